This is an optimization exercise on Yosys and OpenROAD, whose aim is small area, not a production implementation.
In this exercise RTL edits were held to simulation tests only and were not proved equivalent to the original.
Order is by start time. A run may have started before the one above it ended, and the first run may already hold edits.
Some runs may be left out. An edit can pass the tests and still lose a function that they never use.
The clock port is modelled as an ideal driver; clocking choices that lean on that would not hold on a real chip.
Power is estimated from default activity; no workload was simulated.

## run.sh

```bash
#!/bin/bash
# synth_recipe.tcl (not shown) runs the flow's synth.tcl, then flattens the netlist and writes it again
# the make line also repeats each setting of config.mk as NAME=value (left out here)
make -C /OpenROAD-flow-scripts/flow DESIGN_CONFIG=/design/flow/config.mk WORK_HOME=/design/flow/orfs CLKGATE_MAP_FILE= SYNTH_SCRIPT=/design/flow/synth_recipe.tcl finish
```

## config.mk

```make
export PLATFORM = sky130hd
export DESIGN_NAME = videogen
export DESIGN_NICKNAME = videogen
export VERILOG_FILES = /design/flow/design.v
export SDC_FILE = /design/flow/constraint.sdc
export NUM_CORES = 4
export LEC_CHECK = 0
export CAP_MARGIN = 20
export CORE_MARGIN = 2
export CORE_UTILIZATION = 40
export SLEW_MARGIN = 20
```

## constraint.sdc

```tcl
create_clock -name core_clock -period 8.5 [get_ports {clk}]
set_input_delay 1.7000 -clock core_clock [delete_from_list [all_inputs] [get_ports {clk}]]
set_output_delay 1.7000 -clock core_clock [all_outputs]
set_load 0.01 [all_outputs]
```

## design.v

```verilog
module format_vg
    (
        input [7:0] FORMAT,
        output reg INTERLACED,
        output reg [11:0] V_TOTAL_0,
        output reg [11:0] V_FP_0,
        output reg [11:0] V_BP_0,
        output reg [11:0] V_SYNC_0,
        output reg [11:0] V_TOTAL_1,
        output reg [11:0] V_FP_1,
        output reg [11:0] V_BP_1,
        output reg [11:0] V_SYNC_1,
        output reg [11:0] H_TOTAL,
        output reg [11:0] H_FP,
        output reg [11:0] H_BP,
        output reg [11:0] H_SYNC,
        output reg [11:0] HV_OFFSET_0,
        output reg [11:0] HV_OFFSET_1,
        output reg [19:0] PATTERN_RAMP_STEP
    );
    localparam F_CEA_1_640x480p    = 8'd1,
               F_CEA_4_1280x720p   = 8'd4,
               F_CEA_5_1920x1080i  = 8'd5,
               F_CEA_16_1920x1080p = 8'd16,
               F_VESA_1280x800p    = 8'd128;
    always @(*) begin
        case (FORMAT)
            F_CEA_1_640x480p: begin
                INTERLACED = 1'b0;
                V_TOTAL_0 = 12'd525;
                V_FP_0 = 12'd10;
                V_BP_0 = 12'd33;
                V_SYNC_0 = 12'd2;
                V_TOTAL_1 = 12'd0;
                V_FP_1 = 12'd0;
                V_BP_1 = 12'd0;
                V_SYNC_1 = 12'd0;
                H_TOTAL = 12'd800;
                H_FP = 12'd16;
                H_BP = 12'd48;
                H_SYNC = 12'd96;
                HV_OFFSET_0 = 12'd0;
                HV_OFFSET_1 = 12'd0;
                PATTERN_RAMP_STEP = 20'h0666;  
            end
            F_CEA_4_1280x720p: begin
                INTERLACED = 1'b0;
                V_TOTAL_0 = 12'd750;
                V_FP_0 = 12'd5;
                V_BP_0 = 12'd20;
                V_SYNC_0 = 12'd5;
                V_TOTAL_1 = 12'd0;
                V_FP_1 = 12'd0;
                V_BP_1 = 12'd0;
                V_SYNC_1 = 12'd0;
                H_TOTAL = 12'd1650;
                H_FP = 12'd110;
                H_BP = 12'd220;
                H_SYNC = 12'd40;
                HV_OFFSET_0 = 12'd0;
                HV_OFFSET_1 = 12'd0;
                PATTERN_RAMP_STEP = 20'h0333;  
            end
            F_CEA_5_1920x1080i: begin
                INTERLACED = 1'b1;
                V_TOTAL_0 = 12'd562;
                V_FP_0 = 12'd2;
                V_BP_0 = 12'd15;
                V_SYNC_0 = 12'd5;
                V_TOTAL_1 = 12'd563;
                V_FP_1 = 12'd2;
                V_BP_1 = 12'd16;
                V_SYNC_1 = 12'd5;
                H_TOTAL = 12'd2200;
                H_FP = 12'd88;
                H_BP = 12'd148;
                H_SYNC = 12'd44;
                HV_OFFSET_0 = 12'd0;
                HV_OFFSET_1 = 12'd1100;
                PATTERN_RAMP_STEP = 20'h0222;  
            end
            F_CEA_16_1920x1080p: begin
                INTERLACED = 1'b0;
                V_TOTAL_0 = 12'd1125;
                V_FP_0 = 12'd4;
                V_BP_0 = 12'd36;
                V_SYNC_0 = 12'd5;
                V_TOTAL_1 = 12'd0;
                V_FP_1 = 12'd0;
                V_BP_1 = 12'd0;
                V_SYNC_1 = 12'd0;
                H_TOTAL = 12'd2200;
                H_FP = 12'd88;
                H_BP = 12'd148;
                H_SYNC = 12'd44;
                HV_OFFSET_0 = 12'd0;
                HV_OFFSET_1 = 12'd0;
                PATTERN_RAMP_STEP = 20'h0222;  
            end
            F_VESA_1280x800p: begin
                INTERLACED = 1'b0;
                V_TOTAL_0 = 12'd828;
                V_FP_0 = 12'd1;
                V_BP_0 = 12'd24;
                V_SYNC_0 = 12'd3;
                V_TOTAL_1 = 12'd0;
                V_FP_1 = 12'd0;
                V_BP_1 = 12'd0;
                V_SYNC_1 = 12'd0;
                H_TOTAL = 12'd1680;
                H_FP = 12'd64;
                H_BP = 12'd200;
                H_SYNC = 12'd136;
                HV_OFFSET_0 = 12'd0;
                HV_OFFSET_1 = 12'd0;
                PATTERN_RAMP_STEP = 20'h0333;  
            end
            default: begin
                INTERLACED = 1'b0;
                V_TOTAL_0 = 12'd0;
                V_FP_0 = 12'd0;
                V_BP_0 = 12'd0;
                V_SYNC_0 = 12'd0;
                V_TOTAL_1 = 12'd0;
                V_FP_1 = 12'd0;
                V_BP_1 = 12'd0;
                V_SYNC_1 = 12'd0;
                H_TOTAL = 12'd0;
                H_FP = 12'd0;
                H_BP = 12'd0;
                H_SYNC = 12'd0;
                HV_OFFSET_0 = 12'd0;
                HV_OFFSET_1 = 12'd0;
                PATTERN_RAMP_STEP = 20'h0;
            end
        endcase
    end
endmodule
module sync_vg
    #(
        parameter X_BITS=12,
        Y_BITS=12
    )(
        input wire clk,
        input wire reset,
        input wire interlaced,
        input wire [Y_BITS-1:0] v_total_0,
        input wire [Y_BITS-1:0] v_fp_0,
        input wire [Y_BITS-1:0] v_bp_0,
        input wire [Y_BITS-1:0] v_sync_0,
        input wire [Y_BITS-1:0] v_total_1,
        input wire [Y_BITS-1:0] v_fp_1,
        input wire [Y_BITS-1:0] v_bp_1,
        input wire [Y_BITS-1:0] v_sync_1,
        input wire [X_BITS-1:0] h_total,
        input wire [X_BITS-1:0] h_fp,
        input wire [X_BITS-1:0] h_bp,
        input wire [X_BITS-1:0] h_sync,
        input wire [X_BITS-1:0] hv_offset_0,
        input wire [X_BITS-1:0] hv_offset_1,
        output reg vs_out,
        output reg hs_out,
        output reg de_out,
        output reg [Y_BITS:0] v_count_out,
        output reg [X_BITS-1:0] h_count_out,
        output reg [X_BITS-1:0] x_out,
        output reg [Y_BITS:0] y_out,
        output reg field_out
    );
    reg [X_BITS-1:0] h_count;
    reg [Y_BITS-1:0] v_count;
    reg field;
    reg [Y_BITS-1:0] v_total;
    reg [Y_BITS-1:0] v_fp;
    reg [Y_BITS-1:0] v_bp;
    reg [Y_BITS-1:0] v_sync;
    reg [X_BITS-1:0] hv_offset;
    always @(posedge clk) begin
        if (~reset) begin
            h_count <= 0;
        end
        else begin
            if (h_count < h_total - 1'b1)
                h_count <= h_count + 1'b1;
            else
                h_count <= 0;
        end
    end
    always @(posedge clk) begin
        if (~reset) begin
            v_count <= 0;
        end
        else begin
            if (h_count == h_total - 1'b1) begin
                if (v_count == v_total - 1'b1)
                    v_count <= 0;
                else
                    v_count <= v_count + 1'b1;
            end
        end
    end
    always @(posedge clk) begin
        if (~reset) begin
            field <= 0;
            v_total <= v_total_0;
            v_fp <= interlaced ? v_fp_1 : v_fp_0;  
            v_bp <= v_bp_0;
            v_sync <= v_sync_0;
            hv_offset <= hv_offset_0;
        end
        else begin
            if ((interlaced) && ((v_count == v_total - 1) && (h_count == h_total - 1))) begin
                field <= field + interlaced;
                v_total <= field ? v_total_0 : v_total_1;
                v_fp <= field ? v_fp_1 : v_fp_0;  
                v_bp <= field ? v_bp_0 : v_bp_1;
                v_sync <= field ? v_sync_0 : v_sync_1;
                hv_offset <= field ? hv_offset_0 : hv_offset_1;
            end
        end
    end
    always @(posedge clk) begin
        if (~reset) begin
            {vs_out, hs_out, de_out, field_out} <= 4'b0;
        end
        else begin
            hs_out <= ((h_count < h_sync));
            de_out <= (((v_count >= v_sync + v_bp) && (v_count <= v_total - v_fp - 1)) && ((h_count >= h_sync + h_bp) && (h_count <= h_total - h_fp - 1)));
            if ((v_count == 0) && (h_count == hv_offset))
                vs_out <= 1'b1;
            else if ((v_count == v_sync) && (h_count == hv_offset))
                vs_out <= 1'b0;
            h_count_out <= h_count;
            if (field)
                v_count_out <= v_count + v_total_0;
            else
                v_count_out <= v_count;
            x_out <= h_count - (h_sync + h_bp);
            if (interlaced)
                y_out <= { (v_count - (v_sync + v_bp)) , field };
            else
                y_out <= { 1'b0, (v_count - (v_sync + v_bp)) };
            field_out <= field;
        end
    end
endmodule        
module pattern_vg
    #(
        parameter B=8,  
        X_BITS=13,
        Y_BITS=13,
        FRACTIONAL_BITS = 12
    )
    (
        input reset, clk_in,
        input wire [X_BITS-1:0] x,
        input wire [Y_BITS-1:0] y,
        input wire vn_in, hn_in, dn_in,
        input wire [B-1:0] r_in, g_in, b_in,
        output reg vn_out, hn_out, den_out,
        output reg [B-1:0] r_out, g_out, b_out,
        input wire [X_BITS-1:0] total_active_pix,
        input wire [Y_BITS-1:0] total_active_lines,
        input wire [7:0] pattern,
        input wire [B+FRACTIONAL_BITS-1:0] ramp_step
    );
    reg [B+FRACTIONAL_BITS-1:0] ramp_values;  
    always @ (posedge clk_in) begin
        if (~reset) begin
            ramp_values <= 0;
            vn_out <= 1'b0;
            hn_out <= 1'b0;
            den_out <= 1'b0;
        end
        else begin
            vn_out <= vn_in;
            hn_out <= hn_in;
            den_out <= dn_in;
            if (pattern == 8'b0) begin  
                r_out <= r_in;
                g_out <= g_in;
                b_out <= b_in;
            end
            else if (pattern == 8'b1) begin  
                if (dn_in && ((y == 12'b0) || (x == 12'b0) || (x == total_active_pix - 1) || (y == total_active_lines - 1))) begin
                    r_out <= 8'hFF;
                    g_out <= 8'hFF;
                    b_out <= 8'hFF;
                end
                else begin
                    r_out <= r_in;
                    g_out <= g_in;
                    b_out <= b_in;
                end
            end
            else if (pattern == 8'd2) begin  
                if ((dn_in) && x[0] == 1'b1) begin
                    r_out <= 8'hFF;
                    g_out <= 8'hFF;
                    b_out <= 8'hFF;
                end
                else begin
                    r_out <= 8'b0;
                    g_out <= 8'b0;
                    b_out <= 8'b0;
                end
            end
            else if (pattern == 8'd3) begin  
                if ((dn_in) && y[0] == 1'b1) begin
                    r_out <= 8'hFF;
                    g_out <= 8'hFF;
                    b_out <= 8'hFF;
                end
                else begin
                    r_out <= 8'b0;
                    g_out <= 8'b0;
                    b_out <= 8'b0;
                end
            end
            else if (pattern == 8'd4) begin  
                r_out <= ramp_values[B+FRACTIONAL_BITS-1:FRACTIONAL_BITS];
                g_out <= ramp_values[B+FRACTIONAL_BITS-1:FRACTIONAL_BITS];
                b_out <= ramp_values[B+FRACTIONAL_BITS-1:FRACTIONAL_BITS];
                if ((x == total_active_pix - 1) && (dn_in))
                    ramp_values <= 0;
                else if ((x == 0) && (dn_in))
                    ramp_values <= ramp_step;
                else if (dn_in)
                    ramp_values <= ramp_values + ramp_step;
            end
            else if (pattern == 8'd5) begin  
                r_out <= ramp_values[B+FRACTIONAL_BITS-1:FRACTIONAL_BITS];
                g_out <= 8'b0;
                b_out <= 8'b0;
                if ((x == total_active_pix - 1) && (dn_in))
                    ramp_values <= 0;
                else if ((x == 0) && (dn_in))
                    ramp_values <= ramp_step;
                else if (dn_in)
                    ramp_values <= ramp_values + ramp_step;
            end
            else if (pattern == 8'd6) begin  
                r_out <= 8'b0;
                g_out <= ramp_values[B+FRACTIONAL_BITS-1:FRACTIONAL_BITS];
                b_out <= 8'b0;
                if ((x == total_active_pix - 1) && (dn_in))
                    ramp_values <= 0;
                else if ((x == 0) && (dn_in))
                    ramp_values <= ramp_step;
                else if (dn_in)
                    ramp_values <= ramp_values + ramp_step;
            end
            else if (pattern == 8'd7) begin  
                r_out <= 8'b0;
                g_out <= 8'b0;
                b_out <= ramp_values[B+FRACTIONAL_BITS-1:FRACTIONAL_BITS];
                if ((x == total_active_pix - 1) && (dn_in))
                    ramp_values <= 0;
                else if ((x == 0) && (dn_in))
                    ramp_values <= ramp_step;
                else if (dn_in)
                    ramp_values <= ramp_values + ramp_step;
            end
        end
    end
endmodule
module videogen (
    input  wire       clk,
    input  wire       reset_n,
    input  wire [7:0] format,
    input  wire [7:0] pattern,
    input  wire [7:0] r_in,
    input  wire [7:0] g_in,
    input  wire [7:0] b_in,
    output wire       vs,
    output wire       hs,
    output wire       de,
    output wire [7:0] r,
    output wire [7:0] g,
    output wire [7:0] b
);
    wire        interlaced;
    wire [11:0] v_total_0, v_fp_0, v_bp_0, v_sync_0;
    wire [11:0] v_total_1, v_fp_1, v_bp_1, v_sync_1;
    wire [11:0] h_total, h_fp, h_bp, h_sync;
    wire [11:0] hv_offset_0, hv_offset_1;
    wire [19:0] ramp_step;
    format_vg u_format (
        .FORMAT(format),
        .INTERLACED(interlaced),
        .V_TOTAL_0(v_total_0), .V_FP_0(v_fp_0), .V_BP_0(v_bp_0), .V_SYNC_0(v_sync_0),
        .V_TOTAL_1(v_total_1), .V_FP_1(v_fp_1), .V_BP_1(v_bp_1), .V_SYNC_1(v_sync_1),
        .H_TOTAL(h_total), .H_FP(h_fp), .H_BP(h_bp), .H_SYNC(h_sync),
        .HV_OFFSET_0(hv_offset_0), .HV_OFFSET_1(hv_offset_1),
        .PATTERN_RAMP_STEP(ramp_step)
    );
    wire        s_vs, s_hs, s_de, s_field;
    wire [12:0] s_v_count;
    wire [11:0] s_h_count;
    wire [11:0] s_x;
    wire [12:0] s_y;
    sync_vg #(.X_BITS(12), .Y_BITS(12)) u_sync (
        .clk(clk), .reset(reset_n), .interlaced(interlaced),
        .v_total_0(v_total_0), .v_fp_0(v_fp_0), .v_bp_0(v_bp_0), .v_sync_0(v_sync_0),
        .v_total_1(v_total_1), .v_fp_1(v_fp_1), .v_bp_1(v_bp_1), .v_sync_1(v_sync_1),
        .h_total(h_total), .h_fp(h_fp), .h_bp(h_bp), .h_sync(h_sync),
        .hv_offset_0(hv_offset_0), .hv_offset_1(hv_offset_1),
        .vs_out(s_vs), .hs_out(s_hs), .de_out(s_de),
        .v_count_out(s_v_count), .h_count_out(s_h_count),
        .x_out(s_x), .y_out(s_y), .field_out(s_field)
    );
    wire [11:0] active_pix   = h_total - h_fp - h_bp - h_sync;
    wire [12:0] active_lines = {1'b0, v_total_0 - v_fp_0 - v_bp_0 - v_sync_0}
                             + {1'b0, v_total_1 - v_fp_1 - v_bp_1 - v_sync_1};
    pattern_vg #(.B(8), .X_BITS(12), .Y_BITS(13), .FRACTIONAL_BITS(12)) u_pattern (
        .reset(reset_n), .clk_in(clk),
        .x(s_x), .y(s_y),
        .vn_in(s_vs), .hn_in(s_hs), .dn_in(s_de),
        .r_in(r_in), .g_in(g_in), .b_in(b_in),
        .vn_out(vs), .hn_out(hs), .den_out(de),
        .r_out(r), .g_out(g), .b_out(b),
        .total_active_pix(active_pix),
        .total_active_lines(active_lines),
        .pattern(pattern),
        .ramp_step(ramp_step)
    );
endmodule
```

==> flow_metrics.tcl, run 1 <==
set metrics [dict create \
    num_rows 63 \
    die_h_um 176.7 \
    synth_cell_types 77 \
    multi_input_area_um2 8139 \
    seq_area_frac_synth 0.2709 \
    drc 0 \
    antenna_found_initial 0 \
    cts_tree "done" \
    synth_seq_cells 125 \
    r2r_setup_slack_ns 3.90 \
    r2r_start "u_sync.v_total[0]" \
    synth.most_common_cell "ha_1" \
    grt_first_pass_wirelength_um 50830 \
    irDropWorstVdd_v 0.0001282 \
    syn_area_um2 11930 \
    r2r-end "u_sync.de_out" \
    n_fill_cell 2834 \
    track_usage 0.2050 \
    finalCriticalPeriod_ns 8.066 \
    max_cap_viol_count 0 \
    rr_worst_depth 18 \
    tns_ns 0 \
    synth-edff-count 73 \
    vias 10330 \
    required_ns 8.76 \
    fin_nets 1668 \
    core-area_um2 29480 \
    power_density_nw_per_um2 128.3 \
    die_w_um 176.7 \
    cts_buffers 17 \
    io_pins 69 \
    ctsHtreeMaxLevel 4 \
    grt_overflow_total 0 \
    globalplace.congestion 0.9059 \
    hold_class "register to register" \
    die_area_um2 31230 \
    cpPeakStageDelay_ns 0.58 \
    hpwl_um 24590 \
    worstMarginPinSlew_ns 1.031 \
    io_buffer_count 68 \
    cts.clk_slew.worst_paths_ns 0.06 \
    setup_violations 0 \
    synth.largest_area_cell "edfxtp_1" \
    synth.top_cell.area_share 0.1837 \
    first_pass_iters 5 \
    cp_max_fo 10 \
    finalHoldViolCount 0 \
    synth_area_leaders "edfxtp_1, ha_1, dfxtp_1" \
    syn_avg_cell_area_um2 8.654 \
    ant_nets 0 \
    p_leak_nw 5.900 \
    drt-initial-drc-count 647 \
    synthToLayoutAreaGrowth_pct 16.70 \
    clk_path_buf_depth 2 \
    yosys_warnings 3 \
    initial_core_util 0.4048 \
    grt_max_degree 49 \
    clk_latency_ns 0.43 \
    cp-end-kind "register" \
    crit_slowest_cell "or4_4" \
    clock_sinks 125 \
    crit_end "u_pattern.b_out[4]" \
    avgRoutedWirePerCell_um 17.08 \
    postSynthCellCount 1379 \
    clockRootBuffer "clkbuf_16" \
    fin_crit_sh 0.9490 \
    yosys_most_used_dff "edfxtp_1" \
    pre_cts_ws_ns -0.1587 \
    drive_gt1_frac 0.09115 \
    vias_per_cell 5.522 \
    status "finished clean" \
    cp.arrival_ns 8.33 \
    setup_ws_ns 0.4336 \
    fin_worst_skew_ns 0.01303 \
    path_class "input port to register" \
    synth_fp_nets 1579 \
    max_slew_margin 0.3112 \
    ff_latch_area_um2 3233 \
    yosys-top-cells-count "ha_1, nor2_1, a21oi_1, nand2_1, inv_1" \
    cp-startpoint "format[3]" \
    finalPower_mw 1.786 \
    grt_pass1_vias 9821 \
    drv_slew 0 \
    fmax_mhz 124.0 \
    antenna_cells 0 \
    startpoint_type "input port" \
    drt_wl_total_um 31960 \
    async_flop_share 0 \
]
-- power breakdown --
group	internal [mW]	total, mW	leakage, nW	switching [mW]
sequential	0.656	0.673	1.18	0.0171
clock	0.416	0.716	0.285	0.300
combinational	0.190	0.397	4.44	0.207
total	1.26	1.79	5.90	0.524
-- worst max-delay path: cells and delay by family --
kind | cells | cell delay, ns
and+or+nand+nor | 9 | 2.35
adders and majority gates | 5 | 1.87
AOI/OAI and AO/OA | 9 | 1.35
buffers and inverters | 5 | 0.92
muxes | 1 | 0.15
-- worst min path at each step --
stage / from / to / slack [ns] / depth (start not counted)
2_1_floorplan: u_sync.hs_out / u_pattern.hn_out / 0.41 / 1
3_3_place_gp: u_pattern.ramp_values[4] / u_pattern.ramp_values[4] / 0.44 / 2
3_5_place_dp: u_pattern.ramp_values[2] / u_pattern.ramp_values[2] / 0.45 / 2
4_1_cts: u_pattern.ramp_values[2] / u_pattern.ramp_values[2] / 0.46 / 2
5_1_grt: u_sync.hs_out / u_pattern.hn_out / 0.48 / 1
6_report: u_sync.hs_out / u_pattern.hn_out / 0.46 / 1
-- metrics by stage --
stage	utilization	instances	hold WS, ns	cell area [um2]
2_1_floorplan	-	1379	0.4119	11930
3_3_place_gp	0.4514	1838	0.4408	13310
3_5_place_dp	0.4519	1839	0.4489	13320
4_1_cts	0.4712	1871	0.4623	13890
5_1_grt	0.4724	1871	0.4772	13930
6_report	0.4724	1871	0.4575	13930
-- kinds of logic (layout without fill, tap and decap cells) --
family,after synthesis,count (layout),share of synthesized area
fa+ha+maj,158,158,0.1808
compound gates,312,312,0.1838
mux,8,8,0.006920
simple gates,457,457,0.1881
flops,125,125,0.2709
xor+xnor,162,162,0.1189
buf+inv,157,259,0.05064
-- per-layer routing --
layer  vias up  track usage  part of all wire
met5         -            0                 0
met4         0      0.06026             0.018
met3        43      0.02642             0.048
met2       278       0.3486              0.48
met1      4905       0.2718              0.46
li1       5106            -                 -
-- registers in the layout, summed over array words and instances, names as in the netlist, 3 cells and up --
register,count
u_pattern.r_out,8
u_sync.v_sync,3
u_sync.x_out,12
u_sync.v_bp,6
u_sync.y_out,13
u_sync.v_fp,4
u_pattern.b_out,8
u_sync.h_count,12
u_pattern.ramp_values,20
u_pattern.g_out,8
u_sync.v_count,12
u_sync.v_total,11
-- timing repair --
item | in CTS | in global routing
buffers inserted | 0 | 0
endpoints found under the setup margin | 0 | 24
resized for setup | 0 | 8
hold buffers | 0 | 0
-- cell type report --
type	instances	area share
multi-input cells	1097	0.5844
flip-flops and latches	125	0.2321
repair buffers	121	0.07879
well taps	390	0.03504
clock buffers	18	0.03153
inverters	106	0.02866
clock inverters	14	0.009433
-- placed cells by master, fill, tap and decap left out, drive strengths merged, types with 9 or more instances in the layout --
cell type      instances
clkdlybuf4s50         67
a2bb2oi               24
edfxtp                73
inv                  114
nor3                  21
nand2                107
nor2b                 24
xnor2                 98
nand4                 31
nand3                 39
nor4                  20
dfxtp                 52
and2                  14
ha                   134
nand2b                14
a41oi                 26
fa                    24
buf                   54
xor2                  64
and3                  14
nor2                 132
a21boi                 9
a31oi                 10
or3                   11
o21ai                 53
a211oi                 9
clkbuf                18
a21o                  19
o21a                   9
o31ai                  9
a21oi                106
==> run 2, diff against run 1 <==
==> design.v (replaced) <==
module format_vg (
    input  wire [7:0] FORMAT,
    output wire       F1,     
    output wire       F4,     
    output wire       F5,     
    output wire       F16,    
    output wire       F128    
);
    assign F1   =  FORMAT[0] & ~FORMAT[2];
    assign F4   = ~FORMAT[0] &  FORMAT[2];
    assign F5   =  FORMAT[0] &  FORMAT[2];
    assign F128 = ~FORMAT[0] & ~FORMAT[2] &  FORMAT[7];
    assign F16  = ~FORMAT[0] & ~FORMAT[2] & ~FORMAT[7];
endmodule
module sync_vg (
    input  wire        clk,
    input  wire        reset_n,
    input  wire        F1, F4, F5, F16, F128,
    output wire        hs1,       
    output wire        vs1,       
    output wire        de1,       
    output wire        x_first,   
    output wire        x_last,    
    output wire        x_odd,     
    output wire        y_first,   
    output wire        y_last,    
    output wire        y_odd      
);
    reg [11:0] h;
    reg [10:0] l;
    wire h_wrap = F1   ? ((h & 12'd799)  == 12'd799)  :
                  F4   ? ((h & 12'd1649) == 12'd1649) :
                  F128 ? ((h & 12'd1679) == 12'd1679) :
                         ((h & 12'd2199) == 12'd2199);
    wire l_wrap = F1   ? ((l & 11'd524)  == 11'd524)  :
                  F4   ? ((l & 11'd749)  == 11'd749)  :
                  F128 ? ((l & 11'd827)  == 11'd827)  :
                         ((l & 11'd1124) == 11'd1124);
    always @(posedge clk) begin
        if (~reset_n) begin
            h <= 12'd0;
            l <= 11'd0;
        end else if (h_wrap) begin
            h <= 12'd0;
            l <= l_wrap ? 11'd0 : l + 11'd1;
        end else begin
            h <= h + 12'd1;
        end
    end
    assign hs1 = (h != 12'd0) &&
                 (F1   ? (h <= 12'd96)  :
                  F4   ? (h <= 12'd40)  :
                  F128 ? (h <= 12'd136) : (h <= 12'd44));
    wire l0 = (l == 11'd0);
    wire h0 = (h == 12'd0);
    wire [2:0] vsl = F1 ? 3'd2 : F128 ? 3'd3 : 3'd5;
    wire vs_f0 = ((l < {8'd0, vsl}) && !(l0 && h0)) || ((l == {8'd0, vsl}) && h0);
    wire vs_f1 = ((l == 11'd562) && (h >= 12'd1101)) ||
                 ((l >= 11'd563) && (l <= 11'd566)) ||
                 ((l == 11'd567) && (h < 12'd1101));
    assign vs1 = vs_f0 || (F5 && vs_f1);
    wire h_act = F1   ? ((h >= 12'd145) && (h <= 12'd784))  :
                 F4   ? ((h >= 12'd261) && (h <= 12'd1540)) :
                 F128 ? ((h >= 12'd337) && (h <= 12'd1616)) :
                        ((h >= 12'd193) && (h <= 12'd2112));
    wire v_act = F1   ? ((l >= 11'd35) && (l <= 11'd514))  :
                 F4   ? ((l >= 11'd25) && (l <= 11'd744))  :
                 F5   ? (((l >= 11'd20) && (l <= 11'd559)) ||
                         ((l >= 11'd583) && (l <= 11'd1122))) :
                 F16  ? ((l >= 11'd41) && (l <= 11'd1120)) :
                        ((l >= 11'd27) && (l <= 11'd826));
    assign de1 = h_act && v_act;
    assign x_first = F1   ? (h == 12'd145) :
                     F4   ? (h == 12'd261) :
                     F128 ? (h == 12'd337) : (h == 12'd193);
    assign x_last  = F1   ? (h == 12'd784)  :
                     F4   ? (h == 12'd1540) :
                     F128 ? (h == 12'd1616) : (h == 12'd2112);
    assign x_odd = ~h[0];
    assign y_first = F1  ? (l == 11'd35) :
                     F4  ? (l == 11'd25) :
                     F5  ? (l == 11'd20) :
                     F16 ? (l == 11'd41) : (l == 11'd27);
    assign y_last  = F1  ? (l == 11'd514)  :
                     F4  ? (l == 11'd744)  :
                     F5  ? (l == 11'd1122) :
                     F16 ? (l == 11'd1120) : (l == 11'd826);
    assign y_odd = F5 ? (l >= 11'd576) : ~l[0];
endmodule
module pattern_vg (
    input  wire       clk,
    input  wire       reset_n,
    input  wire       F1, F4, F5, F16, F128,
    input  wire       hs1, vs1, de1,
    input  wire       x_first, x_last, x_odd,
    input  wire       y_first, y_last, y_odd,
    input  wire [7:0] pattern,
    input  wire [7:0] r_in, g_in, b_in,
    output reg        vs, hs, de,
    output reg  [7:0] r, g, b
);
    reg  [19:0] ramp;
    wire [19:0] step = F1 ? 20'h00666 : (F4 | F128) ? 20'h00333 : 20'h00222;
    always @(posedge clk) begin
        if (~reset_n) begin
            vs <= 1'b0;
            hs <= 1'b0;
            de <= 1'b0;
        end else begin
            vs <= vs1;
            hs <= hs1;
            de <= de1;
        end
    end
    wire border = x_first | x_last | y_first | y_last;
    always @(posedge clk) begin
        if (~reset_n)
            ramp <= 20'd0;
        else if ((pattern[7:2] == 6'd1) && de1)
            ramp <= x_last ? 20'd0 : ((x_first ? 20'd0 : ramp) + step);
    end
    always @(posedge clk) begin
        if (reset_n && (pattern[7:3] == 5'd0)) begin
            case (pattern[2:0])
                3'd0: {r, g, b} <= {r_in, g_in, b_in};
                3'd1: {r, g, b} <= (de1 && border) ? 24'hFFFFFF : {r_in, g_in, b_in};
                3'd2: {r, g, b} <= {24{de1 & x_odd}};
                3'd3: {r, g, b} <= {24{de1 & y_odd}};
                3'd4: {r, g, b} <= {ramp[19:12], ramp[19:12], ramp[19:12]};
                3'd5: {r, g, b} <= {ramp[19:12], 16'd0};
                3'd6: {r, g, b} <= {8'd0, ramp[19:12], 8'd0};
                default: {r, g, b} <= {16'd0, ramp[19:12]};
            endcase
        end
    end
endmodule
module videogen (
    input  wire       clk,
    input  wire       reset_n,
    input  wire [7:0] format,
    input  wire [7:0] pattern,
    input  wire [7:0] r_in,
    input  wire [7:0] g_in,
    input  wire [7:0] b_in,
    output wire       vs,
    output wire       hs,
    output wire       de,
    output wire [7:0] r,
    output wire [7:0] g,
    output wire [7:0] b
);
    wire f1, f4, f5, f16, f128;
    format_vg u_format (
        .FORMAT(format),
        .F1(f1), .F4(f4), .F5(f5), .F16(f16), .F128(f128)
    );
    wire hs1, vs1, de1, x_first, x_last, x_odd, y_first, y_last, y_odd;
    sync_vg u_sync (
        .clk(clk), .reset_n(reset_n),
        .F1(f1), .F4(f4), .F5(f5), .F16(f16), .F128(f128),
        .hs1(hs1), .vs1(vs1), .de1(de1),
        .x_first(x_first), .x_last(x_last), .x_odd(x_odd),
        .y_first(y_first), .y_last(y_last), .y_odd(y_odd)
    );
    pattern_vg u_pattern (
        .clk(clk), .reset_n(reset_n),
        .F1(f1), .F4(f4), .F5(f5), .F16(f16), .F128(f128),
        .hs1(hs1), .vs1(vs1), .de1(de1),
        .x_first(x_first), .x_last(x_last), .x_odd(x_odd),
        .y_first(y_first), .y_last(y_last), .y_odd(y_odd),
        .pattern(pattern), .r_in(r_in), .g_in(g_in), .b_in(b_in),
        .vs(vs), .hs(hs), .de(de), .r(r), .g(g), .b(b)
    );
endmodule
==> flow_metrics.tcl, run 2 <==
set metrics [dict create \
    synth-edff-count 24 \
    hold_class "register to register" \
    startpoint_type "input port" \
    synth_cell_types 82 \
    clock_sinks 70 \
    drc 0 \
    tns_ns 0 \
    core-area_um2 13830 \
    required_ns 8.74 \
    grt_max_degree 30 \
    yosys_most_used_dff "dfxtp_1" \
    finalHoldViolCount 0 \
    rsz0062_at_grt "no" \
    fmax_mhz 163.4 \
    postSynthCellCount 706 \
    track_usage 0.2407 \
    avgRoutedWirePerCell_um 19.81 \
    yosys-top-cells-count "nor2_1, nand2_1, dfxtp_1" \
    syn_area_um2 5625 \
    holdBufCountCts 0 \
    drive_gt1_frac 0.05335 \
    syn_avg_cell_area_um2 7.968 \
    io_buffer_count 63 \
    die_w_um 122.6 \
    drv_slew 0 \
    die_area_um2 15030 \
    num_rows 43 \
    grt_pass1_vias 5515 \
    initial_core_util 0.4068 \
    first_pass_iters 7 \
    cp.arrival_ns 6.36 \
    final_cell_mix "clkdlybuf4s50_1, nor2_1, nand2_1, dfxtp_1, o21ai_0" \
    yosys_warnings 2 \
    synth.most_common_cell "nor2_1" \
    vias 5825 \
    p_leak_nw 2.343 \
    fin_nets 786 \
    top_register "u_pattern.ramp" \
    max_cap_viol_count 0 \
    seq_area_frac_synth 0.2918 \
    synth.top_cell.area_share 0.1637 \
    synth_seq_cells 70 \
    cts_tree "done" \
    clk_latency_ns 0.35 \
    worstMarginPinSlew_ns 0.9829 \
    finalPower_mw 0.8118 \
    vias_per_cell 6.394 \
    antenna_cells 0 \
    synthToLayoutAreaGrowth_pct 16.39 \
    cts_resized 0 \
    grt_first_pass_wirelength_um 28470 \
    setup_ws_ns 2.380 \
    layout_commonest_cell "clkdlybuf4s50_1" \
    clockRootBuffer "clkbuf_16" \
    synth.largest_area_cell "dfxtp_1" \
    globalplace.congestion 0.9643 \
    largest_reg_flops 20 \
    fin_crit_sh 0.7199 \
    cp_max_fo 19 \
    cts.clk_slew.worst_paths_ns 0.06 \
    cts_buffers 9 \
    cp-end-kind "register" \
    status "finished clean" \
    hpwl_um 12350 \
    max_slew_margin 0.3446 \
    antenna_found_initial 0 \
    synth_area_leaders "dfxtp_1, edfxtp_1, ha_1" \
    grt_overflow_total 0 \
    drt_wl_total_um 18040 \
    die_h_um 122.6 \
    setup_violations 0 \
    path_class "input port to register" \
    cts_setup_buffers 0 \
    synth_fp_nets 766 \
    ctsHtreeMaxLevel 3 \
    ant_nets 0 \
    irDropWorstVdd_v 0.00006900 \
    pre_cts_ws_ns 2.185 \
    fin_worst_skew_ns 0.005970 \
    hold_ws_ns 0.4617 \
    power_density_nw_per_um2 124.0 \
    drt-initial-drc-count 663 \
    reg.largest.list "u_pattern.ramp: 20 flops, u_sync.h: 12 flops, u_sync.l: 11 flops" \
    async_flop_share 0 \
    io_pins 69 \
    clk_path_buf_depth 2 \
    finalCriticalPeriod_ns 6.120 \
]
## run 2: cell count changes in the layout (fill, tap and decap cells not counted), moves of 12 or more
cell / delta
ha_1: -115
xnor2_1: -90
inv_1: -79
nor2_1: -75
a21oi_1: -68
nand2_1: -57
edfxtp_1: -49
buf_4: -47
xor2_1: -46
fa_1: -23
a2bb2oi_1: -14
nor2b_1: -12
nor3b_1: +12
## run 2: final timing paths
| check | startpoint | slack, ns | depth (start not counted) | to |
|---|---|---|---|---|
| max | format[2] | 2.38 | 16 | u_pattern.ramp[14] |
| min | u_pattern.ramp[2] | 0.46 | 2 | u_pattern.ramp[2] |
| max reg2reg | u_sync.h[0] | 3.96 | 13 | u_pattern.ramp[19] |
| min reg2reg | u_pattern.ramp[2] | 0.46 | 2 | u_pattern.ramp[2] |
## run 2: area by class of cell
type                            instances  area (um2)
Fill cell                            1323        7279
Sequential cell                        70        1642
Clock buffer                            9       225.2
Multi-Input combinational cell        555        3664
Clock inverter                          7       48.80
Tap cell                              180       225.2
Timing Repair Buffer                   66       653.1
Inverter                               24       90.09
## run 2: cell families (layout without fill, tap and decap cells)
group,after synthesis,count (layout),synth area share
multiplexers,8,8,0.01424
AND/OR/NAND/NOR,298,298,0.3003
XOR/XNOR,25,25,0.03892
buffers and inverters,81,106,0.05961
adder cells (fa/ha/maj),18,18,0.04004
flip-flops,70,70,0.2918
AO/OA/AOI/OAI,206,206,0.2551
## run 2: worst max-delay path, cell delays in order
cell	delay [ns]
clkdlybuf4s50_1	0.89
nand2b_1	0.39
inv_2	0.21
a41oi_1	0.34
a31o_1	0.68
and2_1	0.22
ha_1	0.18
inv_1	0.06
ha_1	0.18
nor2b_1	0.18
o211ai_1	0.18
a21boi_0	0.29
o2111a_1	0.35
nand2_1	0.11
a221oi_1	0.30
o21ai_1	0.08
## run 2: through the flow
stage | utilization | std cells | instance area [um2]
after global routing | 0.4735 | 911 | 6548
after CTS | 0.4731 | 911 | 6541
after global placement | 0.4533 | 895 | 6267
final | 0.4735 | 911 | 6548
after detailed placement | 0.4533 | 895 | 6267
after floorplan | - | 706 | 5625
## run 2: report_power, final
part / internal, mW / switching, mW / total, mW
sequential: 0.349 / 0.00614 / 0.356
clock: 0.198 / 0.164 / 0.362
combinational: 0.0410 / 0.0537 / 0.0946
total: 0.588 / 0.223 / 0.812
## run 2: routing by layer
metal  global-route usage  vias to the layer above  part of all wire
li1                     -                     2738                 -
met1               0.3209                     2761              0.44
met2               0.3910                      278              0.47
met3              0.03253                       48             0.066
met4               0.1006                        0             0.026
met5                    0                        -                 0
==> run 3, diff against run 2 <==
==> design.v (replaced) <==
module format_vg (
    input  wire [7:0] FORMAT,
    output wire       F1,     
    output wire       F4,     
    output wire       F5,     
    output wire       F16,    
    output wire       F128    
);
    assign F1   =  FORMAT[0] & ~FORMAT[2];
    assign F4   = ~FORMAT[0] &  FORMAT[2];
    assign F5   =  FORMAT[0] &  FORMAT[2];
    assign F128 = ~FORMAT[0] & ~FORMAT[2] &  FORMAT[7];
    assign F16  = ~FORMAT[0] & ~FORMAT[2] & ~FORMAT[7];
endmodule
module sync_vg (
    input  wire        clk,
    input  wire        reset_n,
    input  wire        F1, F4, F5, F16, F128,
    output wire        hs1,       
    output wire        vs1,       
    output wire        de0,       
    output wire        x_odd,     
    output wire        y_first,   
    output wire        y_last,    
    output wire        y_odd      
);
    reg [11:0] h;
    reg [10:0] l;
    function automatic ge12(input [11:0] a, input [11:0] k);    
        integer i;
        begin
            ge12 = 1'b1;
            for (i = 0; i < 12; i = i + 1)
                ge12 = k[i] ? (a[i] & ge12) : (a[i] | ge12);
        end
    endfunction
    function automatic ge11(input [10:0] a, input [10:0] k);    
        integer i;
        begin
            ge11 = 1'b1;
            for (i = 0; i < 11; i = i + 1)
                ge11 = k[i] ? (a[i] & ge11) : (a[i] | ge11);
        end
    endfunction
    function automatic [11:0] inc12(input [11:0] a);
        integer i;
        reg c;
        begin
            c = 1'b1;
            for (i = 0; i < 12; i = i + 1) begin
                inc12[i] = a[i] ^ c;
                c = c & a[i];
            end
        end
    endfunction
    function automatic [10:0] inc11(input [10:0] a);
        integer i;
        reg c;
        begin
            c = 1'b1;
            for (i = 0; i < 11; i = i + 1) begin
                inc11[i] = a[i] ^ c;
                c = c & a[i];
            end
        end
    endfunction
    wire h_wrap = F1   ? ((h & 12'd799)  == 12'd799)  :
                  F4   ? ((h & 12'd1649) == 12'd1649) :
                  F128 ? ((h & 12'd1679) == 12'd1679) :
                         ((h & 12'd2199) == 12'd2199);
    wire l_wrap = F1   ? ((l & 11'd524)  == 11'd524)  :
                  F4   ? ((l & 11'd749)  == 11'd749)  :
                  F128 ? ((l & 11'd827)  == 11'd827)  :
                         ((l & 11'd1124) == 11'd1124);
    always @(posedge clk) begin
        if (~reset_n) begin
            h <= 12'd0;
            l <= 11'd0;
        end else if (h_wrap) begin
            h <= 12'd0;
            l <= l_wrap ? 11'd0 : inc11(l);
        end else begin
            h <= inc12(h);
        end
    end
    assign hs1 = (h != 12'd0) &&
                 (F1   ? (!ge12(h, 12'd97))  :
                  F4   ? (!ge12(h, 12'd41))  :
                  F128 ? (!ge12(h, 12'd137)) : (!ge12(h, 12'd45)));
    wire l0 = (l == 11'd0);
    wire h0 = (h == 12'd0);
    wire [2:0] vsl = F1 ? 3'd2 : F128 ? 3'd3 : 3'd5;
    wire vs_f0 = (!ge11(l, {8'd0, vsl}) && !(l0 && h0)) || ((l == {8'd0, vsl}) && h0);
    wire vs_f1 = ((l == 11'd562) && (ge12(h, 12'd1101))) ||
                 ((ge11(l, 11'd563)) && (!ge11(l, 11'd567))) ||
                 ((l == 11'd567) && (!ge12(h, 12'd1101)));
    assign vs1 = vs_f0 || (F5 && vs_f1);
    wire h_act = F1   ? ((ge12(h, 12'd144)) && (!ge12(h, 12'd784)))  :
                 F4   ? ((ge12(h, 12'd260)) && (!ge12(h, 12'd1540))) :
                 F128 ? ((ge12(h, 12'd336)) && (!ge12(h, 12'd1616))) :
                        ((ge12(h, 12'd192)) && (!ge12(h, 12'd2112)));
    wire v_act = F1   ? ((ge11(l, 11'd35)) && (!ge11(l, 11'd515)))  :
                 F4   ? ((ge11(l, 11'd25)) && (!ge11(l, 11'd745)))  :
                 F5   ? (((ge11(l, 11'd20)) && (!ge11(l, 11'd560))) ||
                         ((ge11(l, 11'd583)) && (!ge11(l, 11'd1123)))) :
                 F16  ? ((ge11(l, 11'd41)) && (!ge11(l, 11'd1121))) :
                        ((ge11(l, 11'd27)) && (!ge11(l, 11'd827)));
    assign de0 = h_act && v_act;
    assign x_odd = ~h[0];
    assign y_first = F1  ? (l == 11'd35) :
                     F4  ? (l == 11'd25) :
                     F5  ? (l == 11'd20) :
                     F16 ? (l == 11'd41) : (l == 11'd27);
    assign y_last  = F1  ? (l == 11'd514)  :
                     F4  ? (l == 11'd744)  :
                     F5  ? (l == 11'd1122) :
                     F16 ? (l == 11'd1120) : (l == 11'd826);
    assign y_odd = F5 ? (ge11(l, 11'd576)) : ~l[0];
endmodule
module pattern_vg (
    input  wire       clk,
    input  wire       reset_n,
    input  wire       F1, F4, F5, F16, F128,
    input  wire       hs1, vs1, de0,
    input  wire       x_odd,
    input  wire       y_first, y_last, y_odd,
    input  wire [7:0] pattern,
    input  wire [7:0] r_in, g_in, b_in,
    output reg        vs, hs, de,
    output reg  [7:0] r, g, b
);
    reg  [19:0] ramp;
    reg         de1;    
    wire x_first = de1 & ~de;
    wire x_last  = de1 & ~de0;
    wire [19:0] step = F1 ? 20'h00666 : (F4 | F128) ? 20'h00333 : 20'h00222;
    always @(posedge clk) begin
        if (~reset_n) begin
            vs  <= 1'b0;
            hs  <= 1'b0;
            de1 <= 1'b0;
            de  <= 1'b0;
        end else begin
            vs  <= vs1;
            hs  <= hs1;
            de1 <= de0;
            de  <= de1;
        end
    end
    function automatic [19:0] add20(input [19:0] a, input [19:0] b);
        integer i;
        reg c;
        begin
            c = 1'b0;
            for (i = 0; i < 20; i = i + 1) begin
                add20[i] = a[i] ^ b[i] ^ c;
                c = (a[i] & b[i]) | (c & (a[i] ^ b[i]));
            end
        end
    endfunction
    wire border = x_first | x_last | y_first | y_last;
    always @(posedge clk) begin
        if (~reset_n)
            ramp <= 20'd0;
        else if ((pattern[7:2] == 6'd1) && de1)
            ramp <= x_last ? 20'd0 : add20(x_first ? 20'd0 : ramp, step);
    end
    always @(posedge clk) begin
        if (reset_n && (pattern[7:3] == 5'd0)) begin
            case (pattern[2:0])
                3'd0: {r, g, b} <= {r_in, g_in, b_in};
                3'd1: {r, g, b} <= (de1 && border) ? 24'hFFFFFF : {r_in, g_in, b_in};
                3'd2: {r, g, b} <= {24{de1 & x_odd}};
                3'd3: {r, g, b} <= {24{de1 & y_odd}};
                3'd4: {r, g, b} <= {ramp[19:12], ramp[19:12], ramp[19:12]};
                3'd5: {r, g, b} <= {ramp[19:12], 16'd0};
                3'd6: {r, g, b} <= {8'd0, ramp[19:12], 8'd0};
                default: {r, g, b} <= {16'd0, ramp[19:12]};
            endcase
        end
    end
endmodule
module videogen (
    input  wire       clk,
    input  wire       reset_n,
    input  wire [7:0] format,
    input  wire [7:0] pattern,
    input  wire [7:0] r_in,
    input  wire [7:0] g_in,
    input  wire [7:0] b_in,
    output wire       vs,
    output wire       hs,
    output wire       de,
    output wire [7:0] r,
    output wire [7:0] g,
    output wire [7:0] b
);
    wire f1, f4, f5, f16, f128;
    format_vg u_format (
        .FORMAT(format),
        .F1(f1), .F4(f4), .F5(f5), .F16(f16), .F128(f128)
    );
    wire hs1, vs1, de0, x_odd, y_first, y_last, y_odd;
    sync_vg u_sync (
        .clk(clk), .reset_n(reset_n),
        .F1(f1), .F4(f4), .F5(f5), .F16(f16), .F128(f128),
        .hs1(hs1), .vs1(vs1), .de0(de0),
        .x_odd(x_odd),
        .y_first(y_first), .y_last(y_last), .y_odd(y_odd)
    );
    pattern_vg u_pattern (
        .clk(clk), .reset_n(reset_n),
        .F1(f1), .F4(f4), .F5(f5), .F16(f16), .F128(f128),
        .hs1(hs1), .vs1(vs1), .de0(de0),
        .x_odd(x_odd),
        .y_first(y_first), .y_last(y_last), .y_odd(y_odd),
        .pattern(pattern), .r_in(r_in), .g_in(g_in), .b_in(b_in),
        .vs(vs), .hs(hs), .de(de), .r(r), .g(g), .b(b)
    );
endmodule
==> flow_metrics.tcl, run 3 <==
set metrics [dict create \
    holdBufCountCts 0 \
    ant_nets 0 \
    setup_ws_ns 1.391 \
    fin_crit_sh 0.8363 \
    core-area_um2 11560 \
    pre_cts_ws_ns 1.041 \
    async_flop_share 0 \
    cts_setup_buffers 0 \
    yosys_most_used_dff "dfxtp_1" \
    clockRootBuffer "clkbuf_16" \
    die_area_um2 12870 \
    initial_core_util 0.4143 \
    fmax_mhz 140.7 \
    synth_fp_nets 589 \
    synth_cell_types 77 \
    synth_area_leaders "dfxtp_1, edfxtp_1, ha_1" \
    path_common_cell "ha_1" \
    cp-end-kind "register" \
    antenna_cells 0 \
    globalplace.congestion 0.9535 \
    die_w_um 113.4 \
    die_h_um 113.4 \
    synth.largest_area_cell "dfxtp_1" \
    r2r_setup_slack_ns 2.55 \
    finalHoldViolCount 0 \
    startpoint_type "input port" \
    clk_path_buf_depth 2 \
    grt_pass1_vias 3794 \
    power_density_nw_per_um2 140.6 \
    synthToLayoutAreaGrowth_pct 19.01 \
    dpl-instance-area_um2 5418 \
    ctsHtreeMaxLevel 3 \
    setup_violations 0 \
    irDropWorstVdd_v 0.0001217 \
    cts_buffers 9 \
    rsz0062_at_grt "no" \
    largest_reg_flops 20 \
    hpwl_um 8751 \
    reg.largest.list "u_pattern.ramp: 20 flops, u_sync.h: 12 flops, u_sync.l: 11 flops" \
    drt_wl_total_um 12320 \
    final_cell_mix "clkdlybuf4s50_1, dfxtp_1, ha_1, nand2_1, edfxtp_1" \
    yosys-top-cells-count "dfxtp_1, ha_1, nand2_1" \
    seq_area_frac_synth 0.3468 \
    antenna_found_initial 0 \
    syn_avg_cell_area_um2 9.525 \
    cp_max_fo 15 \
    synth-edff-count 24 \
    tns_ns 0 \
    hold_class "register to register" \
    worstMarginPinSlew_ns 0.9703 \
    n_fill_cell 1114 \
    yosys_warnings 2 \
    drc 0 \
    max_cap_viol_count 0 \
    max_slew_margin 0.3511 \
    grt_overflow_total 0 \
    cts.clk_slew.worst_paths_ns 0.05 \
    drive_gt1_frac 0.06998 \
    fin_nets 624 \
    num_rows 39 \
    grt_max_degree 25 \
    io_pins 69 \
    layout_commonest_cell "clkdlybuf4s50_1" \
    p_leak_nw 2.319 \
    drv_slew 0 \
    synth.most_common_cell "dfxtp_1" \
    cts_tree "done" \
    finalCriticalPeriod_ns 7.109 \
    crit_slowest_cell "clkdlybuf4s50_1" \
    placed_cells 670 \
    required_ns 8.74 \
    drt-initial-drc-count 213 \
    cts_resized 0 \
    postSynthCellCount 503 \
    track_usage 0.1976 \
    status "finished clean" \
    synth_seq_cells 71 \
    cp.arrival_ns 7.35 \
    path_class "input port to register" \
    final_cells 686 \
    fin_worst_skew_ns 0.008689 \
    avgRoutedWirePerCell_um 17.96 \
    first_pass_iters 4 \
    clock_sinks 71 \
    io_buffer_count 63 \
    cpPeakStageDelay_ns 0.66 \
    vias 4039 \
    synth.top_cell.area_share 0.1964 \
    grt_first_pass_wirelength_um 20110 \
    syn_area_um2 4791 \
    top_register "u_pattern.ramp" \
    clk_latency_ns 0.35 \
    vias_per_cell 5.888 \
    design_area_um2 5702 \
]
## run 3: cell count changes after synthesis, moves of 12 or more
cell / before / now
nor3b_1: 14 / 2
nand2_1: 49 / 29
a22o_1: 1 / 22
nor2_1: 56 / 17
xor2_1: 18 / 2
ha_1: 18 / 39
o21ai_0: 39 / 18
a21oi_1: 36 / 13
nand4_1: 25 / 5
## run 3: metrics by stage
| stage | util | hold WS (ns) | power (mW) |
|---|---|---|---|
| floorplan | - | 0.4249 | 0.4048 |
| global placement | 0.4685 | 0.4370 | 0.4383 |
| detailed placement | 0.4685 | 0.4430 | 0.4393 |
| CTS | 0.4929 | 0.4564 | 0.8100 |
| global route | 0.4930 | 0.4847 | 0.8300 |
| finish | 0.4930 | 0.4513 | 0.8017 |
## run 3: per-layer routing
| metal | GRT usage | part of all wire |
|---|---|---|
| met3 | 0.04570 | 0.041 |
| met2 | 0.3054 | 0.47 |
| met5 | 0 | 0 |
| met4 | 0.07480 | 0.019 |
| met1 | 0.2703 | 0.47 |
## run 3: worst paths after layout
path / startpoint / end / cells after the start
max reg2reg: u_pattern.de / u_pattern.ramp[19] / 31
min reg2reg: u_pattern.ramp[1] / u_pattern.ramp[1] / 2
max: format[0] / u_pattern.ramp[19] / 32
min: u_pattern.ramp[1] / u_pattern.ramp[1] / 2
## run 3: where the power goes
part           switching [mW]  leakage (nW)  internal, mW
clock                   0.144         0.135         0.225
sequential            0.00264         0.557         0.354
combinational          0.0379          1.63        0.0380
total                   0.185          2.32         0.617
## run 3: cells by family after synthesis
logic type | after synthesis | share of synthesized area
mux | 12 | 0.02507
xor+xnor | 3 | 0.005485
simple gates | 170 | 0.2100
buf+inv | 63 | 0.06085
compound gates | 140 | 0.2290
flops | 71 | 0.3468
fa+ha+maj | 44 | 0.1227
## run 3: critical path, delay by kind of cell
| family | cells | cell delay [ns] |
|---|---|---|
| fa+ha+maj | 19 | 3.79 |
| buf+inv | 8 | 1.05 |
| compound gates | 4 | 0.71 |
| xor+xnor | 1 | 0.08 |
## run 3: layout make-up
type | instances | area [um2] | area share
Clock buffer | 11 | 232.7 | 0.04082
Clock inverter | 5 | 50.05 | 0.008778
Inverter | 19 | 71.32 | 0.01251
Multi-Input combinational cell | 369 | 2839 | 0.4979
Sequential cell | 71 | 1662 | 0.2914
Tap cell | 143 | 178.9 | 0.03138
Timing Repair Buffer | 68 | 668.1 | 0.1172
==> run 4, diff against run 3 <==
--- a/design.v
+++ b/design.v
@@ -99,23 +99,29 @@
                  F4   ? ((ge12(h, 12'd260)) && (!ge12(h, 12'd1540))) :
                  F128 ? ((ge12(h, 12'd336)) && (!ge12(h, 12'd1616))) :
                         ((ge12(h, 12'd192)) && (!ge12(h, 12'd2112)));
-    wire v_act = F1   ? ((ge11(l, 11'd35)) && (!ge11(l, 11'd515)))  :
-                 F4   ? ((ge11(l, 11'd25)) && (!ge11(l, 11'd745)))  :
-                 F5   ? (((ge11(l, 11'd20)) && (!ge11(l, 11'd560))) ||
-                         ((ge11(l, 11'd583)) && (!ge11(l, 11'd1123)))) :
-                 F16  ? ((ge11(l, 11'd41)) && (!ge11(l, 11'd1121))) :
-                        ((ge11(l, 11'd27)) && (!ge11(l, 11'd827)));
+    wire va_next = F1   ? (ge11(l, 11'd34) && !ge11(l, 11'd514))  :
+                   F4   ? (ge11(l, 11'd24) && !ge11(l, 11'd744))  :
+                   F5   ? ((ge11(l, 11'd19)  && !ge11(l, 11'd559)) ||
+                           (ge11(l, 11'd582) && !ge11(l, 11'd1122))) :
+                   F16  ? (ge11(l, 11'd40) && !ge11(l, 11'd1120)) :
+                          (ge11(l, 11'd26) && !ge11(l, 11'd826));
+    reg va, vp;
+    always @(posedge clk) begin
+        if (~reset_n) begin
+            va <= 1'b0;
+            vp <= 1'b0;
+        end else if (h_wrap) begin
+            va <= va_next;
+            vp <= va;
+        end
+    end
+    wire v_act = va;
+    wire fld1 = F5 & ge11(l, 11'd576);
     assign de0 = h_act && v_act;
     assign x_odd = ~h[0];
-    assign y_first = F1  ? (l == 11'd35) :
-                     F4  ? (l == 11'd25) :
-                     F5  ? (l == 11'd20) :
-                     F16 ? (l == 11'd41) : (l == 11'd27);
-    assign y_last  = F1  ? (l == 11'd514)  :
-                     F4  ? (l == 11'd744)  :
-                     F5  ? (l == 11'd1122) :
-                     F16 ? (l == 11'd1120) : (l == 11'd826);
-    assign y_odd = F5 ? (ge11(l, 11'd576)) : ~l[0];
+    assign y_first = va & ~vp & ~fld1;
+    assign y_last  = va & ~va_next & (fld1 | ~F5);
+    assign y_odd = F5 ? fld1 : ~l[0];
 endmodule
 module pattern_vg (
     input  wire       clk,
==> flow/run.sh (new file) <==
#!/bin/bash
# Own layout flow: the standard flow (standard.sh) with
#  - an area-oriented ABC script in synthesis (flow/synth.tcl, flow/area.abc),
#  - the smallest buffer for the port buffers that the standard flow inserts.
# make's full output goes to standard.log; each ORFS step logs under orfs/logs.
set -euo pipefail
here=$(pwd)
export AREA_ABC_SCRIPT="$here/flow/area.abc"
bash standard.sh \
  SYNTH_SCRIPT="$here/flow/synth.tcl" \
  "BUFFER_PORTS_ARGS=-buffer_cell sky130_fd_sc_hd__buf_1" \
  finish > "$here/standard.log" 2>&1
==> flow/area.abc (new file) <==
&get -n
&st
&syn3
&dch
&nf -R 1000 -p
&st
&syn3
&dch
&nf -R 1000 -p
&put
topo
stime -c
==> flow/synth.tcl (new file) <==
# The standard synthesis (synth_recipe.tcl, in the work folder), with one
# change: the final technology mapping uses an area-oriented ABC script
# (flow/area.abc) instead of ORFS's delay-oriented one. Flip-flops are mapped
# before ABC runs, so registers, their names and cell types are unchanged.
proc abc {args} {
  set i [lsearch -exact $args -script]
  if {$i >= 0} {
    lset args [expr {$i + 1}] $::env(AREA_ABC_SCRIPT)
  }
  yosys abc {*}$args
}
source [file join [file dirname [file normalize [info script]]] .. synth_recipe.tcl]
==> standard.sh (new file) <==
#!/bin/bash
# synth_recipe.tcl (not shown) runs the flow's synth.tcl, then flattens the netlist and writes it again
# the make line also repeats each setting of config.mk as NAME=value (left out here)
make -C /OpenROAD-flow-scripts/flow DESIGN_CONFIG=/design/flow/config.mk WORK_HOME=/design/flow/orfs CLKGATE_MAP_FILE= SYNTH_SCRIPT=/design/flow/synth_recipe.tcl "${@:-finish}"
--- a/config.mk
+++ b/config.mk
@@ -7,5 +7,6 @@
 export LEC_CHECK = 0
 export CAP_MARGIN = 20
 export CORE_MARGIN = 2
-export CORE_UTILIZATION = 40
+export CORE_UTILIZATION = 60
+export CTS_BUF_LIST = sky130_fd_sc_hd__clkbuf_4 sky130_fd_sc_hd__clkbuf_8
 export SLEW_MARGIN = 20
removed: run.sh
==> flow_metrics.tcl, run 4 <==
set metrics [dict create \
    fin_nets 622 \
    synth_area_leaders "dfxtp_1, edfxtp_1, ha_1" \
    first_pass_iters 5 \
    cp_max_fo 11 \
    antenna_found_initial 0 \
    die_w_um 87.67 \
    whs_endpoint "u_sync.vp" \
    pre_cts_ws_ns 1.148 \
    hpwl_um 6743 \
    r2r_setup_slack_ns 2.69 \
    cp.arrival_ns 7.24 \
    final_core_util 0.7107 \
    holdBufCountCts 0 \
    worstMarginPinSlew_ns 0.9413 \
    top_register "u_pattern.ramp" \
    layout_commonest_cell "buf_1" \
    async_flop_share 0 \
    finalCriticalPeriod_ns 7.009 \
    die_area_um2 7686 \
    synth_seq_cells 73 \
    r2r-end "u_pattern.ramp[19]" \
    drv_slew 0 \
    die_h_um 87.67 \
    globalplace.congestion 0.9304 \
    hold_ws_ns 0.4716 \
    max_cap_viol_count 0 \
    setup_ws_ns 1.491 \
    antenna_cells 0 \
    clk_latency_ns 0.34 \
    initial_core_util 0.6182 \
    synth.most_common_cell "nand2_1" \
    dpl-instance-area_um2 4579 \
    power_density_nw_per_um2 154.8 \
    rr_worst_depth 30 \
    status "finished clean" \
    p_leak_nw 1.942 \
    num_rows 30 \
    path_class "input port to register" \
    yosys_warnings 2 \
    irDropWorstVdd_v 0.0001159 \
    yosys_most_used_dff "dfxtp_1" \
    cts_tree "done" \
    track_usage 0.2505 \
    synth_fp_nets 545 \
    syn_avg_cell_area_um2 9.171 \
    vias_per_cell 5.814 \
    startpoint_type "input port" \
    synthToLayoutAreaGrowth_pct 14.95 \
    required_ns 8.73 \
    grt_first_pass_wirelength_um 15310 \
    cts_resized 0 \
    drt-initial-drc-count 224 \
    core-area_um2 6794 \
    finalHoldViolCount 0 \
    final_cell_mix "buf_1, nand2_1, dfxtp_1, ha_1, o21ai_0" \
    max_slew_margin 0.3702 \
    clk_path_buf_depth 2 \
    fin_crit_sh 0.8246 \
    ctsHtreeMaxLevel 3 \
    reg.largest.list "u_pattern.ramp: 20 flops, u_sync.h: 12 flops, u_sync.l: 11 flops" \
    hp-start "u_sync.vp" \
    rsz0062_at_grt "no" \
    clock_sinks 73 \
    io_pins 69 \
    drc 0 \
    grt_pass1_vias 3283 \
    grt_max_degree 41 \
    postSynthCellCount 458 \
    drive_gt1_frac 0.03704 \
    hold_class "register to register" \
    drt_wl_total_um 9322 \
    clockRootBuffer "clkbuf_8" \
    io_buffer_count 63 \
    setup_violations 0 \
    cts.clk_slew.worst_paths_ns 0.08 \
    syn_area_um2 4200 \
    seq_area_frac_synth 0.4051 \
    synth-edff-count 24 \
    synth.top_cell.area_share 0.2335 \
    r2r_start "u_pattern.de" \
    design_area_um2 4828 \
    largest_reg_flops 20 \
    fin_worst_skew_ns 0.009213 \
    cts_setup_buffers 0 \
    yosys-top-cells-count "nand2_1, dfxtp_1, ha_1" \
    tns_ns 0 \
    cts_buffers 9 \
    synth_cell_types 45 \
    grt_overflow_total 0 \
    avgRoutedWirePerCell_um 14.66 \
    hold_path_depth 2 \
    vias 3698 \
    cp-end-kind "register" \
    fmax_mhz 142.7 \
    ant_nets 0 \
    synth.largest_area_cell "dfxtp_1" \
]
-- run 4: routing by layer --
layer | global-route usage | share of wire | wire, um | up-vias
met3 | 0.05749 | 0.065 | 609 | 9
met1 | 0.3508 | 0.47 | 4360 | 1695
met4 | 0.08392 | 0.010 | 93 | 0
met2 | 0.3843 | 0.46 | 4257 | 141
li1 | - | - | - | 1853
met5 | 0 | 0 | 0 | -
-- run 4: where the power goes --
group | total [mW] | switching (mW) | internal, mW
combinational | 0.0478 | 0.0291 | 0.0187
sequential | 0.365 | 0.00178 | 0.363
clock | 0.335 | 0.135 | 0.200
-- run 4: cell families (layout without fill, tap and decap cells) --
| group | Yosys count | in the layout | synth area share |
|---|---|---|---|
| AO/OA/AOI/OAI | 108 | 108 | 0.1635 |
| buffers and inverters | 19 | 101 | 0.01698 |
| adder cells (fa/ha/maj) | 45 | 45 | 0.1430 |
| multiplexers | 10 | 10 | 0.02383 |
| AND/OR/NAND/NOR | 200 | 200 | 0.2413 |
| flip-flops | 73 | 73 | 0.4051 |
| XOR/XNOR | 3 | 3 | 0.006257 |
-- run 4: area by class of cell --
cell class	instances	area, um2
Clock inverter	6	115.1
Sequential cell	73	1702
Inverter	19	71.32
Tap cell	96	120.1
Fill cell	547	1966
Multi-Input combinational cell	366	2430
Timing Repair Buffer	66	259.0
Clock buffer	10	131.4
-- run 4: worst max-delay path: stages --
cell and delay, ns:
buf_1 0.30, nor2b_1 0.50, clkinv_1 0.41, fa_1 0.51
clkinv_1 0.06, ha_1 0.14, clkinv_1 0.08, fa_1 0.37
ha_1 0.19, clkinv_1 0.05, fa_1 0.16, ha_1 0.16
clkinv_1 0.07, fa_1 0.39, ha_1 0.22, fa_1 0.37
clkinv_1 0.06, ha_1 0.14, ha_1 0.14, ha_1 0.15
ha_1 0.15, ha_1 0.15, ha_1 0.15, ha_1 0.15
ha_1 0.17, nor3b_1 0.06, o21ai_0 0.13, a21boi_0 0.10
-- run 4: worst max path at each step --
stage,from,to,slack (ns),cells after the start
after floorplan,format[0],u_pattern.ramp[18],2.01,30
after global placement,format[0],u_pattern.ramp[19],1.30,28
after detailed placement,format[0],u_pattern.ramp[19],1.15,28
after CTS,format[0],u_pattern.ramp[19],1.47,28
after global routing,format[0],u_pattern.ramp[19],1.07,28
final,format[0],u_pattern.ramp[19],1.49,28
-- run 4: per-stage QoR --
stage | power, mW | cells
2_1_floorplan | 0.3995 | 458
3_3_place_gp | 0.4185 | 620
3_5_place_dp | 0.4200 | 620
4_1_cts | 0.7525 | 636
5_1_grt | 0.7734 | 636
6_report | 0.7473 | 636
==> run 5, diff against run 4 <==
==> flow/run.sh (replaced) <==
#!/bin/bash
# Own layout flow: the standard flow (standard.sh) with
#  - an area-oriented ABC script in synthesis (flow/synth.tcl, flow/area.abc),
#  - the smallest buffer for the port buffers that the standard flow inserts,
#  - clock tree synthesis without dummy loads, from small clock buffers.
# make's full output goes to standard.log; each ORFS step logs under orfs/logs.
set -euo pipefail
here=$(pwd)
export AREA_ABC_SCRIPT="$here/flow/area.abc"
CTS="-sink_clustering_enable -repair_clock_nets -dont_use_dummy_load"
BUFS="-buf_list {sky130_fd_sc_hd__clkbuf_4 sky130_fd_sc_hd__clkbuf_8}"
CTS="$CTS ${EXP_CTS:-$BUFS}"
bash standard.sh \
  SYNTH_SCRIPT="$here/flow/synth.tcl" \
  "BUFFER_PORTS_ARGS=-buffer_cell sky130_fd_sc_hd__buf_1" \
  "CTS_ARGS=$CTS" \
  finish > "$here/standard.log" 2>&1
==> flow/area.abc (replaced) <==
&get -n
&st
&syn4
&syn4
&dch
&nf -R 1000 -p
&st
&syn4
&syn4
&dch
&nf -R 1000 -p
&put
topo
stime -c
--- a/config.mk
+++ b/config.mk
@@ -7,6 +7,6 @@
 export LEC_CHECK = 0
 export CAP_MARGIN = 20
 export CORE_MARGIN = 2
-export CORE_UTILIZATION = 60
-export CTS_BUF_LIST = sky130_fd_sc_hd__clkbuf_4 sky130_fd_sc_hd__clkbuf_8
+export CORE_UTILIZATION = 50
+export GPL_TIMING_DRIVEN = 0
 export SLEW_MARGIN = 20
==> flow_metrics.tcl, run 5 <==
set metrics [dict create \
    status "finished clean" \
    synth-edff-count 24 \
    power_density_nw_per_um2 136.5 \
    cp.arrival_ns 7.12 \
    hold_class "register to register" \
    finalPower_mw 0.6183 \
    final_cell_mix "buf_1, dfxtp_1, ha_1, nand2_1" \
    seq_area_frac_synth 0.4267 \
    async_flop_share 0 \
    cp-startpoint "format[0]" \
    p_leak_nw 1.794 \
    yosys_warnings 2 \
    cp_top_family "adder cells" \
    clk_latency_ns 0.35 \
    irDropWorstVdd_v 0.00006356 \
    cp_max_fo 10 \
    clock_sinks 73 \
    fmax_mhz 146.3 \
    avgRoutedWirePerCell_um 15.69 \
    yosys.area_share.xor_xnor 0.002196 \
    top_register "u_pattern.ramp" \
    track_usage 0.2173 \
    cts_buffers 9 \
    largest_reg_flops 20 \
    synth_compound_area_frac 0.2096 \
    fin_worst_skew_ns 0.02240 \
    yosys_most_used_dff "dfxtp_1" \
    drt-initial-drc-count 107 \
    cts_setup_buffers 0 \
    grt_pass1_vias 3090 \
    die_area_um2 8706 \
    max_slew_margin 0.2523 \
    antenna_cells 0 \
    synthAdderAreaFrac 0.1506 \
    synth_area_leaders "dfxtp_1, edfxtp_1, ha_1" \
    muxShareOfSynthArea 0.002824 \
    yosys-top-cells-count "dfxtp_1, ha_1, nand2_1" \
    num_rows 32 \
    first_pass_iters 4 \
    antenna_found_initial 0 \
    required_ns 8.79 \
    drt_wl_total_um 8976 \
    r2r_start "u_pattern.de" \
    finalHoldViolCount 0 \
    layout_commonest_cell "buf_1" \
    crit_slowest_cell "fa_1" \
    synth.top_cell.area_share 0.2460 \
    synthToLayoutAreaGrowth_pct 13.59 \
    die_h_um 93.31 \
    cp.buffers_inverters 7 \
    grt_overflow_total 0 \
    synth.most_common_cell "dfxtp_1" \
    path_class "input port to register" \
    synth.largest_area_cell "dfxtp_1" \
    tns_ns 0 \
    die_w_um 93.31 \
    cts_resized 0 \
    postSynthCellCount 395 \
    final_core_util 0.5861 \
    startpoint_type "input port" \
    cts_tree "done" \
    synth_top_family_by_area "compound AO/OA/AOI/OAI gates" \
    grt_max_degree 24 \
    syn_area_um2 3988 \
    drc 0 \
    fin_nets 559 \
    synth_seq_cells 73 \
    ant_nets 0 \
    ctsHtreeMaxLevel 3 \
    max_cap_viol_count 0 \
    globalplace.congestion 0.8522 \
    cp-end-kind "register" \
    hp-start "u_pattern.ramp[5]" \
    cts.clk_slew.worst_paths_ns 0.08 \
    setup_violations 0 \
    grt_first_pass_wirelength_um 14980 \
    core-area_um2 7727 \
    io_pins 69 \
    reg.largest.list "u_pattern.ramp: 20 flops, u_sync.h: 12 flops, u_sync.l: 11 flops" \
    io_buffer_count 63 \
    cpPeakStageDelay_ns 0.54 \
    vias 3384 \
    fin_crit_sh 0.8043 \
    holdBufCountCts 0 \
    worstMarginPinSlew_ns 1.119 \
    finalCriticalPeriod_ns 6.837 \
    initial_core_util 0.5160 \
    path_common_cell "ha_1" \
    drive_gt1_frac 0.03191 \
    rsz0062_at_grt "no" \
    yosys.area_share.simple 0.1883 \
    synth_fp_nets 482 \
    clockRootBuffer "clkbuf_8" \
    clk_path_buf_depth 2 \
    hpwl_um 6455 \
    synth_cell_types 41 \
    drv_slew 0 \
    syn_avg_cell_area_um2 10.10 \
    vias_per_cell 5.916 \
]
==> run 5: kinds of logic (layout without fill, tap and decap cells) <==
logic type                 count (synthesis)  count (layout)
and+or+nand+nor                          144             144
AOI/OAI and AO/OA                        110             110
DFF                                       73              73
adders and majority gates                 45              45
buffers and inverters                     21              96
xor gates and xnor gates                   1               1
muxes                                      1               1
==> run 5: power breakdown <==
part           internal [mW]  switching, mW
registers              0.362        0.00179
clock network         0.0945          0.116
logic                 0.0173         0.0267
total                  0.474          0.144
==> run 5: path summary, 6_finish.rpt <==
kind	end	slack (ns)	cells past startpoint
hold reg to reg	u_pattern.ramp[5]	0.46	2
setup reg to reg	u_pattern.ramp[19]	2.71	30
hold / removal	u_pattern.ramp[5]	0.46	2
setup / recovery	u_pattern.ramp[19]	1.66	28
==> run 5: area by class of cell <==
type / instances / area, um2
fill: 689 / 3198
multi-input combinational: 301 / 2216
sequential: 73 / 1702
timing repair buffer: 66 / 281.5
tap: 102 / 127.6
clock buffer: 9 / 123.9
inverter: 21 / 78.83
==> run 5: layer usage <==
layer	part of all wire	GRT usage	vias to the layer above
li1	-	-	1680
met1	0.46	0.2878	1568
met2	0.47	0.3507	127
met3	0.067	0.05157	9
met4	0.0095	0.06985	0
met5	0	0	-
==> run 5: worst reg2reg max path, delay by kind of cell (launching register included) <==
family / cells / cell delay [ns]
simple gates: 2 / 0.82
fa+ha+maj: 19 / 3.85
compound gates: 3 / 0.38
buf+inv: 6 / 0.37
flops: 1 / 0.32
==> run 5: per-stage QoR <==
stage | cells | instance area, um2 | hold WS, ns | worst slack (ns)
2_1_floorplan | 395 | 3988 | 0.4249 | 2.068
3_3_place_gp | 560 | 4352 | 0.4344 | 1.295
3_5_place_dp | 563 | 4405 | 0.4423 | 1.264
4_1_cts | 572 | 4529 | 0.4607 | 1.613
5_1_grt | 572 | 4529 | 0.4995 | 1.309
6_report | 572 | 4529 | 0.4570 | 1.663
==> run 6, diff against run 5 <==
--- a/design.v
+++ b/design.v
@@ -16,8 +16,10 @@
     input  wire        clk,
     input  wire        reset_n,
     input  wire        F1, F4, F5, F16, F128,
-    output wire        hs1,       
-    output wire        vs1,       
+    output wire        hs_set,    
+    output wire        hs_clr,    
+    output wire        vs_set,    
+    output wire        vs_clr,    
     output wire        de0,       
     output wire        x_odd,     
     output wire        y_first,   
@@ -53,11 +55,11 @@
             end
         end
     endfunction
-    function automatic [10:0] inc11(input [10:0] a);
+    function automatic [10:0] inc11(input [10:0] a, input cin);    
         integer i;
         reg c;
         begin
-            c = 1'b1;
+            c = cin;
             for (i = 0; i < 11; i = i + 1) begin
                 inc11[i] = a[i] ^ c;
                 c = c & a[i];
@@ -73,28 +75,24 @@
                   F128 ? ((l & 11'd827)  == 11'd827)  :
                          ((l & 11'd1124) == 11'd1124);
     always @(posedge clk) begin
-        if (~reset_n) begin
+        if (~reset_n || h_wrap)
             h <= 12'd0;
-            l <= 11'd0;
-        end else if (h_wrap) begin
-            h <= 12'd0;
-            l <= l_wrap ? 11'd0 : inc11(l);
-        end else begin
+        else
             h <= inc12(h);
-        end
-    end
-    assign hs1 = (h != 12'd0) &&
-                 (F1   ? (!ge12(h, 12'd97))  :
-                  F4   ? (!ge12(h, 12'd41))  :
-                  F128 ? (!ge12(h, 12'd137)) : (!ge12(h, 12'd45)));
-    wire l0 = (l == 11'd0);
-    wire h0 = (h == 12'd0);
+    end
+    wire l_keep = reset_n & ~(h_wrap & l_wrap);
+    wire l_add  = reset_n & h_wrap & ~l_wrap;
+    always @(posedge clk)
+        l <= inc11(l & {11{l_keep}}, l_add);
+    assign hs_clr = F1   ? (h == 12'd97)  :
+                    F4   ? (h == 12'd41)  :
+                    F128 ? (h == 12'd137) : (h == 12'd45);
+    wire h1 = (h == 12'd1);
+    assign hs_set = h1;
+    wire h1101 = (h == 12'd1101);
     wire [2:0] vsl = F1 ? 3'd2 : F128 ? 3'd3 : 3'd5;
-    wire vs_f0 = (!ge11(l, {8'd0, vsl}) && !(l0 && h0)) || ((l == {8'd0, vsl}) && h0);
-    wire vs_f1 = ((l == 11'd562) && (ge12(h, 12'd1101))) ||
-                 ((ge11(l, 11'd563)) && (!ge11(l, 11'd567))) ||
-                 ((l == 11'd567) && (!ge12(h, 12'd1101)));
-    assign vs1 = vs_f0 || (F5 && vs_f1);
+    assign vs_set = (h1 && (l == 11'd0)) || (F5 && h1101 && (l == 11'd562));
+    assign vs_clr = (h1 && (l == {8'd0, vsl})) || (F5 && h1101 && (l == 11'd567));
     wire h_act = F1   ? ((ge12(h, 12'd144)) && (!ge12(h, 12'd784)))  :
                  F4   ? ((ge12(h, 12'd260)) && (!ge12(h, 12'd1540))) :
                  F128 ? ((ge12(h, 12'd336)) && (!ge12(h, 12'd1616))) :
@@ -127,7 +125,7 @@
     input  wire       clk,
     input  wire       reset_n,
     input  wire       F1, F4, F5, F16, F128,
-    input  wire       hs1, vs1, de0,
+    input  wire       hs_set, hs_clr, vs_set, vs_clr, de0,
     input  wire       x_odd,
     input  wire       y_first, y_last, y_odd,
     input  wire [7:0] pattern,
@@ -147,8 +145,8 @@
             de1 <= 1'b0;
             de  <= 1'b0;
         end else begin
-            vs  <= vs1;
-            hs  <= hs1;
+            vs  <= vs_set | (vs & ~vs_clr);
+            hs  <= hs_set | (hs & ~hs_clr);
             de1 <= de0;
             de  <= de1;
         end
@@ -165,25 +163,26 @@
         end
     endfunction
     wire border = x_first | x_last | y_first | y_last;
-    always @(posedge clk) begin
-        if (~reset_n)
-            ramp <= 20'd0;
-        else if ((pattern[7:2] == 6'd1) && de1)
-            ramp <= x_last ? 20'd0 : add20(x_first ? 20'd0 : ramp, step);
-    end
-    always @(posedge clk) begin
-        if (reset_n && (pattern[7:3] == 5'd0)) begin
-            case (pattern[2:0])
-                3'd0: {r, g, b} <= {r_in, g_in, b_in};
-                3'd1: {r, g, b} <= (de1 && border) ? 24'hFFFFFF : {r_in, g_in, b_in};
-                3'd2: {r, g, b} <= {24{de1 & x_odd}};
-                3'd3: {r, g, b} <= {24{de1 & y_odd}};
-                3'd4: {r, g, b} <= {ramp[19:12], ramp[19:12], ramp[19:12]};
-                3'd5: {r, g, b} <= {ramp[19:12], 16'd0};
-                3'd6: {r, g, b} <= {8'd0, ramp[19:12], 8'd0};
-                default: {r, g, b} <= {16'd0, ramp[19:12]};
-            endcase
-        end
+    wire ramp_on = (pattern[7:2] == 6'd1) & de1;
+    wire keep    = reset_n & ~(ramp_on & (x_first | x_last));
+    wire add     = reset_n & ramp_on & ~x_last;
+    always @(posedge clk)
+        ramp <= add20(ramp & {20{keep}}, step & {20{add}});
+    wire       pat_on = reset_n & (pattern[7:3] == 5'd0);
+    wire [2:0] p      = pattern[2:0];
+    wire set  = pat_on & de1 & ((p == 3'd1) ? border :
+                                (p == 3'd2) ? x_odd  :
+                                (p == 3'd3) ? y_odd  : 1'b0);
+    wire pass = pat_on & ((p == 3'd0) | ((p == 3'd1) & ~(de1 & border)));
+    wire ramp_r = pat_on & p[2] & ~p[1];              
+    wire ramp_g = pat_on & p[2] & ~p[0];              
+    wire ramp_b = pat_on & p[2] & ~(p[1] ^ p[0]);     
+    wire hold = ~pat_on;
+    wire [7:0] rv = ramp[19:12];
+    always @(posedge clk) begin
+        r <= {8{set}} | ({8{pass}} & r_in) | ({8{ramp_r}} & rv) | ({8{hold}} & r);
+        g <= {8{set}} | ({8{pass}} & g_in) | ({8{ramp_g}} & rv) | ({8{hold}} & g);
+        b <= {8{set}} | ({8{pass}} & b_in) | ({8{ramp_b}} & rv) | ({8{hold}} & b);
     end
 endmodule
 module videogen (
@@ -206,18 +205,18 @@
         .FORMAT(format),
         .F1(f1), .F4(f4), .F5(f5), .F16(f16), .F128(f128)
     );
-    wire hs1, vs1, de0, x_odd, y_first, y_last, y_odd;
+    wire hs_set, hs_clr, vs_set, vs_clr, de0, x_odd, y_first, y_last, y_odd;
     sync_vg u_sync (
         .clk(clk), .reset_n(reset_n),
         .F1(f1), .F4(f4), .F5(f5), .F16(f16), .F128(f128),
-        .hs1(hs1), .vs1(vs1), .de0(de0),
+        .hs_set(hs_set), .hs_clr(hs_clr), .vs_set(vs_set), .vs_clr(vs_clr), .de0(de0),
         .x_odd(x_odd),
         .y_first(y_first), .y_last(y_last), .y_odd(y_odd)
     );
     pattern_vg u_pattern (
         .clk(clk), .reset_n(reset_n),
         .F1(f1), .F4(f4), .F5(f5), .F16(f16), .F128(f128),
-        .hs1(hs1), .vs1(vs1), .de0(de0),
+        .hs_set(hs_set), .hs_clr(hs_clr), .vs_set(vs_set), .vs_clr(vs_clr), .de0(de0),
         .x_odd(x_odd),
         .y_first(y_first), .y_last(y_last), .y_odd(y_odd),
         .pattern(pattern), .r_in(r_in), .g_in(g_in), .b_in(b_in),
==> flow/run.sh (replaced) <==
#!/bin/bash
# Own layout flow: the standard flow (standard.sh) with
#  - an area-oriented ABC script in synthesis (flow/synth.tcl, flow/area.abc),
#  - the smallest buffer for the port buffers that the standard flow inserts,
#  - clock tree synthesis without dummy loads, its buffers then shrunk to
#    the smallest sizes that keep the clock pins' slew under a margin
#    (flow/post_cts.tcl).
# make's full output goes to standard.log; each ORFS step logs under orfs/logs.
set -euo pipefail
here=$(pwd)
export AREA_ABC_SCRIPT="$here/flow/area.abc"
CTS="-sink_clustering_enable -repair_clock_nets -dont_use_dummy_load"
CTS="$CTS -buf_list {sky130_fd_sc_hd__clkbuf_4 sky130_fd_sc_hd__clkbuf_8}"
bash standard.sh \
  SYNTH_SCRIPT="$here/flow/synth.tcl" \
  "BUFFER_PORTS_ARGS=-buffer_cell sky130_fd_sc_hd__buf_1" \
  "CTS_ARGS=$CTS" \
  POST_CTS_TCL="$here/flow/post_cts.tcl" \
  finish > "$here/standard.log" 2>&1
==> flow/post_cts.tcl (new file) <==
set clk_slew_limit_ps 110.0
proc clk_pin_slew_ps {} {
  estimate_parasitics -placement
  set mx 0.0
  foreach pin [all_registers -clock_pins -edge_triggered] {
    foreach edge {rise fall} {
      foreach a {min max} {
        set s [sta::time_ui_sta [get_property $pin slew_${a}_$edge]]
        set mx [expr {max($mx, $s * 1e12)}]
      }
    }
  }
  return $mx
}
set sizes {sky130_fd_sc_hd__clkbuf_1 sky130_fd_sc_hd__clkbuf_2 sky130_fd_sc_hd__clkbuf_4 sky130_fd_sc_hd__clkbuf_8 sky130_fd_sc_hd__clkbuf_16}
set block [ord::get_db_block]
set bufs {}
foreach inst [$block getInsts] {
  set m [[$inst getMaster] getName]
  if {[lsearch -exact $sizes $m] >= 0 && [string match "clkbuf_*" [$inst getName]]} {
    lappend bufs [$inst getName]
  }
}
puts "post_cts: clock buffers [llength $bufs], clock pin slew [format %.1f [clk_pin_slew_ps]] ps"
foreach name [lsort -decreasing $bufs] {
  set inst [$block findInst $name]
  while {1} {
    set cur [[$inst getMaster] getName]
    set i [lsearch -exact $sizes $cur]
    if {$i <= 0} break
    set down [lindex $sizes [expr {$i - 1}]]
    replace_cell $name $down
    set s [clk_pin_slew_ps]
    if {$s > $clk_slew_limit_ps} {
      replace_cell $name $cur
      break
    }
  }
  puts "post_cts: $name [[$inst getMaster] getName]"
}
puts "post_cts: clock pin slew after [format %.1f [clk_pin_slew_ps]] ps"
detailed_placement
check_placement -verbose
==> flow_metrics.tcl, run 6 <==
set metrics [dict create \
    fmax_mhz 123.5 \
    io_buffer_count 63 \
    cts_tree "done" \
    grt_first_pass_wirelength_um 15350 \
    cp.arrival_ns 8.72 \
    die_area_um2 8057 \
    grt_max_degree 39 \
    synth.top_cell.area_share 0.3974 \
    async_flop_share 0 \
    synthToLayoutAreaGrowth_pct 13.54 \
    grt_overflow_total 0 \
    crit_slowest_cell "nand4_1" \
    ant_nets 0 \
    cp_max_fo 10 \
    status "finished clean" \
    drt_wl_total_um 8828 \
    max_slew_margin 0.3975 \
    hpwl_um 6395 \
    first_pass_iters 4 \
    io_pins 69 \
    clk_latency_ns 0.75 \
    path_common_cell "ha_1" \
    rsz0062_at_grt "no" \
    top_register "u_pattern.ramp" \
    hold_ws_ns 0.4842 \
    core-area_um2 7176 \
    finalCriticalPeriod_ns 8.094 \
    vias 3342 \
    layout_commonest_cell "dfxtp_1" \
    initial_core_util 0.5125 \
    p_leak_nw 1.879 \
    largest_reg_flops 20 \
    globalplace.congestion 0.9143 \
    power_density_nw_per_um2 142.1 \
    yosys_most_used_dff "dfxtp_1" \
    vias_per_cell 5.693 \
    die_h_um 89.76 \
    track_usage 0.2312 \
    drive_gt1_frac 0.03074 \
    irDropWorstVdd_v 0.0001155 \
    cp-end-kind "register" \
    synth_seq_cells 73 \
    finalHoldViolCount 0 \
    die_w_um 89.76 \
    num_rows 31 \
    postSynthCellCount 412 \
    syn_area_um2 3677 \
    setup_violations 0 \
    avgRoutedWirePerCell_um 15.04 \
    synth_area_leaders "dfxtp_1, ha_1, nand2_1" \
    drv_slew 0 \
    synth_fp_nets 498 \
    fin_nets 576 \
    antenna_found_initial 0 \
    syn_avg_cell_area_um2 8.925 \
    synth-edff-count 0 \
    synth.largest_area_cell "dfxtp_1" \
    path_class "input port to register" \
    yosys_warnings 2 \
    synth_cell_types 39 \
    cts.clk_slew.worst_paths_ns 0.09 \
    fin_worst_skew_ns 0.03071 \
    max_cap_viol_count 0 \
    final_core_util 0.5819 \
    grt_pass1_vias 3295 \
    cpPeakStageDelay_ns 0.38 \
    tns_ns 0 \
    required_ns 9.12 \
    synth.most_common_cell "dfxtp_1" \
    clock_sinks 73 \
    antenna_cells 0 \
    drc 0 \
    fin_crit_sh 0.9523 \
    worstMarginPinSlew_ns 0.9016 \
    reg.largest.list "u_pattern.ramp: 20 flops, u_sync.h: 12 flops, u_sync.l: 11 flops" \
    drt-initial-drc-count 166 \
    final_cell_mix "dfxtp_1, nand2_1, buf_1, ha_1, nor2_1" \
    startpoint_type "input port" \
    hold_class "register to register" \
    yosys-top-cells-count "dfxtp_1, nand2_1, ha_1" \
    seq_area_frac_synth 0.3974 \
]
-- run 6: cell count changes after synthesis, sizes merged, moves of 5 or more --
cell    change
a221oi     +23
nand3      +11
and2       -16
a22o       -22
a221o      -24
nor2        +6
and3       +10
dfxtp      +24
nor2b       +6
nor4        -6
nand2      +39
a211oi      -5
edfxtp     -24
-- run 6: worst paths after layout --
check | startpoint | endpoint | slack [ns] | cells past startpoint
max | format[0] | u_pattern.ramp[19] | 0.41 | 33
min reg2reg | u_sync.vp | u_sync.vp | 0.48 | 2
min | u_sync.vp | u_sync.vp | 0.48 | 2
max reg2reg | u_sync.h[4] | u_pattern.ramp[18] | 0.96 | 32
-- run 6: area by class of cell --
| cell class | count | area (um2) |
|---|---|---|
| inverter | 17 | 63.81 |
| multi-input combinational | 323 | 2181 |
| tap | 99 | 123.9 |
| sequential | 73 | 1461 |
| clock buffer | 9 | 82.58 |
| timing repair buffer | 66 | 262.8 |
| fill | 695 | 3000 |
-- run 6: logic make-up (layout without fill, tap and decap cells) --
group / after synthesis / after routing / synth area share
buffers and inverters: 17 / 92 / 0.01735
XOR/XNOR: 3 / 3 / 0.007147
AND/OR/NAND/NOR: 195 / 196 / 0.2579
flip-flops: 73 / 73 / 0.3974
adder cells (fa/ha/maj): 44 / 44 / 0.1660
AO/OA/AOI/OAI: 80 / 80 / 0.1541
-- run 6: where the power goes --
part	internal, mW	switching [mW]
sequential	0.358	0.00959
combinational	0.0268	0.0351
clock	0.0596	0.104
total	0.444	0.149
-- run 6: critical path, delay by kind of cell --
kind | cells | cell delay, ns
AO/OA/AOI/OAI | 4 | 0.91
XOR/XNOR | 1 | 0.12
adder cells (fa/ha/maj) | 19 | 4.31
buffers and inverters | 5 | 0.57
AND/OR/NAND/NOR | 4 | 1.10
-- run 6: layer usage --
| metal | wire length (um) | global-route usage | share of wire | up-vias |
|---|---|---|---|---|
| met1 | 3906 | 0.2870 | 0.44 | 1577 |
| met3 | 535 | 0.07041 | 0.061 | 8 |
| met5 | 0 | 0 | 0 | - |
| met4 | 87 | 0.06282 | 0.0099 | 0 |
| li1 | - | - | - | 1670 |
| met2 | 4299 | 0.3920 | 0.49 | 87 |
-- run 6: stage by stage --
stage	instance area (um2)	power (mW)	cells	worst slack (ns)
2_1_floorplan	3677	0.4088	412	0.7140
3_3_place_gp	4038	0.4353	574	-0.5595
3_5_place_dp	4083	0.4372	577	-0.7399
5_1_grt	4175	0.6266	587	0.04943
6_report	4175	0.5932	587	0.4058
==> run 7, diff against run 6 <==
--- a/design.v
+++ b/design.v
@@ -1,4 +1,5 @@
 module format_vg (
+    input  wire       clk,
     input  wire [7:0] FORMAT,
     output wire       F1,     
     output wire       F4,     
@@ -6,11 +7,17 @@
     output wire       F16,    
     output wire       F128    
 );
-    assign F1   =  FORMAT[0] & ~FORMAT[2];
-    assign F4   = ~FORMAT[0] &  FORMAT[2];
-    assign F5   =  FORMAT[0] &  FORMAT[2];
-    assign F128 = ~FORMAT[0] & ~FORMAT[2] &  FORMAT[7];
-    assign F16  = ~FORMAT[0] & ~FORMAT[2] & ~FORMAT[7];
+    reg f0, f2, f7;
+    always @(posedge clk) begin
+        f0 <= FORMAT[0];
+        f2 <= FORMAT[2];
+        f7 <= FORMAT[7];
+    end
+    assign F1   =  f0 & ~f2;
+    assign F4   = ~f0 &  f2;
+    assign F5   =  f0 &  f2;
+    assign F128 = ~f0 & ~f2 &  f7;
+    assign F16  = ~f0 & ~f2 & ~f7;
 endmodule
 module sync_vg (
     input  wire        clk,
@@ -202,7 +209,7 @@
 );
     wire f1, f4, f5, f16, f128;
     format_vg u_format (
-        .FORMAT(format),
+        .clk(clk), .FORMAT(format),
         .F1(f1), .F4(f4), .F5(f5), .F16(f16), .F128(f128)
     );
     wire hs_set, hs_clr, vs_set, vs_clr, de0, x_odd, y_first, y_last, y_odd;
==> flow_metrics.tcl, run 7 <==
set metrics [dict create \
    startpoint_type "input port" \
    hold_path_depth 2 \
    avgRoutedWirePerCell_um 14.83 \
    io_pins 69 \
    hp-start "u_pattern.vs" \
    drv_slew 0 \
    synthToLayoutAreaGrowth_pct 13.37 \
    tns_ns 0 \
    fin_crit_sh 0.8663 \
    rsz0062_at_grt "no" \
    track_usage 0.2230 \
    rr_worst_depth 35 \
    fin_worst_skew_ns 0.03232 \
    fmax_mhz 135.8 \
    max_slew_margin 0.4118 \
    synth_area_leaders "dfxtp_1, ha_1, nand2_1" \
    ant_nets 0 \
    clock_sinks 76 \
    required_ns 8.90 \
    reg.largest.list "u_pattern.ramp: 20 flops, u_sync.h: 12 flops, u_sync.l: 11 flops" \
    drt-initial-drc-count 158 \
    cts_tree "done" \
    antenna_found_initial 0 \
    n_fill_cell 694 \
    synth_fp_nets 498 \
    worstMarginPinSlew_ns 0.8801 \
    path_class "input port to register" \
    die_h_um 90.43 \
    whs_endpoint "u_pattern.vs" \
    setup_ws_ns 1.137 \
    status "finished clean" \
    synth-edff-count 0 \
    r2r-end "u_pattern.ramp[19]" \
    finalCriticalPeriod_ns 7.363 \
    yosys_warnings 3 \
    grt_overflow_total 0 \
    r2r_setup_slack_ns 1.49 \
    die_w_um 90.43 \
    synth.largest_area_cell "dfxtp_1" \
    multi_input_area_um2 2157 \
    drive_gt1_frac 0.03476 \
    ff_latch_area_um2 1521 \
    synth.top_cell.area_share 0.4074 \
    cts.clk_slew.worst_paths_ns 0.09 \
    finalHoldViolCount 0 \
    async_flop_share 0 \
    synth_cell_types 39 \
    final_cell_mix "nand2_1, dfxtp_1, buf_1, ha_1, a221oi_1" \
    drt_wl_total_um 8721 \
    largest_reg_flops 20 \
    io_buffer_count 63 \
    synth_seq_cells 76 \
    cp.arrival_ns 7.76 \
    synth.most_common_cell "nand2_1" \
    max_cap_viol_count 0 \
    cp-end-kind "register" \
    grt_first_pass_wirelength_um 14820 \
    yosys_most_used_dff "dfxtp_1" \
    yosys-top-cells-count "nand2_1, dfxtp_1, ha_1" \
    num_rows 31 \
    postSynthCellCount 412 \
    r2r_start "u_sync.h[7]" \
    first_pass_iters 5 \
    syn_avg_cell_area_um2 9.065 \
    p_leak_nw 1.815 \
    drc 0 \
    vias 3306 \
    crit_slowest_cell "fa_1" \
    irDropWorstVdd_v 0.0001320 \
    grt_max_degree 27 \
    power_density_nw_per_um2 147.8 \
    hpwl_um 6422 \
    vias_per_cell 5.622 \
    globalplace.congestion 0.8863 \
    grt_pass1_vias 3109 \
    setup_violations 0 \
    antenna_cells 0 \
    hold_class "register to register" \
    syn_area_um2 3735 \
    core-area_um2 7253 \
    die_area_um2 8177 \
    pre_cts_ws_ns 0.5630 \
    top_register "u_pattern.ramp" \
    path_common_cell "ha_1" \
    seq_area_frac_synth 0.4074 \
    initial_core_util 0.5149 \
    clk_latency_ns 0.52 \
    fin_nets 577 \
    layout_commonest_cell "nand2_1" \
    cp_max_fo 20 \
    cpPeakStageDelay_ns 0.38 \
]
## run 7: changes by cell type after synthesis, moves of 4 or more
| cell | before | now |
|---|---|---|
| and2_0 | 2 | 17 |
| and3_1 | 26 | 10 |
| nand2_1 | 70 | 78 |
| nand3_1 | 20 | 16 |
| nor2_1 | 27 | 23 |
| o21ai_0 | 15 | 9 |
## run 7: worst max path at each step
stage | endpoint | depth (start not counted) | from
floorplan | u_pattern.ramp[19] | 30 | pattern[3]
global placement | u_pattern.ramp[18] | 26 | reset_n
detailed placement | u_pattern.ramp[19] | 31 | pattern[3]
global route | u_pattern.ramp[19] | 31 | pattern[3]
finish | u_pattern.ramp[19] | 31 | pattern[3]
## run 7: worst max-delay path, delay by kind of cell
family                     cells  cell delay, ns
AOI/OAI and AO/OA              1            0.20
xor gates and xnor gates       1            0.12
and+or+nand+nor                4            1.08
buffers and inverters          6            0.38
adders and majority gates     19            4.27
## run 7: area by class of cell
type	instances	area share
Timing Repair Buffer	68	0.06383
Tap cell	99	0.02926
Clock buffer	9	0.02128
Sequential cell	76	0.3593
Inverter	19	0.01684
Multi-Input combinational cell	317	0.5095
## run 7: per-stage QoR
stage,hold WS (ns),util,total power [mW],instances,cell area (um2)
2_1_floorplan,0.4517,-,0.4255,412,3735
3_3_place_gp,0.4639,0.5646,0.4506,574,4095
3_5_place_dp,0.4765,0.5713,0.4520,579,4144
5_1_grt,0.5018,0.5838,0.6541,588,4234
6_report,0.4870,0.5838,0.6256,588,4234
## run 7: cell families after synthesis
group           synth area share
xor+xnor                0.007036
buf+inv                  0.01910
compound gates            0.1528
fa+ha+maj                 0.1635
flops                     0.4074
simple gates              0.2503
## run 7: power by group
group / switching, mW / internal (mW) / total [mW]
registers: 0.0105 / 0.373 / 0.383
logic: 0.0337 / 0.0267 / 0.0604
clock network: 0.116 / 0.0658 / 0.182
## run 7: metal layers
| metal | global-route usage | routed length (um) | up-vias |
|---|---|---|---|
| li1 | - | - | 1647 |
| met3 | 0.06344 | 522 | 19 |
| met1 | 0.2768 | 3865 | 1531 |
| met5 | 0 | 0 | - |
| met2 | 0.3753 | 4154 | 109 |
| met4 | 0.07051 | 178 | 0 |
==> run 8, diff against run 7 <==
==> flow/area.abc (replaced) <==
&get -n
&st
&deepsyn -I 1 -J 50 -T 120
&dch
&nf -R 1000 -p
&put
topo
stime -c
==> flow_metrics.tcl, run 8 <==
set metrics [dict create \
    crit_slowest_cell "fa_1" \
    grt_overflow_total 0 \
    postSynthCellCount 383 \
    synth_seq_cells 76 \
    die_h_um 88.85 \
    layout_commonest_cell "dfxtp_1" \
    path_class "input port to register" \
    syn_avg_cell_area_um2 9.399 \
    synth_cell_types 43 \
    max_slew_margin 0.4156 \
    io_pins 69 \
    yosys.area_share.xor_xnor 0.007299 \
    p_leak_nw 1.677 \
    cp_max_fo 20 \
    synthToLayoutAreaGrowth_pct 13.28 \
    final_cell_mix "dfxtp_1, buf_1, o21ai_0, ha_1, nor2_1" \
    largest_reg_flops 20 \
    power_density_nw_per_um2 145.3 \
    cpPeakStageDelay_ns 0.38 \
    fmax_mhz 135.0 \
    synth.largest_area_cell "dfxtp_1" \
    design_area_um2 4078 \
    synth.most_common_cell "dfxtp_1" \
    cp_top_family "adder cells" \
    dpl-instance-area_um2 3991 \
    yosys_most_used_dff "dfxtp_1" \
    antenna_cells 0 \
    ant_nets 0 \
    synth_fp_nets 469 \
    synth-edff-count 0 \
    yosys.area_share.simple 0.2072 \
    max_cap_viol_count 0 \
    cp-end-kind "register" \
    top_register "u_pattern.ramp" \
    reg.largest.list "u_pattern.ramp: 20 flops, u_sync.h: 12 flops, u_sync.l: 11 flops" \
    die_area_um2 7894 \
    drive_gt1_frac 0.03275 \
    multi_input_area_um2 2033 \
    synth_area_leaders "dfxtp_1, ha_1, o21ai_0" \
    syn_area_um2 3600 \
    ff_latch_area_um2 1521 \
    drv_slew 0 \
    first_pass_iters 5 \
    drt_wl_total_um 8147 \
    cts.clk_slew.worst_paths_ns 0.10 \
    avgRoutedWirePerCell_um 14.71 \
    startpoint_type "input port" \
    antenna_found_initial 0 \
    grt_pass1_vias 2941 \
    synth_top_family_by_area "simple AND/OR/NAND/NOR gates" \
    n_fill_cell 660 \
    io_buffer_count 63 \
    grt_max_degree 27 \
    rsz0062_at_grt "no" \
    core-area_um2 6869 \
    num_rows 30 \
    drc 0 \
    irDropWorstVdd_v 0.00009098 \
    fin_crit_sh 0.8715 \
    clock_sinks 76 \
    cp.arrival_ns 7.71 \
    drt-initial-drc-count 180 \
    worstMarginPinSlew_ns 0.8745 \
    vias_per_cell 5.646 \
    cts_tree "done" \
    yosys-top-cells-count "dfxtp_1, ha_1, o21ai_0" \
    cp.buffers_inverters 6 \
    finalHoldViolCount 0 \
    synth.top_cell.area_share 0.4227 \
    hpwl_um 6119 \
    seq_area_frac_synth 0.4227 \
    synth_compound_area_frac 0.1766 \
    tns_ns 0 \
    track_usage 0.2233 \
    grt_first_pass_wirelength_um 13660 \
    muxShareOfSynthArea 0 \
    setup_violations 0 \
    globalplace.congestion 0.8457 \
    synthAdderAreaFrac 0.1696 \
    status "finished clean" \
    path_common_cell "ha_1" \
    async_flop_share 0 \
    initial_core_util 0.5240 \
    die_w_um 88.85 \
    fin_worst_skew_ns 0.04080 \
    fin_nets 546 \
    clk_latency_ns 0.41 \
    required_ns 8.80 \
    hold_class "register to register" \
    yosys_warnings 3 \
    finalCriticalPeriod_ns 7.408 \
    vias 3128 \
]
-- run 8: report_power, final --
| part | switching (mW) | internal, mW |
|---|---|---|
| logic | 0.0256 | 0.0182 |
| clock network | 0.110 | 0.0642 |
| registers | 0.00743 | 0.367 |
-- run 8: layout make-up --
type / count / area share
inverter: 16 / 0.01473
tap: 96 / 0.02946
clock buffer: 9 / 0.02117
timing repair buffer: 66 / 0.06290
sequential: 76 / 0.3731
multi-input combinational: 291 / 0.4986
-- run 8: kinds of logic (layout without fill, tap and decap cells) --
group	after synthesis	count (layout)
simple gates	145	145
compound gates	99	99
flops	76	76
fa+ha+maj	44	44
buf+inv	16	91
xor+xnor	3	3
-- run 8: path summary, 6_finish.rpt --
path	from	endpoint	slack, ns	cells past startpoint
worst max-delay path	pattern[3]	u_pattern.ramp[19]	1.09	31
worst max register to register	u_sync.h[7]	u_pattern.ramp[19]	1.12	35
worst min-delay path	u_pattern.ramp[19]	u_pattern.ramp[19]	0.48	2
worst min register to register	u_pattern.ramp[19]	u_pattern.ramp[19]	0.48	2
-- run 8: through the flow --
step	power [mW]	setup WS (ns)	instances	utilization	hold slack [ns]
floorplan	0.4053	0.9022	383	-	0.4425
global placement	0.4252	0.1397	542	0.5760	0.4614
detailed placement	0.4263	0.5947	545	0.5811	0.4692
global route	0.6226	0.6450	554	0.5936	0.5086
finish	0.5927	1.092	554	0.5936	0.4820
-- run 8: routing by layer --
layer / vias up / track usage / wire length [um]
met5: - / 0 / 0
li1: 1542 / - / -
met3: 11 / 0.06343 / 415
met4: 0 / 0.06612 / 92
met2: 95 / 0.3704 / 4033
met1: 1480 / 0.2831 / 3606
-- run 8: worst register-to-register path: cells and delay by family, from the launching register on --
family                     cells  cell delay [ns]
and+or+nand+nor                7             1.48
xor gates and xnor gates       1             0.12
adders and majority gates     19             4.28
buffers and inverters          5             0.36
AOI/OAI and AO/OA              3             0.70
DFF                            1             0.40

## separate check: timing with driven ports
No port has a modelled driver above. Below, the same layouts with a new extraction and two added sets of constraints. Step 1, drivers: a clkbuf_16 drives clk and a buf_2 each remaining input, both assumed. Step 2 moves the port delays by t, midway between the first and last clock arrival at a register: inputs arrive t later, outputs are due t later. That takes back most of the time a late clock gives input paths. Three values: no drivers, after step 1, after step 2; two values: the first two.
run	t (ns)	slack for setup (ns)	hold WS [ns]
run 1	0.468	0.434 / 0.457 / -0.011	0.458 / 0.458 / 0.458
run 2	0.392	2.380 / 2.400 / 2.008	0.462 / 0.462 / 0.462
run 3	0.385	1.391 / 1.397 / 1.013	0.451 / 0.451 / 0.451
run 4	0.372	1.491 / 1.487 / 1.115	0.472 / 0.472 / 0.472
run 5	0.368	1.663 / 1.672 / 1.303	0.457 / 0.457 / 0.457
run 6	0.770	0.406 / 0.416 / -0.355	0.484 / 0.484 / 0.484
run 7	0.533	1.137 / 1.143 / 0.610	0.487 / 0.487 / 0.487
run 8	0.419	1.092 / 1.103 / 0.683	0.482 / 0.482 / 0.482
With both steps, setup timing fails in run 1 and run 6, where it was met with ideal ports. The setup slack of run 6, which loses most, moves by +0.010 ns with the drivers and by -0.761 ns with both steps.
